This design comes from an exercise in tuning for small area on the open sky130 flow, not from production work. RTL that was checked went through simulation tests only; none was proved equivalent to the original. Runs are listed by start time; runs that overlapped did not see each other's results, and the first one shown may already differ from the original design. Not every run is shown, and edits may drop behaviour that the tests do not exercise. The RTL of runs 1 to 4 was laid out without a check of its function. The clock cells of runs 7 to 15 come from the design's own scripts or RTL, not from TritonCTS. The clock port is modelled as an ideal driver, which makes a skipped or thinned clock tree look cheaper than it is; a real chip needs a root buffer or a tree. Power and IR drop assume default switching activity.

==> flow/design.v <==
module squareWave (clk, rst, out);
  parameter desiredFreq = 440;
  parameter clkFreq = 50000000;
  parameter clkDivider = clkFreq/desiredFreq/2;
  input clk, rst;
  output reg out;
  reg[31:0] counter;
  always @(posedge clk) begin
    if (rst) begin
      counter <= 0;
      out <= 0;
    end else if (counter == clkDivider-1) begin
      counter <= 0;
      out <= ~out;
    end else begin
      counter <= counter + 1;
    end
  end
endmodule
module edgeDetector(clk, rst, in, pos, neg);
input clk, rst, in;
output reg pos, neg;
reg buffer;
always @(posedge clk) begin
  if (rst) begin
    buffer <= 0;
    pos <= 0;
    neg <= 0;
  end else begin
  buffer <= in;
  if (!(in == buffer)) begin
    if (in) begin
      pos <= 1;
      neg <= 0;
    end else begin
      neg <= 1;
      pos <= 0;
    end
  end else begin
    pos <= 0;
    neg <= 0;
  end
  end
end
endmodule
module lfsr(clk, reset, en, q);
  input clk, reset, en;
  output reg[7:0] q; 
  always @(posedge clk) begin
    if (reset)
      q <= 8'd1;  
    else if (en)
      q <= {q[6:0], q[7] ^ q[5] ^ q[4] ^ q[3]};  
  end
endmodule
module songMemory(clk, Addr, DataOut);
  parameter song_len = 12;
  parameter encoding_len = 12;
  input clk;
  input[5:0] Addr;
  output[encoding_len-1:0] DataOut;
  reg [encoding_len-1:0] mem[song_len-1:0];
  initial begin 
    $readmemb("increasing.dat", mem);
  end
  assign DataOut = (Addr < song_len) ? mem[Addr] : {encoding_len{1'b0}};
endmodule
module keyboardBringup(clk, rst, sw, btn, gpioBank1, gpioBank2, gpioBank3);
  input clk, rst;
  input[7:0] sw;
  input[3:0] btn;
  output[3:0] gpioBank1, gpioBank2, gpioBank3;
  wire reset;
  assign reset = rst;
  wire outG;
  squareWave #(392) G4 (clk, rst, outG);
  assign gpioBank1[0] = outG & sw[7];
  wire outA;
  squareWave #(440) A4 (clk, rst, outA);
  assign gpioBank1[1] = outA & sw[6];
  wire outB;
  squareWave #(494) B4 (clk, rst, outB);
  assign gpioBank1[2] = outB & sw[5];
  wire outC;
  squareWave #(523) C5 (clk, rst, outC);
  assign gpioBank1[3] = outC & sw[4];
  wire outD;
  squareWave #(587) D5 (clk, rst, outD);
  assign gpioBank2[0] = outD & sw[3];
  wire outE;
  squareWave #(659) E5 (clk, rst, outE);
  assign gpioBank2[1] = outE & sw[2];
  wire outFs;
  squareWave #(740) Fs5 (clk, rst, outFs);
  assign gpioBank2[2] = outFs & sw[1];
  wire outGG;
  squareWave #(784) G5 (clk, rst, outGG);
  assign gpioBank2[3] = outGG & sw[0];
  wire nsqG, nposG, nnegG;
  wire[7:0] qG;
  lfsr noiseG (clk, reset, nposG, qG);
  squareWave #(440) nG4 (clk, rst, nsqG);
  edgeDetector ED_G (clk, rst, nsqG, nposG, nnegG);
  assign gpioBank3[0] = qG[0] & btn[3];
  wire nsqA, nposA, nnegA;
  wire[7:0] qA;
  lfsr noiseA (clk, reset, nposA, qA);
  squareWave #(659) nA4 (clk, rst, nsqA);
  edgeDetector ED_A (clk, rst, nsqA, nposA, nnegA);
  assign gpioBank3[1] = qA[0] & btn[2];
  wire nsqB, nposB, nnegB;
  wire[7:0] qB;
  lfsr noiseB (clk, reset, nposB, qB);
  squareWave #(880) nB4 (clk, rst, nsqB);
  edgeDetector ED_B (clk, rst, nsqB, nposB, nnegB);
  assign gpioBank3[2] = qB[0] & btn[1];
  wire nsqC, nposC, nnegC;
  wire[7:0] qC;
  lfsr noiseC (clk, reset, nposC, qC);
  squareWave #(659*2) nC4 (clk, rst, nsqC);
  edgeDetector ED_C (clk, rst, nsqC, nposC, nnegC);
  assign gpioBank3[3] = qC[0] & btn[0];
endmodule
module playFromFile(clk, rst, gpioBank1, gpioBank2, gpioBank3);
  parameter song_len = 12;
  parameter encoding_len = 12;
  parameter note_frequency = 400;
  input clk, rst;
  output[3:0] gpioBank1, gpioBank2, gpioBank3;
  reg[5:0] Addr;
  wire[encoding_len-1:0] notes;
  songMemory sMem (clk, Addr, notes);
  wire metronome, posMet, negMet;
  squareWave #(note_frequency) tempo (clk, rst, metronome);
  edgeDetector tempo_edge (clk, rst, metronome, posMet, negMet);
  keyboardBringup keyboard (clk, rst, notes[11:4], notes[3:0], gpioBank1, gpioBank2, gpioBank3);
  always @(posedge clk) begin
    if (rst) begin
      Addr <= 6'b0;
    end else begin
      Addr <= Addr + posMet;
      if (Addr == song_len) begin
        Addr <= 6'b0;
      end
    end
  end
endmodule
==> flow/increasing.dat <==
100000000000
010000000000
001000000000
000100000000
000010000000
000001000000
000000100000
000000010000
000000001000
000000000100
000000000010
000000000001
==> flow/run.sh <==
#!/bin/bash
# synth_recipe.tcl (not shown) runs the flow's synth.tcl, then flattens the netlist and writes it again
# the make line also repeats each setting of config.mk as NAME=value (left out here)
make -C /OpenROAD-flow-scripts/flow DESIGN_CONFIG=/design/flow/config.mk WORK_HOME=/design/flow/orfs CLKGATE_MAP_FILE= SYNTH_SCRIPT=/design/flow/synth_recipe.tcl finish
==> flow/config.mk <==
export PLATFORM = sky130hd
export DESIGN_NAME = playFromFile
export DESIGN_NICKNAME = playFromFile
export VERILOG_FILES = /design/flow/design.v
export SDC_FILE = /design/flow/constraint.sdc
export NUM_CORES = 4
export LEC_CHECK = 0
export CAP_MARGIN = 20
export CORE_MARGIN = 2
export CORE_UTILIZATION = 40
export SLEW_MARGIN = 20
==> flow/constraint.sdc <==
create_clock -name core_clock -period 20.0 [get_ports {clk}]
set_input_delay 4.0000 -clock core_clock [delete_from_list [all_inputs] [get_ports {clk}]]
set_output_delay 4.0000 -clock core_clock [all_outputs]
set_load 0.01 [all_outputs]
==> results.json, run 1 <==
{
  "clock-sinks": 489,
  "clockRootBuffer": "clkbuf_16",
  "dpl_cell_area_um2": 23700,
  "area_growth_pct": 11.3,
  "critical_path_class": "reg2out",
  "min_path_type": "reg2reg",
  "cts_tree": "done",
  "hold_violations": 0,
  "synthAdderAreaFrac_pct": 1.36,
  "pre_cts_ws_ns": 13.97,
  "period_share_pct": 33.3,
  "ys_seq_area_share_pct": 42.6,
  "regArea_um2": 9790,
  "io_pins": 14,
  "min_period_ns": 6.66,
  "dieArea_um2": 59400,
  "r2r_slack_ns": 17.41,
  "worstHoldPathCells": 1,
  "synth_cells": 2689,
  "internal_power_mw": 1.61,
  "dp_hpwl_um": 33100,
  "reg2reg_from": "keyboard.B4.counter[0]",
  "syn-mean-instance-area_um2": 8.54,
  "yosys.area_share.simple_pct": 31.3,
  "rsz0062_at_grt": "no",
  "min-delay-start": "keyboard.ED_G.buffer",
  "r2r.worst_path.cells": 5,
  "required_ns": 16.00,
  "row_count": 87,
  "layout_setup_ws_ns": 13.34,
  "slowest_delay_ns": 0.86,
  "grt_overflow_total": 0,
  "cts_resized": 0,
  "max-clock-path-buffers": 3,
  "path_clk_slew_ns": 0.06,
  "dieHeight_um": 244,
  "synth_area_leaders": "dfxtp_1, or4_1, a21oi_1",
  "grt_pass1_vias": 18397,
  "dieWidth_um": 244,
  "viasPerCell": 5.76,
  "timing.rr.end": "keyboard.B4.counter[28]",
  "fin_skew_ns": 0.0354,
  "yosysTopAreaCellShare_pct": 42.6,
  "leakagePower_nw": 7.72,
  "multiInputGateArea_um2": 12400,
  "power.density_nw_per_um2": 80.3,
  "drtIter0Drc": 1149,
  "clk_latency_ns": 0.61,
  "yosysMostFrequentCell": "dfxtp_1",
  "yosys_warnings": 15,
  "peakVddDrop_uv": 61.8,
  "fillers": 5452,
  "initial_utilization_pct": 40.6,
  "sw_frac_of_total_pct": 21.5,
  "clkPwrFrac_pct": 49.9,
  "hold_buffers": 0,
  "synth_mux_area_share_pct": 1.70,
  "status": "no timing/DRC/antenna violations",
  "path_cells": "a211oi_2, and3_1, clkdlybuf4s50_1",
  "synthFlopType": "dfxtp_1",
  "synth_compound_area_share_pct": 12.2,
  "grt_max_degree": 51,
  "drcViolationCount": 0,
  "start_kind": "flip-flop",
  "power_frac_seq_pct": 48.2,
  "syn_area_um2": 23000,
  "routedWlPerCell_um": 14.7,
  "synth_top_family_by_area": "simple AND/OR/NAND/NOR gates",
  "crit_family": "compound AO/OA/AOI/OAI gates",
  "async_flop_share_pct": 0,
  "antenna_left": 0,
  "crit_slowest_cell": "a211oi_2",
  "tns_ns": 0,
  "drtPass1Iterations": 5,
  "wl_um": 50200,
  "drv_cap": 0,
  "comb_power_share_pct": 1.8,
  "grt_usage_pct": 16.6,
  "crit_arrival_ns": 2.66,
  "port_buffers": 13,
  "place_congestion": 0.808,
  "synth-seq-cells": 489,
  "endpoint_kind": "primary output",
  "antenna_cells_inserted": 0,
  "synth_fp_nets": 2716,
  "synth_xor_area_share_pct": 7.13,
  "switching_power_uw": 440,
  "clock.fmax_ghz": 0.150,
  "htreeDepth": 2,
  "antenna_found_initial": 0,
  "setup_viol": 0,
  "synth.distinct_cells": 48,
  "synth_area_leader_cell": "dfxtp_1",
  "nets": 2653,
  "grt_pass1_wl_um": 86700,
  "tightestPinTransition_ns": 0.987,
  "slew_violations": 0,
  "synth-edff-count": 0,
  "fin_area_um2": 25600,
  "path_buf_inv": 1,
  "slew_headroom_pct": 34.1,
  "drive_gt1_share_pct": 5.25,
  "route.vias.total": 19740,
  "post-cts-setup-buffers": 0,
  "core_um2": 56600,
  "synth_common_cells": "dfxtp_1, nor2_1, a21oi_1",
  "hold_end": "keyboard.ED_G.pos",
  "crit_fanout": 12,
  "cts_buffers": 53
}
-- flip-flops by register name, summed over array words and instances (netlist names), 6 cells and up, named ones only --
name and flops:
keyboard.noiseG.q 8, keyboard.G5.counter 32, keyboard.E5.counter 32, keyboard.Fs5.counter 32, keyboard.B4.counter 32, keyboard.A4.counter 32, keyboard.nA4.counter 32, Addr 6
keyboard.nC4.counter 32, keyboard.nB4.counter 32, keyboard.C5.counter 32, keyboard.G4.counter 32, keyboard.noiseC.q 8, keyboard.noiseA.q 8, tempo.counter 32, keyboard.noiseB.q 8
keyboard.D5.counter 32, keyboard.nG4.counter 32
-- power by group through the flow --
stage	logic [mW]	clock network, mW	registers, mW
after detailed placement	0.0374	0	1.01
final	0.0374	1.02	0.989
after global routing	0.0423	1.09	0.990
after CTS	0.0377	1.06	0.989
after floorplan	0.0278	0	1.01
after global placement	0.0357	0	1.01
-- kinds of logic (layout without fill, tap and decap cells) --
| group | after synthesis | after routing |
|---|---|---|
| flops | 489 | 489 |
| simple gates | 1255 | 1255 |
| mux | 39 | 39 |
| buf+inv | 222 | 202 |
| xor+xnor | 187 | 187 |
| compound gates | 472 | 472 |
| fa+ha+maj | 25 | 25 |
-- worst max path at each step --
stage / from / slack [ns] / cells after the start / end
2_1_floorplan: Addr[3] / 14.92 / 3 / gpioBank1[0]
3_3_place_gp: Addr[3] / 14.02 / 3 / gpioBank2[2]
3_5_place_dp: Addr[3] / 13.97 / 3 / gpioBank2[3]
4_1_cts: Addr[3] / 13.29 / 3 / gpioBank2[2]
5_1_grt: Addr[3] / 13.18 / 3 / gpioBank2[3]
6_report: Addr[3] / 13.34 / 3 / gpioBank2[2]
-- cells in the final DEF, fill, tap and decap left out, types with 105 or more instances in the layout --
cell / n
a21oi_1: 209
dfxtp_1: 489
nand2_1: 136
nand3_1: 141
nand4_1: 149
nor2_1: 247
o31ai_1: 121
or3_1: 106
or4_1: 147
xnor2_1: 105
-- cell type report --
type / count / share of cell area (%)
clock buffer: 77 / 6.10
clock inverter: 21 / 1.13
inverter: 76 / 1.12
multi-input combinational: 1978 / 48.7
sequential: 489 / 38.3
tap: 756 / 3.70
timing repair buffer: 28 / 0.984
-- metal layers --
metal  track usage [%]  part of all wire [%]  vias up
li1                  -                     -     9934
met1              21.8                    48     9417
met2              28.0                    47      328
met3              2.81                   4.0       61
met4              4.34                   1.7        0
met5                 0                     0        -
-- stage by stage --
step	util (%)	hold WS (ns)	instances	total power, mW
after CTS	45.1	0.389	3424	2.08
final	45.1	0.384	3425	2.05
after global routing	45.1	0.397	3425	2.13
after global placement	41.8	0.371	3325	1.05
after floorplan	-	0.367	2689	1.04
after detailed placement	41.8	0.380	3326	1.05
==> run 2: changes to the inputs <==
==> flow/design.v (replaced) <==
module playFromFile(clk, rst, gpioBank1, gpioBank2, gpioBank3);
  input clk, rst;
  output[3:0] gpioBank1, gpioBank2, gpioBank3;
  reg [15:0] c_g4;
  wire end_g4 = c_g4[0] & c_g4[1] & c_g4[2] & c_g4[3] & c_g4[4] & ~c_g4[5] & c_g4[6] & c_g4[7] & ~c_g4[9] & ~c_g4[10] & ~c_g4[11] & c_g4[12] & ~c_g4[13] & c_g4[14] & ~c_g4[15];
  always @(posedge clk)
    if (rst | end_g4) c_g4 <= 16'd0;
    else c_g4 <= {~c_g4[14:0], c_g4[8] ^ c_g4[14] ^ c_g4[15]};
  reg [14:0] c_a;
  wire end_a = c_a[1] & ~c_a[2] & ~c_a[3] & c_a[4] & c_a[5] & ~c_a[6] & ~c_a[7] & c_a[8] & ~c_a[9] & c_a[10] & c_a[11] & ~c_a[13] & ~c_a[14];
  wire one_a = c_a[1] & c_a[2] & c_a[3] & c_a[4] & c_a[5] & c_a[6] & c_a[7] & c_a[9] & c_a[10] & c_a[11] & c_a[12] & c_a[13] & c_a[14];
  always @(posedge clk)
    if (rst | end_a) c_a <= 15'd0;
    else c_a <= {~c_a[13:0], c_a[6] ^ c_a[14]};
  reg [15:0] c_b4;
  wire end_b4 = c_b4[1] & ~c_b4[2] & c_b4[3] & c_b4[4] & c_b4[5] & ~c_b4[7] & c_b4[8] & c_b4[9] & ~c_b4[10] & c_b4[11] & ~c_b4[12] & ~c_b4[13] & c_b4[14] & ~c_b4[15];
  always @(posedge clk)
    if (rst | end_b4) c_b4 <= 16'd0;
    else c_b4 <= {~c_b4[14:0], c_b4[6] ^ c_b4[15]};
  reg [15:0] c_c5;
  wire end_c5 = ~c_c5[0] & c_c5[1] & ~c_c5[3] & ~c_c5[4] & ~c_c5[5] & c_c5[6] & c_c5[7] & c_c5[8] & ~c_c5[9] & ~c_c5[10] & ~c_c5[11] & ~c_c5[13] & c_c5[14] & ~c_c5[15];
  always @(posedge clk)
    if (rst | end_c5) c_c5 <= 16'd0;
    else c_c5 <= {~c_c5[14:0], ~(c_c5[2] ^ c_c5[15])};
  reg [15:0] c_d5;
  wire end_d5 = c_d5[0] & ~c_d5[1] & c_d5[3] & ~c_d5[5] & ~c_d5[6] & c_d5[7] & ~c_d5[8] & c_d5[9] & ~c_d5[10] & c_d5[11] & ~c_d5[12] & c_d5[13] & c_d5[14] & ~c_d5[15];
  always @(posedge clk)
    if (rst | end_d5) c_d5 <= 16'd0;
    else c_d5 <= {~c_d5[14:0], c_d5[2] ^ c_d5[15]};
  reg [14:0] c_e;
  wire end_e = ~c_e[0] & c_e[4] & c_e[5] & c_e[6] & c_e[7] & c_e[8] & ~c_e[9] & ~c_e[10] & c_e[11] & c_e[12] & c_e[13] & ~c_e[14];
  wire one_e = c_e[1] & c_e[3] & c_e[4] & c_e[5] & c_e[6] & c_e[7] & c_e[8] & c_e[9] & c_e[10] & c_e[11] & c_e[12] & c_e[13] & c_e[14];
  always @(posedge clk)
    if (rst | end_e) c_e <= 15'd0;
    else c_e <= {~c_e[13:0], c_e[0] ^ c_e[14]};
  reg [15:0] c_fs5;
  wire end_fs5 = c_fs5[0] & c_fs5[2] & c_fs5[3] & c_fs5[5] & ~c_fs5[7] & ~c_fs5[8] & ~c_fs5[9] & c_fs5[10] & ~c_fs5[11] & ~c_fs5[12] & c_fs5[13] & c_fs5[14] & c_fs5[15];
  always @(posedge clk)
    if (rst | end_fs5) c_fs5 <= 16'd0;
    else c_fs5 <= {~c_fs5[14:0], c_fs5[2] ^ c_fs5[15]};
  reg [14:0] c_g5;
  wire end_g5 = ~c_g5[0] & c_g5[1] & c_g5[3] & c_g5[4] & ~c_g5[5] & c_g5[6] & ~c_g5[7] & ~c_g5[8] & ~c_g5[9] & ~c_g5[10] & ~c_g5[11] & c_g5[12] & ~c_g5[13] & c_g5[14];
  always @(posedge clk)
    if (rst | end_g5) c_g5 <= 15'd0;
    else c_g5 <= {~c_g5[13:0], c_g5[3] ^ c_g5[14]};
  reg [15:0] c_t;
  wire end_t = ~c_t[0] & ~c_t[1] & ~c_t[2] & ~c_t[3] & c_t[4] & ~c_t[5] & c_t[6] & ~c_t[7] & ~c_t[8] & c_t[9] & ~c_t[10] & ~c_t[11] & c_t[12] & c_t[13] & ~c_t[14];
  wire one_t = c_t[1] & c_t[2] & c_t[3] & c_t[4] & c_t[5] & c_t[6] & c_t[7] & c_t[8] & c_t[9] & c_t[10] & c_t[11] & c_t[12] & c_t[13] & c_t[14] & c_t[15];
  always @(posedge clk)
    if (rst | end_t) c_t <= 16'd0;
    else c_t <= {~c_t[14:0], c_t[6] ^ c_t[15]};
  reg w_g4;
  always @(posedge clk) if (rst) w_g4 <= 1'b0; else if (end_g4) w_g4 <= ~w_g4;
  reg w_b4;
  always @(posedge clk) if (rst) w_b4 <= 1'b0; else if (end_b4) w_b4 <= ~w_b4;
  reg w_c5;
  always @(posedge clk) if (rst) w_c5 <= 1'b0; else if (end_c5) w_c5 <= ~w_c5;
  reg w_d5;
  always @(posedge clk) if (rst) w_d5 <= 1'b0; else if (end_d5) w_d5 <= ~w_d5;
  reg w_fs5;
  always @(posedge clk) if (rst) w_fs5 <= 1'b0; else if (end_fs5) w_fs5 <= ~w_fs5;
  reg w_g5;
  always @(posedge clk) if (rst) w_g5 <= 1'b0; else if (end_g5) w_g5 <= ~w_g5;
  reg w_n880;
  always @(posedge clk) if (rst) w_n880 <= 1'b0; else if (end_a) w_n880 <= ~w_n880;
  reg w_n1318;
  always @(posedge clk) if (rst) w_n1318 <= 1'b0; else if (end_e) w_n1318 <= ~w_n1318;
  reg w_met;
  always @(posedge clk) if (rst) w_met <= 1'b0; else if (end_t) w_met <= ~w_met;
  reg w_a4, w_e5;    
  always @(posedge clk) if (rst) w_a4 <= 1'b0; else if (end_a & w_n880) w_a4 <= ~w_a4;
  always @(posedge clk) if (rst) w_e5 <= 1'b0; else if (end_e & w_n1318) w_e5 <= ~w_e5;
  wire st_n440 = one_a & ~w_n880 & w_a4;
  wire st_n880 = one_a & w_n880;
  wire st_n659 = one_e & ~w_n1318 & w_e5;
  wire st_n1318 = one_e & w_n1318;
  reg [7:0] q_n440;
  always @(posedge clk) if (rst) q_n440 <= 8'd1; else if (st_n440) q_n440 <= {q_n440[6:0], q_n440[7] ^ q_n440[5] ^ q_n440[4] ^ q_n440[3]};
  reg [7:0] q_n880;
  always @(posedge clk) if (rst) q_n880 <= 8'd1; else if (st_n880) q_n880 <= {q_n880[6:0], q_n880[7] ^ q_n880[5] ^ q_n880[4] ^ q_n880[3]};
  reg [7:0] q_n659;
  always @(posedge clk) if (rst) q_n659 <= 8'd1; else if (st_n659) q_n659 <= {q_n659[6:0], q_n659[7] ^ q_n659[5] ^ q_n659[4] ^ q_n659[3]};
  reg [7:0] q_n1318;
  always @(posedge clk) if (rst) q_n1318 <= 8'd1; else if (st_n1318) q_n1318 <= {q_n1318[6:0], q_n1318[7] ^ q_n1318[5] ^ q_n1318[4] ^ q_n1318[3]};
  reg [3:0] Addr;
  wire posMet = one_t & w_met;
  always @(posedge clk)
    if (rst | (Addr == 4'd12)) Addr <= 4'd0;
    else if (posMet) Addr <= Addr + 4'd1;
  assign gpioBank1[0] = w_g4 & (Addr == 4'd0);
  assign gpioBank1[1] = w_a4 & (Addr == 4'd1);
  assign gpioBank1[2] = w_b4 & (Addr == 4'd2);
  assign gpioBank1[3] = w_c5 & (Addr == 4'd3);
  assign gpioBank2[0] = w_d5 & (Addr == 4'd4);
  assign gpioBank2[1] = w_e5 & (Addr == 4'd5);
  assign gpioBank2[2] = w_fs5 & (Addr == 4'd6);
  assign gpioBank2[3] = w_g5 & (Addr == 4'd7);
  assign gpioBank3[0] = q_n440[0] & (Addr == 4'd8);
  assign gpioBank3[1] = q_n659[0] & (Addr == 4'd9);
  assign gpioBank3[2] = q_n880[0] & (Addr == 4'd10);
  assign gpioBank3[3] = q_n1318[0] & (Addr == 4'd11);
endmodule
removed: flow/increasing.dat
==> run 2 against run 1 <==
Compared with the run above: combinational power shrank 43%; synthesized area shrank 74%; flip-flop and latch count shrank 301; non-clock buffer count shrank 13; critical path type unchanged.
==> results.json, run 2 <==
{
  "status": "no timing/DRC/antenna violations",
  "worstHoldPathCells": 1,
  "synth_area_leaders": "dfxtp_1, nor2_1, mux2i_1",
  "layout_commonest_cell": "dfxtp_1",
  "grt_pass1_wl_um": 16700,
  "drv_cap": 0,
  "cts_resized": 0,
  "path_clk_slew_ns": 0.07,
  "period_share_pct": 30.0,
  "synth_top_family_by_area": "simple AND/OR/NAND/NOR gates",
  "yosysMostFrequentCell": "dfxtp_1",
  "wl_um": 9480,
  "drtIter0Drc": 192,
  "min_path_type": "reg2reg",
  "max-clock-path-buffers": 2,
  "synthAdderAreaFrac_pct": 0.847,
  "syn-mean-instance-area_um2": 10.4,
  "row_count": 44,
  "drtPass1Iterations": 4,
  "fin_area_um2": 6770,
  "syn_area_um2": 5910,
  "synthFlopType": "dfxtp_1",
  "antenna_found_initial": 0,
  "crit_fanout": 7,
  "routedWlPerCell_um": 12.2,
  "dp.cells": 747,
  "yosys_warnings": 1,
  "synth-edff-count": 0,
  "route.vias.total": 3718,
  "initial_utilization_pct": 40.8,
  "clock-sinks": 188,
  "required_ns": 16.00,
  "drive_gt1_share_pct": 7.06,
  "synth_mux_area_share_pct": 4.74,
  "peakVddDrop_uv": 65.5,
  "drcViolationCount": 0,
  "leakagePower_nw": 2.91,
  "endpoint_kind": "primary output",
  "area_growth_pct": 14.5,
  "slew_violations": 0,
  "slew_headroom_pct": 51.4,
  "rsz0062_at_grt": "no",
  "most-common-layout-cells": "dfxtp_1, nor2_1, mux2i_1",
  "r2r.worst_path.cells": 4,
  "min_period_ns": 6.00,
  "post-cts-setup-buffers": 0,
  "dp_hpwl_um": 6350,
  "clock.fmax_ghz": 0.167,
  "synth_common_cells": "dfxtp_1, nor2_1, mux2i_1",
  "antenna_cells_inserted": 0,
  "synth_area_leader_cell": "dfxtp_1",
  "start_kind": "flip-flop",
  "yosys.area_share.simple_pct": 22.8,
  "synth_xor_area_share_pct": 4.59,
  "io_pins": 14,
  "grt_usage_pct": 13.1,
  "fillers": 1336,
  "cts_buffers": 17,
  "synth_compound_area_share_pct": 1.71,
  "synth_cells": 568,
  "clk_latency_ns": 0.43,
  "core_um2": 14500,
  "viasPerCell": 4.77,
  "stdcell_count": 779,
  "hold_buffers": 0,
  "nets": 588,
  "antenna_left": 0,
  "synth-seq-cells": 188,
  "htreeDepth": 4,
  "critical_path_class": "reg2out",
  "final_util_pct": 46.8,
  "dpl_cell_area_um2": 6200,
  "synth.distinct_cells": 39,
  "dieWidth_um": 126,
  "dieArea_um2": 15800,
  "setup_viol": 0,
  "tightestPinTransition_ns": 0.727,
  "port_buffers": 13,
  "clockRootBuffer": "clkbuf_16",
  "grt_pass1_vias": 3650,
  "power.density_nw_per_um2": 110,
  "fin_skew_ns": 0.00677,
  "hold_violations": 0,
  "async_flop_share_pct": 0,
  "synth_fp_nets": 574,
  "grt_max_degree": 58,
  "dieHeight_um": 126,
  "cts_tree": "done",
  "tns_ns": 0,
  "place_congestion": 0.741,
  "crit_arrival_ns": 2.00,
  "ys_seq_area_share_pct": 63.7,
  "grt_overflow_total": 0,
  "yosysTopAreaCellShare_pct": 63.7
}
[run 2: layout make-up]
| cell class | count | area, um^2 | share of cell area (%) |
|---|---|---|---|
| clock inverter | 13 | 115 | 1.70 |
| inverter | 4 | 15.0 | 0.222 |
| timing repair buffer | 15 | 140 | 2.07 |
| tap | 184 | 230 | 3.40 |
| sequential | 188 | 3760 | 55.6 |
| multi-input combinational | 356 | 2050 | 30.3 |
| clock buffer | 19 | 453 | 6.69 |
[run 2: routing by layer]
layer  track usage, %  wire length (um)  up-vias
li1                 -                 -     1910
met1             16.6              4740     1756
met2             20.0              4210       35
met3             4.66               308       17
met4             6.14               216        0
met5                0                 0        -
[run 2: power breakdown]
part | internal (mW) | switching, mW | total, mW
registers | 0.396 | 0.0118 | 0.408
clock network | 0.179 | 0.140 | 0.318
logic | 0.00945 | 0.0120 | 0.0214
[run 2: worst max-delay path: stages (launching register included)]
cell	delay [ns]
dfxtp_1	0.42
nor2b_1	0.36
and3_1	0.25
clkdlybuf4s50_1	0.55
[run 2: cell families (layout without fill, tap and decap cells)]
| logic type | Yosys count | after routing |
|---|---|---|
| simple gates | 277 | 277 |
| flops | 188 | 188 |
| compound gates | 16 | 16 |
| buf+inv | 24 | 51 |
| xor+xnor | 31 | 31 |
| fa+ha+maj | 4 | 4 |
| mux | 28 | 28 |
[run 2: per-stage QoR]
step                      hold slack, ns  power [mW]  worst slack (ns)
after floorplan                    0.368       0.431             15.03
after global placement             0.370       0.436             14.25
after detailed placement           0.374       0.438             14.21
after CTS                          0.383       0.756             13.99
after global routing               0.395       0.777             13.94
final                              0.382       0.747             14.00
[run 2: worst paths after layout]
check	from	slack, ns	endpoint
worst min-delay path	c_fs5[6]	0.38	c_fs5[7]
worst min register to register	c_fs5[6]	0.38	c_fs5[7]
worst max register to register	c_d5[8]	18.22	c_d5[0]
worst max-delay path	Addr[2]	14.00	gpioBank2[0]
==> run 3: changes to the inputs <==
--- a/flow/config.mk
+++ b/flow/config.mk
@@ -8,4 +8,6 @@
 export CAP_MARGIN = 20
 export CORE_MARGIN = 2
 export CORE_UTILIZATION = 40
+export CTS_BUF_LIST = sky130_fd_sc_hd__clkbuf_8
+export CTS_CLUSTER_SIZE = 20
 export SLEW_MARGIN = 20
==> run 3 against run 2 <==
Compared with the run above: still clean; combinational power about the same; core utilization fell by 1.3 points; clock skew rose by 0.0029 ns; register-to-register slack barely moved; critical path type unchanged; largest cell class unchanged; largest power group unchanged.
==> results.json, run 3 <==
{
  "internal_power_uw": 511,
  "grt_usage_pct": 12.9,
  "clock.fmax_ghz": 0.166,
  "tightestPinTransition_ns": 0.728,
  "max-clock-path-buffers": 2,
  "pre_cts_ws_ns": 14.21,
  "worstHoldPathCells": 1,
  "initial_utilization_pct": 40.8,
  "layout_commonest_cell": "dfxtp_1",
  "clkPwrFrac_pct": 35.2,
  "synth_cells": 568,
  "fin_skew_ns": 0.00969,
  "grt_overflow_total": 0,
  "antenna_cells_inserted": 0,
  "route.vias.total": 3707,
  "hold_buffers": 0,
  "yosys_warnings": 1,
  "yosysTopAreaCellShare_pct": 63.7,
  "port_buffers": 13,
  "slew_headroom_pct": 51.4,
  "dieWidth_um": 126,
  "most-common-layout-cells": "dfxtp_1, nor2_1, mux2i_1",
  "viasPerCell": 4.76,
  "grt_pass1_vias": 3651,
  "wl_um": 9300,
  "comb_power_share_pct": 3.2,
  "hold_violations": 0,
  "status": "no timing/DRC/antenna violations",
  "critical_path_class": "reg2out",
  "cts_resized": 0,
  "crit_fanout": 7,
  "io_pins": 14,
  "antenna_found_initial": 0,
  "sw_frac_of_total_pct": 22.8,
  "timing.rr.end": "c_d5[0]",
  "synth_area_leader_cell": "dfxtp_1",
  "drtPass1Iterations": 4,
  "grt_max_degree": 58,
  "row_count": 44,
  "power.density_nw_per_um2": 101,
  "dieArea_um2": 15800,
  "r2r_slack_ns": 18.22,
  "period_share_pct": 30.2,
  "power_frac_seq_pct": 61.6,
  "antenna_left": 0,
  "synthFlopType": "dfxtp_1",
  "cts_buffers": 17,
  "slew_violations": 0,
  "layout_setup_ws_ns": 13.97,
  "drv_cap": 0,
  "rsz0062_at_grt": "no",
  "routedWlPerCell_um": 11.9,
  "drive_gt1_share_pct": 7.06,
  "nets": 588,
  "ys_seq_area_share_pct": 63.7,
  "tns_ns": 0,
  "drtIter0Drc": 142,
  "drcViolationCount": 0,
  "synth_area_leaders": "dfxtp_1, nor2_1, mux2i_1",
  "peakVddDrop_uv": 38.7,
  "synth-edff-count": 0,
  "start_kind": "flip-flop",
  "required_ns": 16.00,
  "r2r.worst_path.cells": 4,
  "path_clk_slew_ns": 0.09,
  "hold_ws_ns": 0.385,
  "place_congestion": 0.741,
  "fin_area_um2": 6580,
  "dp_hpwl_um": 6350,
  "leakagePower_nw": 2.82,
  "synth-seq-cells": 188,
  "synth_fp_nets": 574,
  "final_util_pct": 45.4,
  "min-delay-start": "c_fs5[6]",
  "cts_tree": "done",
  "dpl_cell_area_um2": 6200,
  "yosysMostFrequentCell": "dfxtp_1",
  "core_um2": 14500,
  "clk_latency_ns": 0.44,
  "area_growth_pct": 11.3,
  "crit_arrival_ns": 2.03,
  "synth_common_cells": "dfxtp_1, nor2_1, mux2i_1",
  "min_period_ns": 6.03,
  "htreeDepth": 4,
  "endpoint_kind": "primary output",
  "syn-mean-instance-area_um2": 10.4,
  "fillers": 1365,
  "grt_pass1_wl_um": 16500,
  "clockRootBuffer": "clkbuf_8",
  "hold_end": "c_fs5[7]",
  "setup_viol": 0,
  "dieHeight_um": 126,
  "syn_area_um2": 5910,
  "clock-sinks": 188,
  "post-cts-setup-buffers": 0,
  "min_path_type": "reg2reg",
  "synth.distinct_cells": 39,
  "switching_power_uw": 151,
  "reg2reg_from": "c_d5[8]",
  "async_flop_share_pct": 0
}
run 3: cell counts after synthesis:
Identical to the previous run, type by type.
run 3: metal layers:
layer / global-route usage, % / vias to the layer above / part of all wire (%)
met3: 3.89 / 17 / 2.7
met1: 15.9 / 1749 / 50
met2: 20.4 / 33 / 45
met5: 0 / - / 0
met4: 6.73 / 0 / 2.2
li1: - / 1908 / -
run 3: worst max path at each step:
stage / startpoint / to / cells past startpoint
after floorplan: rst / q_n1318[7] / 4
after global placement: rst / c_g4[0] / 5
after detailed placement: rst / c_g4[3] / 5
after CTS: Addr[2] / gpioBank2[1] / 3
after global routing: Addr[2] / gpioBank2[1] / 3
final: Addr[2] / gpioBank2[1] / 3
run 3: cell type report:
type,count,area (um^2),share of cell area [%]
Clock buffer,19,262,3.97
Clock inverter,13,115,1.75
Inverter,4,15.0,0.228
Multi-Input combinational cell,356,2050,31.2
Sequential cell,188,3760,57.2
Tap cell,184,230,3.50
Timing Repair Buffer,15,140,2.13
run 3: worst max-delay path, cell delays in order (launching register included):
cell,delay (ns)
dfxtp_1,0.43
nor2b_1,0.36
and3_1,0.25
clkdlybuf4s50_1,0.55
run 3: logic make-up (layout without fill, tap and decap cells):
| group | Yosys count | count (layout) | share of synthesized area [%] |
|---|---|---|---|
| AOI/OAI and AO/OA | 16 | 16 | 1.71 |
| xor gates and xnor gates | 31 | 31 | 4.59 |
| muxes | 28 | 28 | 4.74 |
| DFF | 188 | 188 | 63.7 |
| adders and majority gates | 4 | 4 | 0.847 |
| buffers and inverters | 24 | 51 | 1.61 |
| and+or+nand+nor | 277 | 277 | 22.8 |
run 3: power by group through the flow:
stage          Clock, mW  Combinational, mW  Sequential, mW
4_1_cts            0.242             0.0219           0.408
3_5_place_dp           0             0.0218           0.416
5_1_grt            0.257             0.0250           0.410
6_report           0.233             0.0213           0.407
2_1_floorplan          0             0.0184           0.413
3_3_place_gp           0             0.0207           0.416
run 3: metrics by stage:
step | std cells | power (mW)
floorplan | 568 | 0.431
global placement | 747 | 0.436
detailed placement | 747 | 0.438
CTS | 779 | 0.672
global route | 779 | 0.692
finish | 779 | 0.662
==> run 4: changes to the inputs <==
==> flow/flow/run.sh (new file) <==
#!/bin/bash
# Standard ORFS layout (standard.sh, standard synthesis unchanged) with two changes:
# clock tree synthesis without dummy loads, and buf_1 cells as the port buffers.
set -o pipefail
cp standard.sh standard_sh.log
export CTS_ARGS="-sink_clustering_enable -repair_clock_nets -dont_use_dummy_load"
export BUFFER_PORTS_ARGS="-buffer_cell sky130_fd_sc_hd__buf_1"
bash standard.sh > standard_run.log 2>&1
==> flow/standard.sh (new file) <==
#!/bin/bash
# synth_recipe.tcl (not shown) runs the flow's synth.tcl, then flattens the netlist and writes it again
# the make line also repeats each setting of config.mk as NAME=value (left out here)
make -C /OpenROAD-flow-scripts/flow DESIGN_CONFIG=/design/flow/config.mk WORK_HOME=/design/flow/orfs CLKGATE_MAP_FILE= SYNTH_SCRIPT=/design/flow/synth_recipe.tcl "${@:-finish}"
--- a/flow/config.mk
+++ b/flow/config.mk
@@ -9,5 +9,4 @@
 export CORE_MARGIN = 2
 export CORE_UTILIZATION = 40
 export CTS_BUF_LIST = sky130_fd_sc_hd__clkbuf_8
-export CTS_CLUSTER_SIZE = 20
 export SLEW_MARGIN = 20
removed: flow/run.sh
==> run 4 against run 3 <==
Compared with the run above: first-iteration DRC count increased by 22%; register-to-register slack worse by 0.04 ns; clock skew rose by 0.0049 ns; die area stayed put; wire length is 0.69% higher; count of clock-buffer cells in the layout down 2; setup slack better by 0.50 ns; largest cell class unchanged; highest routed layer unchanged.
==> results.json, run 4 <==
{
  "status": "no timing/DRC/antenna violations",
  "hold_violations": 0,
  "synth_area_leaders": "dfxtp_1, nor2_1, mux2i_1",
  "period_share_pct": 27.6,
  "htreeDepth": 4,
  "cts_tree": "done",
  "max-clock-path-buffers": 2,
  "fin_skew_ns": 0.0146,
  "grt_usage_pct": 13.1,
  "drv_cap": 0,
  "layout_commonest_cell": "dfxtp_1",
  "r2r.worst_path.cells": 4,
  "slew_violations": 0,
  "row_count": 44,
  "peakVddDrop_uv": 61.5,
  "ys_seq_area_share_pct": 63.7,
  "critical_path_class": "reg2out",
  "dieArea_um2": 15800,
  "layout_setup_ws_ns": 14.47,
  "nets": 587,
  "r2r_slack_ns": 18.18,
  "clk_latency_ns": 0.43,
  "start_kind": "flip-flop",
  "async_flop_share_pct": 0,
  "min_period_ns": 5.53,
  "synth_common_cells": "dfxtp_1, nor2_1, mux2i_1",
  "worstHoldPathCells": 1,
  "area_growth_pct": 10.7,
  "antenna_cells_inserted": 0,
  "synthFlopType": "dfxtp_1",
  "yosys_warnings": 1,
  "place_congestion": 0.753,
  "tightestPinTransition_ns": 0.743,
  "wl_um": 9360,
  "yosysTopAreaCellShare_pct": 63.7,
  "viasPerCell": 4.82,
  "synth.distinct_cells": 39,
  "most-common-layout-cells": "dfxtp_1, nor2_1, mux2i_1",
  "tns_ns": 0,
  "final_util_pct": 45.2,
  "dp_hpwl_um": 6370,
  "pre_cts_ws_ns": 14.11,
  "syn-mean-instance-area_um2": 10.4,
  "grt_overflow_total": 0,
  "clock.fmax_ghz": 0.181,
  "drive_gt1_share_pct": 4.49,
  "antenna_found_initial": 0,
  "drtIter0Drc": 173,
  "synth_cells": 568,
  "rsz0062_at_grt": "no",
  "synth_area_leader_cell": "dfxtp_1",
  "synth_fp_nets": 574,
  "crit_arrival_ns": 1.53,
  "crit_fanout": 5,
  "power.density_nw_per_um2": 106,
  "endpoint_kind": "primary output",
  "drtPass1Iterations": 4,
  "initial_utilization_pct": 40.8,
  "grt_max_degree": 78,
  "post-cts-setup-buffers": 0,
  "switching_power_uw": 142,
  "stdcell_count": 763,
  "route.vias.total": 3674,
  "yosysMostFrequentCell": "dfxtp_1",
  "min_path_type": "reg2reg",
  "grt_pass1_wl_um": 16800,
  "synth-edff-count": 0,
  "hold_buffers": 0,
  "routedWlPerCell_um": 12.3,
  "cts_buffers": 17,
  "synth-seq-cells": 188,
  "fin_area_um2": 6550,
  "comb_power_share_pct": 3.0,
  "slew_headroom_pct": 50.5,
  "dieWidth_um": 126,
  "dp.cells": 746,
  "port_buffers": 13,
  "core_um2": 14500,
  "sw_frac_of_total_pct": 20.4,
  "cts_resized": 0,
  "antenna_left": 0,
  "internal_power_uw": 553,
  "dpl_cell_area_um2": 6120,
  "required_ns": 16.00,
  "clkPwrFrac_pct": 38.3,
  "leakagePower_nw": 2.81,
  "clock-sinks": 188,
  "clockRootBuffer": "clkbuf_16",
  "grt_pass1_vias": 3746,
  "power_frac_seq_pct": 58.7,
  "drcViolationCount": 0,
  "path_clk_slew_ns": 0.06,
  "setup_viol": 0,
  "syn_area_um2": 5910,
  "dieHeight_um": 126,
  "io_pins": 14
}
run 4: cell counts after synthesis:
Identical to the previous run, type by type.
run 4: critical path: stages (launching register included):
cell and delay [ns]:
dfxtp_1 0.40, inv_1 0.11, ha_1 0.26, and3_1 0.20, buf_1 0.13
run 4: layer usage:
layer / share of wire, % / wire [um] / track usage [%] / vias to the layer above
met5: 0 / 0 / 0 / -
met2: 46 / 4320 / 21.3 / 44
met1: 48 / 4470 / 15.7 / 1716
met3: 3.5 / 332 / 4.32 / 17
li1: - / - / - / 1897
met4: 2.6 / 239 / 6.54 / 0
run 4: stage by stage:
stage	power (mW)	hold WS (ns)
floorplan	0.431	0.368
global route	0.725	0.389
CTS	0.705	0.381
detailed placement	0.438	0.373
global placement	0.437	0.370
finish	0.695	0.377
run 4: worst paths after layout:
check        startpoint      endpoint
max reg2reg     c_d5[8]       c_d5[0]
max             Addr[0]  gpioBank1[0]
min             c_d5[4]       c_d5[5]
min reg2reg     c_d5[4]       c_d5[5]
run 4: logic make-up after synthesis:
family	share of synthesized area, %
AO/OA/AOI/OAI	1.71
AND/OR/NAND/NOR	22.8
multiplexers	4.74
adder cells (fa/ha/maj)	0.847
XOR/XNOR	4.59
buffers and inverters	1.61
flip-flops	63.7
run 4: final cells by class:
class	count	area (um^2)
inverters	4	15.0
multi-input cells	356	2050
clock buffers	17	425
flip-flops and latches	188	3760
repair buffers	14	57.6
well taps	184	230
fillers	1354	7930
run 4: power by group through the flow:
stage	registers, mW	logic [mW]	clock network (mW)
detailed placement	0.416	0.0217	0
CTS	0.408	0.0218	0.274
floorplan	0.413	0.0184	0
global placement	0.416	0.0206	0
global route	0.411	0.0247	0.289
finish	0.408	0.0212	0.266
==> run 5: changes to the inputs <==
--- a/flow/design.v
+++ b/flow/design.v
@@ -7,11 +7,12 @@
     if (rst | end_g4) c_g4 <= 16'd0;
     else c_g4 <= {~c_g4[14:0], c_g4[8] ^ c_g4[14] ^ c_g4[15]};
   reg [14:0] c_a;
-  wire end_a = c_a[1] & ~c_a[2] & ~c_a[3] & c_a[4] & c_a[5] & ~c_a[6] & ~c_a[7] & c_a[8] & ~c_a[9] & c_a[10] & c_a[11] & ~c_a[13] & ~c_a[14];
-  wire one_a = c_a[1] & c_a[2] & c_a[3] & c_a[4] & c_a[5] & c_a[6] & c_a[7] & c_a[9] & c_a[10] & c_a[11] & c_a[12] & c_a[13] & c_a[14];
+  wire end_a = c_a[0] & ~c_a[1] & ~c_a[2] & c_a[3] & ~c_a[5] & ~c_a[6] & c_a[7] & ~c_a[8] & c_a[9] & c_a[10] & c_a[11] & ~c_a[12] & ~c_a[13] & c_a[14];
+  wire win_a = ~c_a[1] & c_a[2] & ~c_a[3] & c_a[4] & ~c_a[5] & c_a[6] & ~c_a[7] & c_a[8] & ~c_a[9] & c_a[10] & ~c_a[11] & c_a[12] & ~c_a[13];    
+  wire one_a = win_a & ~c_a[0];
   always @(posedge clk)
-    if (rst | end_a) c_a <= 15'd0;
-    else c_a <= {~c_a[13:0], c_a[6] ^ c_a[14]};
+    if (rst | end_a) c_a <= 15'd21845;
+    else c_a <= {~c_a[13:0], c_a[0] ^ c_a[14]};
   reg [15:0] c_b4;
   wire end_b4 = c_b4[1] & ~c_b4[2] & c_b4[3] & c_b4[4] & c_b4[5] & ~c_b4[7] & c_b4[8] & c_b4[9] & ~c_b4[10] & c_b4[11] & ~c_b4[12] & ~c_b4[13] & c_b4[14] & ~c_b4[15];
   always @(posedge clk)
@@ -28,10 +29,11 @@
     if (rst | end_d5) c_d5 <= 16'd0;
     else c_d5 <= {~c_d5[14:0], c_d5[2] ^ c_d5[15]};
   reg [14:0] c_e;
-  wire end_e = ~c_e[0] & c_e[4] & c_e[5] & c_e[6] & c_e[7] & c_e[8] & ~c_e[9] & ~c_e[10] & c_e[11] & c_e[12] & c_e[13] & ~c_e[14];
-  wire one_e = c_e[1] & c_e[3] & c_e[4] & c_e[5] & c_e[6] & c_e[7] & c_e[8] & c_e[9] & c_e[10] & c_e[11] & c_e[12] & c_e[13] & c_e[14];
+  wire end_e = c_e[0] & ~c_e[2] & ~c_e[3] & c_e[4] & ~c_e[5] & c_e[6] & ~c_e[8] & ~c_e[9] & ~c_e[10] & c_e[12] & c_e[13] & c_e[14];
+  wire win_e = ~c_e[1] & c_e[2] & ~c_e[3] & c_e[4] & ~c_e[5] & c_e[6] & ~c_e[7] & c_e[8] & ~c_e[9] & c_e[10] & ~c_e[11] & c_e[12] & ~c_e[13];    
+  wire one_e = win_e & ~c_e[0];
   always @(posedge clk)
-    if (rst | end_e) c_e <= 15'd0;
+    if (rst | end_e) c_e <= 15'd21845;
     else c_e <= {~c_e[13:0], c_e[0] ^ c_e[14]};
   reg [15:0] c_fs5;
   wire end_fs5 = c_fs5[0] & c_fs5[2] & c_fs5[3] & c_fs5[5] & ~c_fs5[7] & ~c_fs5[8] & ~c_fs5[9] & c_fs5[10] & ~c_fs5[11] & ~c_fs5[12] & c_fs5[13] & c_fs5[14] & c_fs5[15];
@@ -44,11 +46,12 @@
     if (rst | end_g5) c_g5 <= 15'd0;
     else c_g5 <= {~c_g5[13:0], c_g5[3] ^ c_g5[14]};
   reg [15:0] c_t;
-  wire end_t = ~c_t[0] & ~c_t[1] & ~c_t[2] & ~c_t[3] & c_t[4] & ~c_t[5] & c_t[6] & ~c_t[7] & ~c_t[8] & c_t[9] & ~c_t[10] & ~c_t[11] & c_t[12] & c_t[13] & ~c_t[14];
-  wire one_t = c_t[1] & c_t[2] & c_t[3] & c_t[4] & c_t[5] & c_t[6] & c_t[7] & c_t[8] & c_t[9] & c_t[10] & c_t[11] & c_t[12] & c_t[13] & c_t[14] & c_t[15];
+  wire end_t = c_t[0] & c_t[2] & ~c_t[3] & c_t[4] & c_t[5] & ~c_t[6] & ~c_t[7] & c_t[8] & c_t[9] & ~c_t[10] & c_t[11] & c_t[12] & ~c_t[13] & c_t[14] & ~c_t[15];
+  wire win_t = c_t[1] & ~c_t[2] & c_t[3] & ~c_t[4] & c_t[5] & ~c_t[6] & c_t[7] & ~c_t[8] & c_t[9] & ~c_t[10] & c_t[11] & ~c_t[12] & c_t[13] & ~c_t[14] & c_t[15];    
+  wire one_t = win_t & c_t[0];
   always @(posedge clk)
-    if (rst | end_t) c_t <= 16'd0;
-    else c_t <= {~c_t[14:0], c_t[6] ^ c_t[15]};
+    if (rst | end_t) c_t <= 16'd43690;
+    else c_t <= {~c_t[14:0], c_t[8] ^ c_t[15]};
   reg w_g4;
   always @(posedge clk) if (rst) w_g4 <= 1'b0; else if (end_g4) w_g4 <= ~w_g4;
   reg w_b4;
@@ -71,17 +74,23 @@
   always @(posedge clk) if (rst) w_a4 <= 1'b0; else if (end_a & w_n880) w_a4 <= ~w_a4;
   always @(posedge clk) if (rst) w_e5 <= 1'b0; else if (end_e & w_n1318) w_e5 <= ~w_e5;
   wire st_n440 = one_a & ~w_n880 & w_a4;
-  wire st_n880 = one_a & w_n880;
   wire st_n659 = one_e & ~w_n1318 & w_e5;
-  wire st_n1318 = one_e & w_n1318;
   reg [7:0] q_n440;
   always @(posedge clk) if (rst) q_n440 <= 8'd1; else if (st_n440) q_n440 <= {q_n440[6:0], q_n440[7] ^ q_n440[5] ^ q_n440[4] ^ q_n440[3]};
-  reg [7:0] q_n880;
-  always @(posedge clk) if (rst) q_n880 <= 8'd1; else if (st_n880) q_n880 <= {q_n880[6:0], q_n880[7] ^ q_n880[5] ^ q_n880[4] ^ q_n880[3]};
   reg [7:0] q_n659;
   always @(posedge clk) if (rst) q_n659 <= 8'd1; else if (st_n659) q_n659 <= {q_n659[6:0], q_n659[7] ^ q_n659[5] ^ q_n659[4] ^ q_n659[3]};
-  reg [7:0] q_n1318;
-  always @(posedge clk) if (rst) q_n1318 <= 8'd1; else if (st_n1318) q_n1318 <= {q_n1318[6:0], q_n1318[7] ^ q_n1318[5] ^ q_n1318[4] ^ q_n1318[3]};
+  reg q0_n880;
+  always @* case ({w_a4, w_n880, win_a})
+    3'b000, 3'b001, 3'b011, 3'b110: q0_n880 = q_n440[0] ^ q_n440[2] ^ q_n440[3] ^ q_n440[4];
+    3'b010, 3'b101: q0_n880 = q_n440[2];
+    default: q0_n880 = q_n440[3];
+  endcase
+  reg q0_n1318;
+  always @* case ({w_e5, w_n1318, win_e})
+    3'b000, 3'b001, 3'b011, 3'b110: q0_n1318 = q_n659[0] ^ q_n659[2] ^ q_n659[3] ^ q_n659[4];
+    3'b010, 3'b101: q0_n1318 = q_n659[2];
+    default: q0_n1318 = q_n659[3];
+  endcase
   reg [3:0] Addr;
   wire posMet = one_t & w_met;
   always @(posedge clk)
@@ -97,6 +106,6 @@
   assign gpioBank2[3] = w_g5 & (Addr == 4'd7);
   assign gpioBank3[0] = q_n440[0] & (Addr == 4'd8);
   assign gpioBank3[1] = q_n659[0] & (Addr == 4'd9);
-  assign gpioBank3[2] = q_n880[0] & (Addr == 4'd10);
-  assign gpioBank3[3] = q_n1318[0] & (Addr == 4'd11);
+  assign gpioBank3[2] = q0_n880 & (Addr == 4'd10);
+  assign gpioBank3[3] = q0_n1318 & (Addr == 4'd11);
 endmodule
==> flow/flow/run.sh (replaced) <==
#!/bin/bash
# Standard ORFS layout (standard.sh, standard synthesis unchanged) with two changes:
# clock tree synthesis without dummy loads, and buf_1 cells as the port buffers.
set -o pipefail
export CTS_ARGS="-sink_clustering_enable -repair_clock_nets -dont_use_dummy_load -buf_list sky130_fd_sc_hd__clkbuf_8 -sink_clustering_size 25 -sink_clustering_max_diameter 120"
export BUFFER_PORTS_ARGS="-buffer_cell sky130_fd_sc_hd__buf_1"
bash standard.sh > standard_run.log 2>&1
--- a/flow/config.mk
+++ b/flow/config.mk
@@ -8,5 +8,4 @@
 export CAP_MARGIN = 20
 export CORE_MARGIN = 2
 export CORE_UTILIZATION = 40
-export CTS_BUF_LIST = sky130_fd_sc_hd__clkbuf_8
 export SLEW_MARGIN = 20
==> run 5 against run 4 <==
Compared with the run above: synthesized area down 7.6%; power shrank 20%; global-route usage down 0.22 points; die area is 7.3% lower; hold slack lost 0.0060 ns; sequential power shrank about 10%; clock power shrank 35%; combinational power decreased by 9.9%.
==> results.json, run 5 <==
{
  "path_clk_slew_ns": 0.07,
  "slew_violations": 0,
  "synth.distinct_cells": 41,
  "endpoint_kind": "primary output",
  "synth_common_cells": "dfxtp_1, nor2_1, nand2_1",
  "antenna_left": 0,
  "dp.cells": 706,
  "crit_fanout": 5,
  "wl_um": 8660,
  "setup_viol": 0,
  "area_growth_pct": 7.67,
  "critical_path_class": "reg2out",
  "layout_setup_ws_ns": 13.49,
  "viasPerCell": 4.78,
  "routedWlPerCell_um": 12.0,
  "syn_area_um2": 5460,
  "dp_hpwl_um": 5960,
  "path_cells": "or4b_1, or4_1, xor2_1, a32oi_1, a21oi_1, buf_1",
  "crit_slowest_cell": "or4_1",
  "clk_latency_ns": 0.43,
  "power.total_uw": 558,
  "layout_commonest_cell": "dfxtp_1",
  "start_kind": "flip-flop",
  "multiInputGateArea_um2": 1920,
  "min_period_ns": 6.51,
  "row_count": 42,
  "path_buf_inv": 1,
  "pre_cts_ws_ns": 13.92,
  "status": "no timing/DRC/antenna violations",
  "core_um2": 13300,
  "clock-sinks": 172,
  "max-clock-path-buffers": 2,
  "clock.fmax_ghz": 0.154,
  "grt_pass1_vias": 3398,
  "yosys_warnings": 1,
  "drtIter0Drc": 191,
  "synth_cells": 537,
  "grt_overflow_total": 0,
  "io_pins": 14,
  "synth-edff-count": 0,
  "most-common-layout-cells": "dfxtp_1, nor2_1, nand2_1",
  "htreeDepth": 4,
  "rsz0062_at_grt": "no",
  "ys_seq_area_share_pct": 63.0,
  "yosysTopAreaCellShare_pct": 63.0,
  "required_ns": 16.00,
  "synth-seq-cells": 172,
  "drcViolationCount": 0,
  "slew_headroom_pct": 46.2,
  "cts_tree": "done",
  "dieArea_um2": 14600,
  "final_util_pct": 44.3,
  "tns_ns": 0,
  "drive_gt1_share_pct": 5.30,
  "syn-mean-instance-area_um2": 10.2,
  "cts_buffers": 17,
  "tightestPinTransition_ns": 0.807,
  "dieWidth_um": 121,
  "regArea_um2": 3440,
  "reg2reg_from": "c_e[11]",
  "port_buffers": 13,
  "min-delay-start": "c_c5[12]",
  "period_share_pct": 32.6,
  "hold_violations": 0,
  "hold_buffers": 0,
  "post-cts-setup-buffers": 0,
  "r2r.worst_path.cells": 4,
  "dpl_cell_area_um2": 5650,
  "fin_area_um2": 5880,
  "drtPass1Iterations": 4,
  "grt_max_degree": 82,
  "clockRootBuffer": "clkbuf_8",
  "leakagePower_nw": 2.44,
  "nets": 555,
  "synth_area_leader_cell": "dfxtp_1",
  "async_flop_share_pct": 0,
  "min_path_type": "reg2reg",
  "cts_resized": 0,
  "fin_skew_ns": 0.0289,
  "fillers": 1282,
  "synthFlopType": "dfxtp_1",
  "peakVddDrop_uv": 38.7,
  "timing.rr.end": "q_n659[0]",
  "drv_cap": 0,
  "crit_family": "simple AND/OR/NAND/NOR gates",
  "worstHoldPathCells": 1,
  "synth_area_leaders": "dfxtp_1, nor2_1, xnor2_1",
  "grt_pass1_wl_um": 15100,
  "slowest_delay_ns": 0.60,
  "hold_end": "c_c5[13]",
  "crit_arrival_ns": 2.51,
  "power.density_nw_per_um2": 94.8,
  "stdcell_count": 723,
  "dieHeight_um": 121,
  "r2r_slack_ns": 17.49,
  "yosysMostFrequentCell": "dfxtp_1",
  "initial_utilization_pct": 41.1,
  "route.vias.total": 3454,
  "hold_ws_ns": 0.371,
  "antenna_cells_inserted": 0,
  "antenna_found_initial": 0,
  "place_congestion": 0.733,
  "synth_fp_nets": 543,
  "grt_usage_pct": 12.9
}
==> run 5: changes by cell type after synthesis, sizes merged, moves of 4 or more <==
cell / delta
nor2: -33
nor4: -5
xor2: +8
nand4: -7
dfxtp: -16
and3: -4
nand2b: +7
nor3: +8
nand2: +26
and4: -5
mux2i: -12
buf: +4
==> run 5: where the power goes <==
group          internal (mW)  switching, mW
Combinational        0.00808         0.0110
Clock                 0.0752         0.0972
Sequential             0.358        0.00810
Total                  0.442          0.116
==> run 5: layer usage <==
layer	global-route usage [%]	vias to the layer above	routed length, um
met1	16.2	1636	4290
met4	5.01	0	74
met2	20.8	44	4010
met3	4.09	8	287
met5	0	-	0
li1	-	1766	-
==> run 5: area by class of cell <==
class,count,share of cell area [%]
sequential,172,58.5
multi-input combinational,342,32.6
clock buffer,17,3.98
tap,176,3.74
timing repair buffer,14,0.978
inverter,2,0.128
==> run 5: worst max-delay path by stage <==
stage / from / endpoint / slack (ns) / cells past startpoint
finish: c_a[5] / gpioBank3[2] / 13.49 / 6
global route: c_a[1] / gpioBank3[2] / 13.33 / 6
CTS: c_a[5] / gpioBank3[2] / 13.45 / 6
detailed placement: c_a[5] / gpioBank3[2] / 13.92 / 6
global placement: c_a[5] / gpioBank3[2] / 13.99 / 6
floorplan: c_a[5] / gpioBank3[2] / 14.13 / 6
==> run 5: cells by family (layout without fill, tap and decap cells) <==
logic type | count (synthesis) | count (layout) | synth area share, %
AO/OA/AOI/OAI | 13 | 13 | 1.56
XOR/XNOR | 36 | 36 | 5.77
adder cells (fa/ha/maj) | 4 | 4 | 0.916
buffers and inverters | 23 | 33 | 1.83
flip-flops | 172 | 172 | 63.0
multiplexers | 16 | 16 | 2.93
AND/OR/NAND/NOR | 273 | 273 | 24.0
==> run 6: changes to the inputs <==
==> flow/flow/run.sh (replaced) <==
#!/bin/bash
# Standard ORFS layout (standard.sh, standard synthesis unchanged) with two changes:
# clock tree synthesis without dummy loads, and buf_1 cells as the port buffers.
set -o pipefail
export CTS_ARGS="-sink_clustering_enable -repair_clock_nets -dont_use_dummy_load -buf_list sky130_fd_sc_hd__clkbuf_8"
export BUFFER_PORTS_ARGS="-buffer_cell sky130_fd_sc_hd__buf_1"
bash standard.sh > standard_run.log 2>&1
==> run 6 against run 5 <==
Compared with the run above: still clean on timing, DRC and antenna; count of clock-buffer cells in the layout is the same; die area is the same; combinational power is essentially flat; hold slack is the same; non-clock buffer count is the same; synthesized area is the same; setup slack is the same; cell count is the same; critical endpoint unchanged; highest routed layer unchanged.
==> results.json, run 6 <==
{
  "syn_area_um2": 5460,
  "clockRootBuffer": "clkbuf_8",
  "setup_viol": 0,
  "antenna_cells_inserted": 0,
  "power.density_nw_per_um2": 94.8,
  "max-clock-path-buffers": 2,
  "min_period_ns": 6.51,
  "async_flop_share_pct": 0,
  "place_congestion": 0.733,
  "slew_headroom_pct": 46.2,
  "synth-seq-cells": 172,
  "path_clk_slew_ns": 0.07,
  "route.vias.total": 3454,
  "reg2reg_from": "c_e[11]",
  "peakVddDrop_uv": 38.7,
  "synth_area_leader_cell": "dfxtp_1",
  "synth-edff-count": 0,
  "clock.fmax_ghz": 0.154,
  "synth_cells": 537,
  "viasPerCell": 4.78,
  "r2r.worst_path.cells": 4,
  "drv_cap": 0,
  "initial_utilization_pct": 41.1,
  "syn-mean-instance-area_um2": 10.2,
  "r2r_slack_ns": 17.49,
  "post-cts-setup-buffers": 0,
  "period_share_pct": 32.6,
  "htreeDepth": 4,
  "cts_resized": 0,
  "routedWlPerCell_um": 12.0,
  "grt_max_degree": 82,
  "area_growth_pct": 7.67,
  "endpoint_kind": "primary output",
  "io_pins": 14,
  "dieArea_um2": 14600,
  "fin_area_um2": 5880,
  "tightestPinTransition_ns": 0.807,
  "dieWidth_um": 121,
  "hold_ws_ns": 0.371,
  "synth.distinct_cells": 41,
  "slew_violations": 0,
  "leakagePower_nw": 2.44,
  "dieHeight_um": 121,
  "nets": 555,
  "synth_common_cells": "dfxtp_1, nor2_1, nand2_1",
  "grt_usage_pct": 12.9,
  "clock-sinks": 172,
  "dp_hpwl_um": 5960,
  "wl_um": 8660,
  "worstHoldPathCells": 1,
  "synth_area_leaders": "dfxtp_1, nor2_1, xnor2_1",
  "antenna_found_initial": 0,
  "grt_pass1_wl_um": 15100,
  "most-common-layout-cells": "dfxtp_1, nor2_1, nand2_1",
  "drcViolationCount": 0,
  "drtIter0Drc": 191,
  "critPathCapture": "gpioBank3[2]",
  "start_kind": "flip-flop",
  "yosysTopAreaCellShare_pct": 63.0,
  "clk_latency_ns": 0.43,
  "layout_setup_ws_ns": 13.49,
  "drive_gt1_share_pct": 5.30,
  "cts_tree": "done",
  "rsz0062_at_grt": "no",
  "hold_buffers": 0,
  "status": "no timing/DRC/antenna violations",
  "dpl_cell_area_um2": 5650,
  "crit_fanout": 5,
  "yosysMostFrequentCell": "dfxtp_1",
  "hold_violations": 0,
  "drtPass1Iterations": 4,
  "synth_fp_nets": 543,
  "timing.rr.end": "q_n659[0]",
  "yosys_warnings": 1,
  "grt_overflow_total": 0,
  "row_count": 42,
  "fin_skew_ns": 0.0289,
  "grt_pass1_vias": 3398,
  "min_path_type": "reg2reg",
  "required_ns": 16.00,
  "pre_cts_ws_ns": 13.92,
  "startpoint": "c_a[5]",
  "crit_arrival_ns": 2.51,
  "synthFlopType": "dfxtp_1",
  "core_um2": 13300,
  "cts_buffers": 17,
  "min-delay-start": "c_c5[12]",
  "ys_seq_area_share_pct": 63.0,
  "antenna_left": 0,
  "critical_path_class": "reg2out",
  "tns_ns": 0,
  "layout_commonest_cell": "dfxtp_1",
  "port_buffers": 13
}
## run 6: cell counts in the layout (fill, tap and decap cells not counted)
No cell type changed its count.
## run 6: metal layers
layer	track usage, %	wire [um]	vias to the layer above
met5	0	0	-
met4	5.01	74	0
met3	4.09	287	8
met2	20.8	4010	44
met1	16.2	4290	1636
li1	-	-	1766
## run 6: worst min-delay path by stage
stage | endpoint
CTS | c_c5[13]
global route | c_c5[13]
floorplan | c_e[8]
detailed placement | c_e[10]
finish | c_c5[13]
global placement | c_e[10]
## run 6: cells by family (layout without fill, tap and decap cells)
kind of cell	Yosys count	count (layout)	share of synthesized area [%]
AND/OR/NAND/NOR	273	273	24.0
flip-flops	172	172	63.0
adder cells (fa/ha/maj)	4	4	0.916
buffers and inverters	23	33	1.83
multiplexers	16	16	2.93
XOR/XNOR	36	36	5.77
AO/OA/AOI/OAI	13	13	1.56
## run 6: critical path, stage by stage (launching register included)
cell	delay (ns)
dfxtp_1	0.30
or4b_1	0.53
or4_1	0.60
xor2_1	0.20
a32oi_1	0.12
a21oi_1	0.18
buf_1	0.17
## run 6: report_power, final
group / switching (mW) / total, mW / internal (mW) / leakage, nW
clock network: 0.0972 / 0.172 / 0.0752 / 0.122
logic: 0.0110 / 0.0191 / 0.00808 / 0.897
registers: 0.00810 / 0.366 / 0.358 / 1.42
total: 0.116 / 0.558 / 0.442 / 2.44
## run 6: layout make-up
class                   instances  area [um^2]
well taps                     176          220
clock buffers                  17          234
flip-flops and latches        172         3440
repair buffers                 14         57.6
inverters                       2         7.51
multi-input cells             342         1920
fillers                      1282         7410
## run 6: per-stage QoR
stage                     utilization, %  power [mW]  cells
final                               44.3       0.558    723
after global placement              42.5       0.392    706
after floorplan                        -       0.388    537
after detailed placement            42.5       0.394    706
after CTS                           44.3       0.566    723
after global routing                44.3       0.586    723
==> run 7: changes to the inputs <==
--- a/flow/design.v
+++ b/flow/design.v
@@ -93,19 +93,35 @@
   endcase
   reg [3:0] Addr;
   wire posMet = one_t & w_met;
+  reg fb;
+  always @* case (Addr)
+    4'd0: fb = 1'b1;
+    4'd1: fb = 1'b0;
+    4'd2: fb = 1'b1;
+    4'd5: fb = 1'b1;
+    4'd11: fb = 1'b0;
+    4'd6: fb = 1'b1;
+    4'd13: fb = 1'b0;
+    4'd10: fb = 1'b0;
+    4'd4: fb = 1'b1;
+    4'd9: fb = 1'b1;
+    4'd3: fb = 1'b1;
+    4'd7: fb = 1'b0;
+    default: fb = 1'bx;
+  endcase
   always @(posedge clk)
-    if (rst | (Addr == 4'd12)) Addr <= 4'd0;
-    else if (posMet) Addr <= Addr + 4'd1;
+    if (rst | (Addr == 4'd14)) Addr <= 4'd0;
+    else if (posMet) Addr <= {Addr[2:0], fb};
   assign gpioBank1[0] = w_g4 & (Addr == 4'd0);
   assign gpioBank1[1] = w_a4 & (Addr == 4'd1);
   assign gpioBank1[2] = w_b4 & (Addr == 4'd2);
-  assign gpioBank1[3] = w_c5 & (Addr == 4'd3);
-  assign gpioBank2[0] = w_d5 & (Addr == 4'd4);
-  assign gpioBank2[1] = w_e5 & (Addr == 4'd5);
-  assign gpioBank2[2] = w_fs5 & (Addr == 4'd6);
-  assign gpioBank2[3] = w_g5 & (Addr == 4'd7);
-  assign gpioBank3[0] = q_n440[0] & (Addr == 4'd8);
+  assign gpioBank1[3] = w_c5 & (Addr == 4'd5);
+  assign gpioBank2[0] = w_d5 & (Addr == 4'd11);
+  assign gpioBank2[1] = w_e5 & (Addr == 4'd6);
+  assign gpioBank2[2] = w_fs5 & (Addr == 4'd13);
+  assign gpioBank2[3] = w_g5 & (Addr == 4'd10);
+  assign gpioBank3[0] = q_n440[0] & (Addr == 4'd4);
   assign gpioBank3[1] = q_n659[0] & (Addr == 4'd9);
-  assign gpioBank3[2] = q0_n880 & (Addr == 4'd10);
-  assign gpioBank3[3] = q0_n1318 & (Addr == 4'd11);
+  assign gpioBank3[2] = q0_n880 & (Addr == 4'd3);
+  assign gpioBank3[3] = q0_n1318 & (Addr == 4'd7);
 endmodule
==> flow/flow/run.sh (replaced) <==
#!/bin/bash
# Standard ORFS layout (standard.sh, standard synthesis unchanged) with two changes:
# a two-level clock tree built by flow/mycts.tcl in place of TritonCTS, and buf_1 cells
# as the port buffers.
set -o pipefail
export PRE_CTS_TCL=$PWD/flow/cts_hook.tcl
export MYCTS_NET=clk MYCTS_MAX=29 MYCTS_LEAF=sky130_fd_sc_hd__clkbuf_8 MYCTS_ROOT=sky130_fd_sc_hd__clkbuf_8
export BUFFER_PORTS_ARGS="-buffer_cell sky130_fd_sc_hd__buf_1"
bash standard.sh > standard_run.log 2>&1
==> flow/flow/cts_hook.tcl (new file) <==
# Sourced by ORFS cts.tcl before clock tree synthesis (PRE_CTS_TCL): replace TritonCTS's
# H-tree with the two-level tree of mycts.tcl; the rest of cts.tcl (placement legalisation,
# timing repair) runs unchanged.
source [file join [file dirname [info script]] mycts.tcl]
rename clock_tree_synthesis orig_clock_tree_synthesis
proc clock_tree_synthesis {args} {
  mycts
  set_propagated_clock [all_clocks]
}
==> flow/flow/mycts.tcl (new file) <==
# Clock tree built by hand: the register clock pins are split by recursive median
# bisection into clusters of at most $::env(MYCTS_MAX) sinks; each cluster gets one leaf
# buffer at its centroid, and one root buffer at the centroid of the leaves drives them.
proc mycts_split {items maxn} {
  if {[llength $items] <= $maxn} { return [list $items] }
  set xs {}; set ys {}
  foreach it $items { lappend xs [lindex $it 1]; lappend ys [lindex $it 2] }
  set dx [expr {[tcl::mathfunc::max {*}$xs] - [tcl::mathfunc::min {*}$xs]}]
  set dy [expr {[tcl::mathfunc::max {*}$ys] - [tcl::mathfunc::min {*}$ys]}]
  set k [expr {$dx >= $dy ? 1 : 2}]
  set s [lsort -real -index $k $items]
  set h [expr {[llength $s] / 2}]
  return [concat [mycts_split [lrange $s 0 [expr {$h-1}]] $maxn] [mycts_split [lrange $s $h end] $maxn]]
}
proc mycts {} {
  set db [ord::get_db]
  set block [ord::get_db_block]
  set clk [$block findNet $::env(MYCTS_NET)]
  set leafm [$db findMaster $::env(MYCTS_LEAF)]
  set rootm [$db findMaster $::env(MYCTS_ROOT)]
  set items {}
  foreach it [$clk getITerms] {
    set inst [$it getInst]
    set bb [$inst getBBox]
    lappend items [list $it [expr {([$bb xMin]+[$bb xMax])/2}] [expr {([$bb yMin]+[$bb yMax])/2}]]
  }
  set clusters [mycts_split $items $::env(MYCTS_MAX)]
  set rootnet [odb::dbNet_create $block "clknet_root"]
  $rootnet setSigType CLOCK
  set root [odb::dbInst_create $block $rootm "clkbuf_root"]
  set i 0; set sx 0; set sy 0
  foreach c $clusters {
    set net [odb::dbNet_create $block "clknet_leaf_$i"]
    $net setSigType CLOCK
    set buf [odb::dbInst_create $block $leafm "clkbuf_leaf_$i"]
    set x 0; set y 0
    foreach it $c {
      set x [expr {$x + [lindex $it 1]}]; set y [expr {$y + [lindex $it 2]}]
      set iterm [lindex $it 0]
      $iterm disconnect
      $iterm connect $net
    }
    set x [expr {int($x / [llength $c])}]; set y [expr {int($y / [llength $c])}]
    $buf setLocation $x $y
    $buf setPlacementStatus PLACED
    [$buf findITerm A] connect $rootnet
    [$buf findITerm X] connect $net
    set sx [expr {$sx + $x}]; set sy [expr {$sy + $y}]
    puts "mycts: leaf $i [llength $c] sinks at $x $y"
    incr i
  }
  $root setLocation [expr {int($sx / $i)}] [expr {int($sy / $i)}]
  $root setPlacementStatus PLACED
  [$root findITerm A] connect $clk
  [$root findITerm X] connect $rootnet
}
--- a/flow/config.mk
+++ b/flow/config.mk
@@ -7,5 +7,5 @@
 export LEC_CHECK = 0
 export CAP_MARGIN = 20
 export CORE_MARGIN = 2
-export CORE_UTILIZATION = 40
+export CORE_UTILIZATION = 60
 export SLEW_MARGIN = 20
==> run 7 against run 6 <==
Compared with the run above: largest power group unchanged; maximum frequency grew 0.28%; flip-flop and latch count is the same; global-route usage grew 3.9 points; synthesized area shrank 0.23%; register-to-register slack is essentially flat; synthesized cell count shrank 0.37%; wire length shrank 2.7%; hold slack gained 0.018 ns; setup slack gained 0.018 ns.
==> results.json, run 7 <==
{
  "hold_buffers": 0,
  "peakVddDrop_uv": 59.0,
  "min_period_ns": 6.50,
  "endpoint_kind": "primary output",
  "fin_skew_ns": 0.0124,
  "io_pins": 14,
  "synth_fp_nets": 537,
  "clk_latency_ns": 0.39,
  "cts_resized": 0,
  "critical_path_class": "reg2out",
  "period_share_pct": 32.5,
  "synthFlopType": "dfxtp_1",
  "async_flop_share_pct": 0,
  "yosysTopAreaCellShare_pct": 63.2,
  "clock.fmax_ghz": 0.154,
  "routedWlPerCell_um": 13.1,
  "required_ns": 16.00,
  "synth_common_cells": "dfxtp_1, nor2_1, nand2_1",
  "grt_usage_pct": 16.8,
  "dieWidth_um": 99.3,
  "grt_pass1_wl_um": 14300,
  "hold_ws_ns": 0.389,
  "synth-seq-cells": 172,
  "r2r_slack_ns": 17.48,
  "nets": 540,
  "drcViolationCount": 0,
  "syn-mean-instance-area_um2": 10.2,
  "most-common-layout-cells": "dfxtp_1, nor2_1, nand2_1",
  "grt_pass1_vias": 3233,
  "wl_um": 8430,
  "slew_headroom_pct": 56.9,
  "drv_cap": 0,
  "path_cells": "or4b_1, or4_1, xor2_1, a32oi_1, a21oi_1, buf_1",
  "final_util_pct": 64.8,
  "area_growth_pct": 4.11,
  "viasPerCell": 5.23,
  "dieHeight_um": 99.3,
  "route.vias.total": 3367,
  "crit_fanout": 5,
  "path_clk_slew_ns": 0.13,
  "place_congestion": 0.794,
  "ys_seq_area_share_pct": 63.2,
  "status": "no timing/DRC/antenna violations",
  "slew_violations": 0,
  "post-cts-setup-buffers": 0,
  "yosys_warnings": 1,
  "rsz0062_at_grt": "no",
  "tightestPinTransition_ns": 0.644,
  "core_um2": 8760,
  "row_count": 34,
  "fillers": 754,
  "layout_commonest_cell": "dfxtp_1",
  "antenna_left": 0,
  "yosysMostFrequentCell": "dfxtp_1",
  "port_buffers": 13,
  "synth_area_leader_cell": "dfxtp_1",
  "slowest_delay_ns": 0.60,
  "antenna_found_initial": 0,
  "antenna_cells_inserted": 0,
  "dieArea_um2": 9860,
  "grt_overflow_total": 0,
  "drtPass1Iterations": 4,
  "syn_area_um2": 5450,
  "leakagePower_nw": 2.34,
  "setup_viol": 0,
  "hold_violations": 0,
  "drtIter0Drc": 105,
  "synth.distinct_cells": 46,
  "grt_max_degree": 45,
  "drive_gt1_share_pct": 4.66,
  "path_buf_inv": 1,
  "dp_hpwl_um": 5840,
  "crit_family": "simple AND/OR/NAND/NOR gates",
  "synth-edff-count": 0,
  "tns_ns": 0,
  "initial_utilization_pct": 62.2,
  "synth_cells": 535,
  "synth_area_leaders": "dfxtp_1, nor2_1, xnor2_1",
  "power.density_nw_per_um2": 91.3,
  "start_kind": "flip-flop",
  "crit_slowest_cell": "or4_1",
  "crit_arrival_ns": 2.50,
  "min_path_type": "reg2reg"
}
[run 7: cell types whose count changed in the layout (fill, tap and decap cells not counted), moves of 2 or more]
cell | before | now
nor3_1 | 8 | 6
and4_1 | 0 | 2
nor2_1 | 152 | 156
xor2_1 | 14 | 11
and3_1 | 13 | 10
clkbuf_8 | 17 | 9
nand2_1 | 32 | 26
mux2i_1 | 16 | 18
ha_1 | 4 | 0
[run 7: area by class of cell]
cell class | instances | area (um^2) | share of cell area, %
timing repair buffer | 15 | 65.1 | 1.15
sequential | 172 | 3440 | 60.7
buffer | 9 | 124 | 2.18
multi-input combinational | 339 | 1900 | 33.6
inverter | 1 | 3.75 | 0.0661
tap | 108 | 135 | 2.38
[run 7: logic make-up after synthesis]
group	synth area share, %
AOI/OAI and AO/OA	2.00
muxes	3.51
buffers and inverters	1.90
and+or+nand+nor	24.1
DFF	63.2
xor gates and xnor gates	5.30
[run 7: power by group]
group	total [mW]	switching (mW)	internal, mW
combinational	0.0190	0.0109	0.00814
sequential	0.367	0.00823	0.358
clock	0.132	0.0911	0.0413
[run 7: path summary, 6_finish.rpt]
path,depth (start not counted),end,from
setup reg to reg,4,q_n440[0],c_a[5]
hold reg to reg,1,c_a[4],c_a[3]
setup / recovery,6,gpioBank3[2],c_a[5]
hold / removal,1,c_a[4],c_a[3]
[run 7: routing by layer]
metal | wire length [um] | GRT usage (%) | share of wire (%)
met1 | 4280 | 23.8 | 51
met2 | 3810 | 29.0 | 45
met3 | 188 | 1.34 | 2.2
met4 | 141 | 2.74 | 1.7
met5 | 0 | 0 | 0
[run 7: stage by stage]
stage / std cells / area, um^2 / setup WS [ns] / power, mW
3_3_place_gp: 635 / 5550 / 14.00 / 0.392
3_5_place_dp: 635 / 5550 / 13.95 / 0.394
5_1_grt: 644 / 5680 / 13.38 / 0.538
4_1_cts: 644 / 5680 / 13.48 / 0.523
6_report: 644 / 5680 / 13.50 / 0.518
2_1_floorplan: 535 / 5450 / 14.13 / 0.388
==> run 8: changes to the inputs <==
--- a/flow/flow/run.sh
+++ b/flow/flow/run.sh
@@ -4,6 +4,6 @@
 # as the port buffers.
 set -o pipefail
 export PRE_CTS_TCL=$PWD/flow/cts_hook.tcl
-export MYCTS_NET=clk MYCTS_MAX=29 MYCTS_LEAF=sky130_fd_sc_hd__clkbuf_8 MYCTS_ROOT=sky130_fd_sc_hd__clkbuf_8
+export MYCTS_NET=clk MYCTS_MAX=15 MYCTS_LEAF=sky130_fd_sc_hd__clkbuf_8 MYCTS_ROOT=sky130_fd_sc_hd__clkbuf_8
 export BUFFER_PORTS_ARGS="-buffer_cell sky130_fd_sc_hd__buf_1"
 bash standard.sh > standard_run.log 2>&1
--- a/flow/flow/mycts.tcl
+++ b/flow/flow/mycts.tcl
@@ -1,16 +1,17 @@
-# Clock tree built by hand: the register clock pins are split by recursive median
-# bisection into clusters of at most $::env(MYCTS_MAX) sinks; each cluster gets one leaf
+# Clock tree built by hand: the register clock pins are split by recursive
+# bisection into ceil(sinks / $::env(MYCTS_MAX)) clusters of near-equal size; each cluster gets one leaf
 # buffer at its centroid, and one root buffer at the centroid of the leaves drives them.
-proc mycts_split {items maxn} {
-  if {[llength $items] <= $maxn} { return [list $items] }
+proc mycts_split {items k} {
+  if {$k <= 1} { return [list $items] }
   set xs {}; set ys {}
   foreach it $items { lappend xs [lindex $it 1]; lappend ys [lindex $it 2] }
   set dx [expr {[tcl::mathfunc::max {*}$xs] - [tcl::mathfunc::min {*}$xs]}]
   set dy [expr {[tcl::mathfunc::max {*}$ys] - [tcl::mathfunc::min {*}$ys]}]
-  set k [expr {$dx >= $dy ? 1 : 2}]
-  set s [lsort -real -index $k $items]
-  set h [expr {[llength $s] / 2}]
-  return [concat [mycts_split [lrange $s 0 [expr {$h-1}]] $maxn] [mycts_split [lrange $s $h end] $maxn]]
+  set ix [expr {$dx >= $dy ? 1 : 2}]
+  set s [lsort -real -index $ix $items]
+  set k1 [expr {$k / 2}]
+  set h [expr {([llength $s] * $k1 + $k / 2) / $k}]
+  return [concat [mycts_split [lrange $s 0 [expr {$h-1}]] $k1] [mycts_split [lrange $s $h end] [expr {$k - $k1}]]]
 }
 proc mycts {} {
   set db [ord::get_db]
@@ -24,7 +25,7 @@
     set bb [$inst getBBox]
     lappend items [list $it [expr {([$bb xMin]+[$bb xMax])/2}] [expr {([$bb yMin]+[$bb yMax])/2}]]
   }
-  set clusters [mycts_split $items $::env(MYCTS_MAX)]
+  set clusters [mycts_split $items [expr {int(ceil([llength $items] / double($::env(MYCTS_MAX))))}]]
   set rootnet [odb::dbNet_create $block "clknet_root"]
   $rootnet setSigType CLOCK
   set root [odb::dbInst_create $block $rootm "clkbuf_root"]
==> run 8 against run 7 <==
Compared with the run above: highest routed layer unchanged; register-to-register slack is essentially flat; largest cell class unchanged; clock power up 15%; via count increased by 0.86%; wire length hardly changed; critical path depth unchanged; cell area up 0.97%; critical path type unchanged; cell count grew 0.62%; power increased by 3.8%.
==> results.json, run 8 <==
{
  "routedWlPerCell_um": 13.0,
  "row_count": 34,
  "drtIter0Drc": 116,
  "drive_gt1_share_pct": 5.37,
  "peakVddDrop_uv": 79.5,
  "post-cts-setup-buffers": 0,
  "grt_max_degree": 45,
  "rsz0062_at_grt": "no",
  "grt_usage_pct": 17.1,
  "reg2reg_from": "c_a[5]",
  "drtPass1Iterations": 4,
  "power_frac_seq_pct": 68.1,
  "syn_area_um2": 5450,
  "grt_overflow_total": 0,
  "syn-mean-instance-area_um2": 10.2,
  "antenna_cells_inserted": 0,
  "hold_violations": 0,
  "slew_violations": 0,
  "r2r_slack_ns": 17.48,
  "crit_slowest_cell": "or4_1",
  "crit_arrival_ns": 2.50,
  "synth_compound_area_share_pct": 2.00,
  "power.density_nw_per_um2": 93.8,
  "dieWidth_um": 99.3,
  "comb_power_share_pct": 3.5,
  "min_period_ns": 6.50,
  "tightestPinTransition_ns": 0.647,
  "port_buffers": 13,
  "dieHeight_um": 99.3,
  "synth_mux_area_share_pct": 3.51,
  "min_path_type": "reg2reg",
  "initial_utilization_pct": 62.2,
  "synth.distinct_cells": 46,
  "sw_frac_of_total_pct": 21.1,
  "internal_power_uw": 424,
  "antenna_found_initial": 0,
  "synth_area_leader_cell": "dfxtp_1",
  "timing.rr.end": "q_n440[0]",
  "switching_power_uw": 113,
  "fillers": 750,
  "path_cells": "or4b_1, or4_1, xor2_1, a32oi_1, a21oi_1, buf_1",
  "synth-seq-cells": 172,
  "fin_skew_ns": 0.0124,
  "clkPwrFrac_pct": 28.4,
  "hold_buffers": 0,
  "critical_path_class": "reg2out",
  "min-delay-start": "c_e[5]",
  "r2r.worst_path.cells": 4,
  "dp_hpwl_um": 5840,
  "tns_ns": 0,
  "synth-edff-count": 0,
  "drv_cap": 0,
  "cts_resized": 0,
  "leakagePower_nw": 2.37,
  "synth_area_leaders": "dfxtp_1, nor2_1, xnor2_1",
  "clk_latency_ns": 0.41,
  "core_um2": 8760,
  "yosys_warnings": 1,
  "hold_end": "c_e[6]",
  "worstHoldPathCells": 1,
  "slowest_delay_ns": 0.60,
  "yosys.area_share.simple_pct": 24.1,
  "path_clk_slew_ns": 0.09,
  "area_growth_pct": 5.12,
  "most-common-layout-cells": "dfxtp_1, nor2_1, nand2_1",
  "path_buf_inv": 1,
  "synth_top_family_by_area": "simple AND/OR/NAND/NOR gates",
  "route.vias.total": 3396,
  "io_pins": 14,
  "synth_common_cells": "dfxtp_1, nor2_1, nand2_1",
  "status": "no timing/DRC/antenna violations",
  "antenna_left": 0,
  "crit_fanout": 5,
  "synth_fp_nets": 537,
  "viasPerCell": 5.24,
  "slew_headroom_pct": 56.6,
  "grt_pass1_wl_um": 14500,
  "yosysMostFrequentCell": "dfxtp_1",
  "required_ns": 16.00,
  "hold_ws_ns": 0.380,
  "endpoint_kind": "primary output",
  "yosysTopAreaCellShare_pct": 63.2,
  "start_kind": "flip-flop",
  "period_share_pct": 32.5,
  "clock.fmax_ghz": 0.154,
  "grt_pass1_vias": 3239,
  "ys_seq_area_share_pct": 63.2,
  "nets": 544,
  "crit_family": "simple AND/OR/NAND/NOR gates",
  "async_flop_share_pct": 0,
  "dieArea_um2": 9860,
  "wl_um": 8430,
  "synth_cells": 535,
  "setup_viol": 0,
  "synthFlopType": "dfxtp_1",
  "synth_xor_area_share_pct": 5.30,
  "place_congestion": 0.794,
  "synthAdderAreaFrac_pct": 0,
  "drcViolationCount": 0,
  "layout_commonest_cell": "dfxtp_1"
}
[run 8: cell counts after synthesis]
No cell type changed its count.
[run 8: final cells by class]
type                    count  area, um^2  share of cell area [%]
well taps                 108         135                    2.36
multi-input cells         339        1900                    33.2
plain buffers              13         179                    3.12
inverters                   1        3.75                  0.0655
flip-flops and latches    172        3440                    60.1
repair buffers             15        65.1                    1.14
[run 8: per-layer routing]
metal  wire length, um  global-route usage, %  vias to the layer above  share of wire (%)
li1                  -                      -                     1753                  -
met1              4200                   24.7                     1604                 50
met2              3870                   28.8                       26                 46
met3               211                   1.62                       13                2.5
met4               150                   2.85                        0                1.8
met5                 0                      0                        -                  0
[run 8: stage by stage]
step | instances | power [mW] | util [%] | setup WS, ns | instance area [um^2]
3_5_place_dp | 635 | 0.394 | 63.3 | 13.95 | 5550
5_1_grt | 648 | 0.561 | 65.4 | 13.37 | 5730
2_1_floorplan | 535 | 0.388 | - | 14.13 | 5450
3_3_place_gp | 635 | 0.392 | 63.3 | 14.00 | 5550
6_report | 648 | 0.538 | 65.4 | 13.50 | 5730
4_1_cts | 648 | 0.545 | 65.4 | 13.47 | 5730
[run 8: cell families (layout without fill, tap and decap cells)]
logic type             after synthesis  after routing
AO/OA/AOI/OAI                       16             16
XOR/XNOR                            33             33
buffers and inverters               24             29
flip-flops                         172            172
multiplexers                        19             19
AND/OR/NAND/NOR                    271            271
[run 8: power by group through the flow]
stage	clock (mW)	combinational [mW]	sequential, mW
3_3_place_gp	0	0.0184	0.374
5_1_grt	0.170	0.0221	0.368
6_report	0.152	0.0190	0.366
3_5_place_dp	0	0.0192	0.374
2_1_floorplan	0	0.0162	0.372
4_1_cts	0.159	0.0194	0.366
[run 8: worst register-to-register path, cell delays in order, from the launching register on]
cell,delay (ns)
dfxtp_1,0.32
or4b_1,0.54
or4_1,0.60
or3_1,0.60
a211o_1,0.35
[run 8: how the worst max path moves through the flow]
stage | startpoint | endpoint | slack (ns) | cells after the start
finish | c_a[5] | gpioBank3[2] | 13.50 | 6
global route | c_a[5] | gpioBank3[2] | 13.37 | 6
global placement | c_a[5] | gpioBank3[2] | 14.00 | 6
floorplan | c_a[5] | gpioBank3[2] | 14.13 | 6
CTS | c_a[5] | gpioBank3[2] | 13.47 | 6
detailed placement | c_a[5] | gpioBank3[2] | 13.95 | 6
==> run 9: changes to the inputs <==
==> flow/flow/run.sh (replaced) <==
#!/bin/bash
# Standard ORFS layout (standard.sh) with three changes:
#  - after the standard synthesis, its combinational logic is re-mapped for area by
#    flow/remap.tcl (registers untouched);
#  - a two-level clock tree built by flow/mycts.tcl in place of TritonCTS;
#  - buf_1 cells as the port buffers.
set -o pipefail
export PRE_CTS_TCL=$PWD/flow/cts_hook.tcl
export MYCTS_NET=clk MYCTS_MAX=15 MYCTS_LEAF=sky130_fd_sc_hd__clkbuf_8 MYCTS_ROOT=sky130_fd_sc_hd__clkbuf_8
export BUFFER_PORTS_ARGS="-buffer_cell sky130_fd_sc_hd__buf_1"
bash standard.sh synth > standard_synth.log 2>&1 || exit 1
R=$PWD/orfs/results/$FLOW_PLATFORM/playFromFile/base
cp $R/1_2_yosys.v $PWD/standard_1_2_yosys.v
export REMAP_IN=$PWD/standard_1_2_yosys.v REMAP_OUT=$R/1_2_yosys.v
export REMAP_LIB=$FLOW_HOME/platforms/$FLOW_PLATFORM/lib/sky130_fd_sc_hd__tt_025C_1v80.lib
export REMAP_SCRIPT=$PWD/flow/remap_abc.script
export REMAP_DONT_USE="$(sed -n '/DONT_USE_CELLS *+=/,/^$/p' $FLOW_HOME/platforms/$FLOW_PLATFORM/config.mk | grep -oE 'sky130_fd_sc_hd__[a-z0-9_]+' | tr '\n' ' ')"
YOSYS=$(command -v yosys || echo $FLOW_HOME/../tools/install/yosys/bin/yosys)
$YOSYS -c flow/remap.tcl > remap_yosys.log 2>&1 || exit 1
rm -f $R/1_synth.odb $R/1_synth.sdc
bash standard.sh > standard_run.log 2>&1
==> flow/flow/remap.tcl (new file) <==
# Re-map the combinational logic of the standard synthesis netlist for area, keeping every
# register cell (instance name, cell type, connections) as the standard synthesis left it.
# Run by flow/run.sh as: yosys -c flow/remap.tcl (env: REMAP_IN, REMAP_OUT, REMAP_LIB,
# REMAP_DONT_USE, REMAP_SCRIPT).
yosys read_liberty -ignore_miss_func $::env(REMAP_LIB)
# sequential cells stay black boxes, so flatten below only dissolves the logic cells
yosys blackbox sky130_fd_sc_hd__df* sky130_fd_sc_hd__edf* sky130_fd_sc_hd__sdf* sky130_fd_sc_hd__sedf* sky130_fd_sc_hd__dl* sky130_fd_sc_hd__sdl*
yosys read_verilog $::env(REMAP_IN)
yosys hierarchy -top $::env(FLOW_TOP)
yosys stat -liberty $::env(REMAP_LIB)
yosys flatten
yosys rename -hide w:*.*
yosys rename -hide c:*.*
yosys opt -purge
set du {}
foreach c $::env(REMAP_DONT_USE) { lappend du -dont_use $c }
yosys abc -liberty $::env(REMAP_LIB) {*}$du -script $::env(REMAP_SCRIPT)
yosys opt_clean -purge
yosys stat -liberty $::env(REMAP_LIB)
yosys read_liberty -lib -overwrite $::env(REMAP_LIB)
yosys check -assert -mapped
yosys write_verilog -noattr -nohex -nodec $::env(REMAP_OUT)
==> flow/flow/remap_abc.script (new file) <==
strash
dch -f
amap
topo
==> run 9 against run 8 <==
Compared with the run above: still clean on timing, DRC and antenna; cell area shrank 1.0%; flip-flop and latch count is the same; synthesized cell count grew 3.0%; critical path type unchanged; highest routed layer unchanged.
==> results.json, run 9 <==
{
  "required_ns": 16.00,
  "synth_fp_nets": 553,
  "hold_violations": 0,
  "drive_gt1_share_pct": 2.60,
  "switching_power_uw": 116,
  "area_growth_pct": 7.01,
  "min_period_ns": 6.91,
  "slew_headroom_pct": 32.8,
  "grt_pass1_vias": 3469,
  "drtIter0Drc": 160,
  "peakVddDrop_uv": 60.7,
  "slew_violations": 0,
  "crit_slowest_cell": "nor4b_1",
  "grt_pass1_wl_um": 15900,
  "syn_area_um2": 5300,
  "path_clk_slew_ns": 0.09,
  "yosys_warnings": 1,
  "hold_buffers": 0,
  "final_util_pct": 65.7,
  "period_share_pct": 34.6,
  "grt_max_degree": 66,
  "wl_um": 9160,
  "antenna_left": 0,
  "cts_resized": 0,
  "dieHeight_um": 98.0,
  "hold_ws_ns": 0.385,
  "clock.fmax_ghz": 0.145,
  "most-common-layout-cells": "dfxtp_1, nor2_1, nand2_1",
  "sw_frac_of_total_pct": 21.6,
  "io_pins": 14,
  "crit_fanout": 3,
  "post-cts-setup-buffers": 0,
  "initial_utilization_pct": 61.4,
  "comb_power_share_pct": 3.3,
  "crit_family": "simple AND/OR/NAND/NOR gates",
  "leakagePower_nw": 2.12,
  "power.density_nw_per_um2": 95.0,
  "pre_cts_ws_ns": 13.59,
  "dieArea_um2": 9600,
  "rsz0062_at_grt": "no",
  "antenna_found_initial": 0,
  "endpoint_kind": "primary output",
  "row_count": 34,
  "layout_commonest_cell": "dfxtp_1",
  "grt_overflow_total": 0,
  "antenna_cells_inserted": 0,
  "critical_path_class": "reg2out",
  "layout_setup_ws_ns": 13.09,
  "syn-mean-instance-area_um2": 9.62,
  "clk_latency_ns": 0.42,
  "path_buf_inv": 2,
  "dieWidth_um": 98.0,
  "drtPass1Iterations": 4,
  "grt_usage_pct": 19.1,
  "core_um2": 8640,
  "viasPerCell": 5.42,
  "nets": 582,
  "dp_hpwl_um": 6260,
  "status": "no timing/DRC/antenna violations",
  "route.vias.total": 3721,
  "routedWlPerCell_um": 13.4,
  "internal_power_uw": 423,
  "min_path_type": "reg2reg",
  "start_kind": "flip-flop",
  "setup_viol": 0,
  "crit_arrival_ns": 2.91,
  "place_congestion": 0.834,
  "power_frac_seq_pct": 67.8,
  "synth_cells": 551,
  "drv_cap": 0,
  "clkPwrFrac_pct": 28.8,
  "path_cells": "nor4b_1, nand3_1, nor4b_1, clkinv_1, a21oi_1, o21a_1, nor2_1, nor3_1, a21oi_1, nor3_1, buf_1",
  "tightestPinTransition_ns": 1.01,
  "tns_ns": 0,
  "fin_skew_ns": 0.0111,
  "port_buffers": 13,
  "fillers": 724,
  "drcViolationCount": 0,
  "slowest_delay_ns": 0.46
}
==> run 9: power groups by stage <==
stage	registers, mW	clock network (mW)	logic, mW
global route	0.368	0.173	0.0212
global placement	0.373	0	0.0176
floorplan	0.371	0	0.0127
finish	0.366	0.155	0.0180
detailed placement	0.374	0	0.0183
CTS	0.366	0.159	0.0184
==> run 9: metal layers <==
layer / track usage (%) / wire length [um] / share of wire [%]
met1: 28.1 / 4530 / 49
met2: 30.2 / 4080 / 44
met3: 3.15 / 391 / 4.3
met4: 3.74 / 166 / 1.8
met5: 0 / 0 / 0
==> run 9: path summary, 6_finish.rpt <==
path	startpoint	slack, ns	to	cells past startpoint
max	c_e[3]	13.09	gpioBank3[3]	11
min	c_g5[2]	0.39	c_g5[3]	1
max reg2reg	c_a[1]	16.96	q_n440[6]	8
min reg2reg	c_g5[2]	0.39	c_g5[3]	1
==> run 9: layout make-up <==
| class | instances | area, um^2 | share of cell area (%) |
|---|---|---|---|
| inverter | 31 | 116 | 2.05 |
| tap | 108 | 135 | 2.38 |
| multi-input combinational | 348 | 1740 | 30.7 |
| buffer | 13 | 179 | 3.15 |
| timing repair buffer | 14 | 57.6 | 1.01 |
| sequential | 172 | 3440 | 60.7 |
==> run 9: worst reg2reg max path, delay by kind of cell, from the launching register on <==
| family | cells | cell delay, ns |
|---|---|---|
| AO/OA/AOI/OAI | 1 | 0.23 |
| buffers and inverters | 1 | 0.48 |
| flip-flops | 1 | 0.32 |
| AND/OR/NAND/NOR | 6 | 1.88 |
==> run 9: stage by stage <==
step	std cells	area (um^2)	power (mW)
CTS	686	5670	0.544
floorplan	551	5300	0.384
finish	686	5670	0.539
global route	686	5670	0.562
detailed placement	673	5490	0.392
global placement	673	5490	0.391
==> run 10: changes to the inputs <==
==> flow/flow/remap_abc.script (replaced) <==
&get -n
&st
&deepsyn -T 30
&dch -f
&nf -R 1000
&dch -f
&nf -R 1000
&put
topo
==> run 10 against run 9 <==
Compared with the run above: first-iteration DRC count decreased by 16%; synthesized cell count down 8.9%; maximum frequency grew 13%; setup slack gained 0.77 ns; highest routed layer unchanged.
==> results.json, run 10 <==
{
  "slew_violations": 0,
  "dieWidth_um": 96.9,
  "crit_arrival_ns": 2.14,
  "required_ns": 16.00,
  "crit_fanout": 2,
  "topRoutingLayerUsed": "met4",
  "synth_cells": 502,
  "multiInputGateArea_um2": 1720,
  "peakVddDrop_uv": 59.3,
  "min_period_ns": 6.14,
  "initial_utilization_pct": 62.4,
  "io_pins": 14,
  "tns_ns": 0,
  "syn-mean-instance-area_um2": 10.3,
  "port_buffers": 13,
  "grt_pass1_wl_um": 15200,
  "most-common-layout-cells": "dfxtp_1, nor2_1, nand2_1",
  "status": "no timing/DRC/antenna violations",
  "yosys_warnings": 1,
  "drtPass1Iterations": 4,
  "grt_usage_pct": 18.5,
  "rsz0062_at_grt": "no",
  "hold_violations": 0,
  "grt_max_degree": 67,
  "row_count": 33,
  "start_kind": "flip-flop",
  "hold_buffers": 0,
  "antenna_left": 0,
  "dpl_cell_area_um2": 5370,
  "drv_cap": 0,
  "endpoint_kind": "primary output",
  "drtIter0Drc": 135,
  "routedWlPerCell_um": 13.9,
  "grt_pass1_vias": 3382,
  "antenna_cells_inserted": 0,
  "drcViolationCount": 0,
  "path_clk_slew_ns": 0.09,
  "drive_gt1_share_pct": 2.84,
  "min_path_type": "reg2reg",
  "slew_headroom_pct": 36.8,
  "clock.fmax_ghz": 0.163,
  "tightestPinTransition_ns": 0.938,
  "post-cts-setup-buffers": 0,
  "fin_area_um2": 5550,
  "r2r_slack_ns": 17.94,
  "viasPerCell": 5.44,
  "met3RoutedLength_um": 328,
  "leakagePower_nw": 2.22,
  "m1WireLength_um": 4330,
  "dp_hpwl_um": 6040,
  "syn_area_um2": 5180,
  "synth_fp_nets": 504,
  "core_um2": 8300,
  "route.vias.total": 3448,
  "dieArea_um2": 9390,
  "antenna_found_initial": 0,
  "clk_latency_ns": 0.42,
  "setup_viol": 0,
  "fillers": 698,
  "critical_path_class": "reg2out",
  "cts_resized": 0,
  "fin_skew_ns": 0.0108,
  "dieHeight_um": 96.9,
  "nets": 533,
  "wl_met2_um": 3950,
  "area_growth_pct": 7.10,
  "place_congestion": 0.829,
  "power.density_nw_per_um2": 96.9,
  "wl_um": 8830,
  "period_share_pct": 30.7,
  "regArea_um2": 3440,
  "grt_overflow_total": 0,
  "layout_commonest_cell": "dfxtp_1"
}
-- run 10: routing by layer --
metal / track usage [%] / vias to the layer above
met5: 0 / -
met4: 4.77 / 0
met3: 2.82 / 20
met2: 31.3 / 46
met1: 25.0 / 1630
li1: - / 1752
-- run 10: layout make-up --
cell class	instances	area share, %
multi-input cells	325	30.9
inverters	5	0.338
plain buffers	13	3.23
repair buffers	14	1.04
flip-flops and latches	172	62.1
well taps	105	2.37
-- run 10: per-stage QoR --
step | worst slack [ns] | hold WS [ns] | utilization [%] | total power, mW | std cells
after global routing | 13.64 | 0.396 | 66.8 | 0.560 | 634
after floorplan | 14.35 | 0.353 | - | 0.385 | 502
after global placement | 14.01 | 0.365 | 64.7 | 0.392 | 621
after detailed placement | 13.98 | 0.368 | 64.7 | 0.393 | 621
after CTS | 13.81 | 0.387 | 66.8 | 0.543 | 634
final | 13.86 | 0.388 | 66.8 | 0.537 | 634
-- run 10: path summary, 6_finish.rpt --
check	cells past startpoint	start	to
worst min register to register	1	c_t[10]	c_t[11]
worst min-delay path	1	c_t[10]	c_t[11]
worst max register to register	6	c_a[13]	q_n440[7]
worst max-delay path	9	c_e[9]	gpioBank3[3]
-- run 10: power breakdown --
group          internal, mW  switching (mW)  total, mW
Combinational       0.00712          0.0108     0.0180
Clock                0.0581          0.0950      0.153
Sequential            0.358         0.00844      0.366
Total                 0.423           0.114      0.537
-- run 10: critical path, cell delays in order (launching register included) --
cell and delay [ns]:
dfxtp_1 0.32, nand4b_1 0.16, nor3_1 0.20, nand2_1 0.11, nand2_1 0.11, nor2_1 0.05, nor2_1 0.15, nor3_1 0.08
a2111oi_0 0.35, buf_1 0.19
==> run 11: changes to the inputs <==
==> flow/flow/run.sh (replaced) <==
#!/bin/bash
# Standard ORFS layout (standard.sh) with three changes:
#  - after the standard synthesis, its combinational logic is re-mapped for area by
#    flow/remap.tcl (registers untouched); four ABC runs with different seeds, the
#    smallest netlist is kept;
#  - a two-level clock tree built by flow/mycts.tcl in place of TritonCTS;
#  - buf_1 cells as the port buffers.
set -o pipefail
export PRE_CTS_TCL=$PWD/flow/cts_hook.tcl
export MYCTS_NET=clk MYCTS_MAX=16 MYCTS_LEAF=sky130_fd_sc_hd__clkbuf_8 MYCTS_ROOT=sky130_fd_sc_hd__clkbuf_2
export BUFFER_PORTS_ARGS="-buffer_cell sky130_fd_sc_hd__buf_1"
bash standard.sh synth > standard_synth.log 2>&1 || exit 1
R=$PWD/orfs/results/$FLOW_PLATFORM/playFromFile/base
cp $R/1_2_yosys.v $PWD/standard_1_2_yosys.v
export REMAP_IN=$PWD/standard_1_2_yosys.v
export REMAP_LIB=$FLOW_HOME/platforms/$FLOW_PLATFORM/lib/sky130_fd_sc_hd__tt_025C_1v80.lib
export REMAP_DONT_USE="$(sed -n '/DONT_USE_CELLS *+=/,/^$/p' $FLOW_HOME/platforms/$FLOW_PLATFORM/config.mk | grep -oE 'sky130_fd_sc_hd__[a-z0-9_]+' | tr '\n' ' ')"
YOSYS=$(command -v yosys || echo $FLOW_HOME/../tools/install/yosys/bin/yosys)
for s in 1 2 3 4; do
  sed "s/&deepsyn -T 30/&deepsyn -T 30 -S $s/" flow/remap_abc.script > remap_abc_$s.script
  REMAP_SCRIPT=$PWD/remap_abc_$s.script REMAP_OUT=$PWD/remap_$s.v $YOSYS -c flow/remap.tcl > remap_yosys_$s.log 2>&1 &
done
wait
best=""; besta=""
for s in 1 2 3 4; do
  a=$(grep "Chip area for module" remap_yosys_$s.log | tail -1 | awk '{print $NF}')
  [ -s remap_$s.v ] && grep -q "Found and reported 0 problems" remap_yosys_$s.log || continue
  if [ -z "$besta" ] || awk "BEGIN{exit !($a < $besta)}"; then best=$s; besta=$a; fi
done
echo "remap areas: $(grep -h 'Chip area for module' remap_yosys_*.log | awk '{print $NF}' | tr '\n' ' ') kept $best ($besta)" > remap_choice.log
[ -n "$best" ] || exit 1
cp remap_$best.v $R/1_2_yosys.v
rm -f $R/1_synth.odb $R/1_synth.sdc
bash standard.sh > standard_run.log 2>&1
==> run 11 against run 10 <==
Compared with the run above: synthesized area hardly changed; combinational power about the same; via count shrank 0.46%; maximum frequency fell by 9.4%; sequential share of layout area up 0.18 points; cell area is 0.29% lower; wire length shrank 4.6%; power decreased by 2.0%; register-to-register slack got worse by 0.56 ns; core utilization fell by 0.20 points; global-route usage fell by 0.74 points; largest power group unchanged.
==> results.json, run 11 <==
{
  "status": "no timing/DRC/antenna violations",
  "met3RoutedLength_um": 349,
  "drtPass1Iterations": 7,
  "topRoutingLayerUsed": "met4",
  "antenna_cells_inserted": 0,
  "most-common-layout-cells": "dfxtp_1, nor2_1, nand2_1",
  "slew_headroom_pct": 36.3,
  "crit_arrival_ns": 2.77,
  "antenna_found_initial": 0,
  "path_cells": "nor4b_1, nand4_1, nor4b_1, nand2_1, or2_0, nand3_1, o211ai_1, a21oi_1, buf_1",
  "yosys_warnings": 1,
  "peakVddDrop_uv": 57.0,
  "dieHeight_um": 96.9,
  "leakagePower_nw": 2.18,
  "worst_path_most_repeated_cell": "nor4b_1",
  "drtIter0Drc": 78,
  "core_um2": 8300,
  "wl_met2_um": 3590,
  "grt_pass1_wl_um": 14700,
  "grt_pass1_vias": 3248,
  "slew_violations": 0,
  "multiInputGateArea_um2": 1730,
  "path_buf_inv": 1,
  "nets": 531,
  "endpoint_kind": "primary output",
  "port_buffers": 13,
  "synth_cells": 501,
  "path_clk_slew_ns": 0.10,
  "grt_overflow_total": 0,
  "drv_cap": 0,
  "wl_um": 8420,
  "clk_latency_ns": 0.66,
  "crit_fanout": 2,
  "min_path_type": "reg2reg",
  "crit_family": "simple AND/OR/NAND/NOR gates",
  "rsz0062_at_grt": "no",
  "clock.fmax_ghz": 0.148,
  "post-cts-setup-buffers": 0,
  "hold_buffers": 0,
  "syn-mean-instance-area_um2": 10.3,
  "drcViolationCount": 0,
  "drive_gt1_share_pct": 2.85,
  "min_period_ns": 6.77,
  "dpl_cell_area_um2": 5370,
  "grt_max_degree": 69,
  "hold_violations": 0,
  "dieArea_um2": 9390,
  "dp_hpwl_um": 5740,
  "crit_slowest_cell": "nor4b_1",
  "route.vias.total": 3432,
  "hold_ws_ns": 0.386,
  "period_share_pct": 33.9,
  "cts_resized": 0,
  "regArea_um2": 3440,
  "routedWlPerCell_um": 13.3,
  "row_count": 33,
  "tightestPinTransition_ns": 0.949,
  "initial_utilization_pct": 62.4,
  "area_growth_pct": 6.76,
  "io_pins": 14,
  "slowest_delay_ns": 0.39,
  "setup_viol": 0,
  "critical_path_class": "reg2out",
  "viasPerCell": 5.43,
  "m1WireLength_um": 4320,
  "syn_area_um2": 5180,
  "fin_area_um2": 5530,
  "grt_usage_pct": 17.8,
  "tns_ns": 0,
  "fillers": 693,
  "synth_fp_nets": 503,
  "place_congestion": 0.842,
  "dieWidth_um": 96.9,
  "required_ns": 16.00,
  "layout_commonest_cell": "dfxtp_1",
  "power.density_nw_per_um2": 95.2,
  "fin_skew_ns": 0.0113,
  "antenna_left": 0,
  "start_kind": "flip-flop"
}
[run 11: changes by cell type in the layout (fill, tap and decap cells not counted), moves of 2 or more]
cell / previous run / this run
nand2_1: 42 / 38
a21oi_1: 12 / 14
a22oi_1: 0 / 2
a32o_1: 2 / 0
clkbuf_8: 13 / 11
nand4b_1: 11 / 9
o211ai_1: 0 / 2
xnor2_1: 12 / 14
xor2_1: 8 / 6
[run 11: layout make-up]
class / count / area share, %
Multi-Input combinational cell: 325 / 31.2
Inverter: 4 / 0.271
Sequential cell: 172 / 62.3
Timing Repair Buffer: 14 / 1.04
Tap cell: 105 / 2.38
Buffer: 12 / 2.83
[run 11: report_power, final]
part           switching (mW)  internal (mW)  total (mW)
combinational          0.0107        0.00722      0.0179
sequential            0.00857          0.358       0.367
clock                  0.0925         0.0497       0.142
total                   0.112          0.415       0.527
[run 11: stage by stage]
| step | util (%) | total power [mW] | instances | setup slack, ns |
|---|---|---|---|---|
| 5_1_grt | 66.6 | 0.550 | 632 | 12.88 |
| 3_5_place_dp | 64.7 | 0.393 | 620 | 13.94 |
| 4_1_cts | 66.6 | 0.533 | 632 | 13.18 |
| 6_report | 66.6 | 0.527 | 632 | 13.23 |
| 3_3_place_gp | 64.7 | 0.392 | 620 | 13.99 |
| 2_1_floorplan | - | 0.385 | 501 | 14.18 |
[run 11: path summary, 6_finish.rpt]
check                from           end  slack, ns  cells past startpoint
setup reg to reg  c_a[13]     q_n440[2]      17.38                      8
setup / recovery  c_a[13]  gpioBank3[2]      13.23                      9
hold / removal     c_e[9]       c_e[10]       0.39                      1
hold reg to reg    c_e[9]       c_e[10]       0.39                      1
[run 11: per-layer routing]
metal | GRT usage (%) | vias to the layer above
li1 | - | 1755
met1 | 26.6 | 1607
met2 | 27.9 | 51
met3 | 2.60 | 19
met4 | 3.14 | 0
met5 | 0 | -
==> run 12: changes to the inputs <==
==> flow/flow/run.sh (replaced) <==
#!/bin/bash
# Standard ORFS layout (standard.sh) with three changes:
#  - after the standard synthesis, its combinational logic is re-mapped for area by
#    flow/remap.tcl (registers untouched);
#  - a two-level clock tree built by flow/mycts.tcl in place of TritonCTS;
#  - buf_1 cells as the port buffers.
set -o pipefail
export PRE_CTS_TCL=$PWD/flow/cts_hook.tcl
export MYCTS_NET=clk MYCTS_MAX=16 MYCTS_LEAF=sky130_fd_sc_hd__clkbuf_8 MYCTS_ROOT=sky130_fd_sc_hd__clkbuf_2
export BUFFER_PORTS_ARGS="-buffer_cell sky130_fd_sc_hd__buf_1"
bash standard.sh synth > standard_synth.log 2>&1 || exit 1
R=$PWD/orfs/results/$FLOW_PLATFORM/playFromFile/base
cp $R/1_2_yosys.v $PWD/standard_1_2_yosys.v
export REMAP_IN=$PWD/standard_1_2_yosys.v REMAP_OUT=$R/1_2_yosys.v
export REMAP_LIB=$FLOW_HOME/platforms/$FLOW_PLATFORM/lib/sky130_fd_sc_hd__tt_025C_1v80.lib
export REMAP_SCRIPT=$PWD/flow/remap_abc.script
export REMAP_DONT_USE="$(sed -n '/DONT_USE_CELLS *+=/,/^$/p' $FLOW_HOME/platforms/$FLOW_PLATFORM/config.mk | grep -oE 'sky130_fd_sc_hd__[a-z0-9_]+' | tr '\n' ' ')"
YOSYS=$(command -v yosys || echo $FLOW_HOME/../tools/install/yosys/bin/yosys)
$YOSYS -c flow/remap.tcl > remap_yosys.log 2>&1 || exit 1
rm -f $R/1_synth.odb $R/1_synth.sdc
bash standard.sh > standard_run.log 2>&1
--- a/flow/config.mk
+++ b/flow/config.mk
@@ -7,5 +7,5 @@
 export LEC_CHECK = 0
 export CAP_MARGIN = 20
 export CORE_MARGIN = 2
-export CORE_UTILIZATION = 60
+export CORE_UTILIZATION = 80
 export SLEW_MARGIN = 20
==> run 12 against run 11 <==
Compared with the run above: hold slack got worse by 0.0036 ns; critical path depth did not move; combinational power barely moved; critical path type unchanged; still clean on timing, DRC and antenna; synthesized cell count rose by 0.20%; cell count fell by 4.3%; clock skew rose by 0.0033 ns; via count rose by 1.7%.
==> results.json, run 12 <==
{
  "met3RoutedLength_um": 286,
  "path_clk_slew_ns": 0.10,
  "synth_cells": 502,
  "endpoint_kind": "primary output",
  "comb_power_share_pct": 3.4,
  "status": "no timing/DRC/antenna violations",
  "place_congestion": 0.858,
  "period_share_pct": 32.3,
  "m1WireLength_um": 4200,
  "initial_utilization_pct": 82.0,
  "hold_buffers": 0,
  "area_growth_pct": 5.99,
  "crit_arrival_ns": 2.45,
  "fillers": 321,
  "clock.fmax_ghz": 0.155,
  "grt_pass1_vias": 3442,
  "dieArea_um2": 7130,
  "internal_power_uw": 415,
  "power_frac_seq_pct": 69.5,
  "fin_skew_ns": 0.0146,
  "grt_usage_pct": 25.5,
  "drive_gt1_share_pct": 2.65,
  "core_um2": 6310,
  "peakVddDrop_uv": 90.8,
  "clk_latency_ns": 0.65,
  "antenna_found_initial": 0,
  "switching_power_uw": 114,
  "drtIter0Drc": 139,
  "dieWidth_um": 84.5,
  "antenna_cells_inserted": 0,
  "yosys_warnings": 1,
  "leakagePower_nw": 2.21,
  "grt_pass1_wl_um": 15400,
  "io_pins": 14,
  "start_kind": "flip-flop",
  "row_count": 29,
  "route.vias.total": 3489,
  "grt_overflow_total": 0,
  "syn-mean-instance-area_um2": 10.3,
  "routedWlPerCell_um": 15.1,
  "multiInputGateArea_um2": 1720,
  "nets": 532,
  "sw_frac_of_total_pct": 21.5,
  "tns_ns": 0,
  "grt_max_degree": 67,
  "clkPwrFrac_pct": 27.0,
  "dieHeight_um": 84.5,
  "regArea_um2": 3440,
  "layout_commonest_cell": "dfxtp_1",
  "synth_fp_nets": 504,
  "min_period_ns": 6.45,
  "viasPerCell": 5.77,
  "antenna_left": 0,
  "post-cts-setup-buffers": 0,
  "drtPass1Iterations": 4,
  "power.density_nw_per_um2": 96.3,
  "slew_violations": 0,
  "cts_resized": 0,
  "rsz0062_at_grt": "no",
  "dp.cells": 593,
  "topRoutingLayerUsed": "met4",
  "drcViolationCount": 0,
  "crit_fanout": 2,
  "stdcell_count": 605,
  "drv_cap": 0,
  "required_ns": 16.00,
  "hold_violations": 0,
  "setup_viol": 0,
  "dp_hpwl_um": 6430,
  "most-common-layout-cells": "dfxtp_1, nor2_1, nand2_1",
  "critical_path_class": "reg2out",
  "slew_headroom_pct": 37.8,
  "syn_area_um2": 5180,
  "min_path_type": "reg2reg",
  "tightestPinTransition_ns": 0.924,
  "wl_um": 9160,
  "pre_cts_ws_ns": 14.10,
  "wl_met2_um": 4520,
  "layout_setup_ws_ns": 13.55,
  "port_buffers": 13
}
==> run 12: cell count changes in the layout (fill, tap and decap cells not counted), moves of 2 or more <==
cell and delta:
a21oi_1 -2, nand4b_1 +2, xor2_1 +2, a32o_1 +2, o211ai_1 -2, xnor2_1 -2, a22oi_1 -2, nand2_1 +4
==> run 12: power by group through the flow <==
stage	Sequential [mW]	Clock, mW	Combinational [mW]
after global routing	0.369	0.155	0.0205
after global placement	0.374	0	0.0169
after floorplan	0.372	0	0.0130
after CTS	0.368	0.143	0.0182
after detailed placement	0.375	0	0.0181
final	0.368	0.143	0.0181
==> run 12: path summary, 6_finish.rpt <==
path	cells past startpoint	slack [ns]	end	from
worst max-delay path	9	13.55	gpioBank3[3]	c_e[9]
worst min-delay path	1	0.38	c_t[11]	c_t[10]
worst max register to register	6	17.81	Addr[1]	c_t[5]
worst min register to register	1	0.38	c_t[11]	c_t[10]
==> run 12: cell type report <==
type                            instances  area share, %
Buffer                                 12           2.85
Inverter                                5          0.342
Multi-Input combinational cell        325           31.3
Sequential cell                       172           62.7
Tap cell                               77           1.76
Timing Repair Buffer                   14           1.05
==> run 12: layer usage <==
metal,track usage (%),up-vias
met2,45.5,57
met5,0,-
met1,34.9,1663
met4,3.90,0
met3,2.46,17
li1,-,1752
==> run 12: critical path, stage by stage (launching register included) <==
cell and delay, ns:
dfxtp_1 0.32, nand4b_1 0.16, nor3_1 0.24, nand2_1 0.13
nand2_1 0.12, nor2_1 0.05, nor2_1 0.15, nor3_1 0.07
a2111oi_0 0.36, buf_1 0.21
==> run 12: metrics by stage <==
| step | total power, mW | instance area [um^2] | util (%) | hold slack (ns) |
|---|---|---|---|---|
| floorplan | 0.385 | 5180 | - | 0.353 |
| global placement | 0.391 | 5330 | 84.5 | 0.363 |
| detailed placement | 0.393 | 5330 | 84.5 | 0.367 |
| CTS | 0.529 | 5490 | 86.9 | 0.381 |
| global route | 0.545 | 5490 | 86.9 | 0.397 |
| finish | 0.529 | 5490 | 86.9 | 0.382 |
==> run 13: changes to the inputs <==
--- a/flow/config.mk
+++ b/flow/config.mk
@@ -7,5 +7,5 @@
 export LEC_CHECK = 0
 export CAP_MARGIN = 20
 export CORE_MARGIN = 2
-export CORE_UTILIZATION = 80
+export CORE_UTILIZATION = 60
 export SLEW_MARGIN = 20
==> run 13 against run 12 <==
Compared with the run above: still clean on timing, DRC and antenna; sequential share of layout area decreased by 0.40 points; clock skew decreased by 0.0029 ns; cell count increased by 4.6%; synthesized area unchanged; critical path type unchanged; first-iteration DRC count decreased by 7.9%; wire length decreased by 4.7%; synthesized cell count unchanged; die area increased by 32%; clock power about the same; largest power group unchanged.
==> results.json, run 13 <==
{
  "synth_cells": 502,
  "path_clk_slew_ns": 0.10,
  "hold_buffers": 0,
  "clk_latency_ns": 0.68,
  "dieWidth_um": 96.9,
  "peakVddDrop_uv": 60.3,
  "core_um2": 8300,
  "dp.cells": 621,
  "start_kind": "flip-flop",
  "fin_skew_ns": 0.0118,
  "initial_utilization_pct": 62.4,
  "viasPerCell": 5.41,
  "crit_fanout": 3,
  "hold_violations": 0,
  "hold_ws_ns": 0.388,
  "row_count": 33,
  "io_pins": 14,
  "min_period_ns": 6.40,
  "nets": 532,
  "tns_ns": 0,
  "rsz0062_at_grt": "no",
  "post-cts-setup-buffers": 0,
  "drcViolationCount": 0,
  "syn_area_um2": 5180,
  "drv_cap": 0,
  "port_buffers": 13,
  "slew_headroom_pct": 37.5,
  "cts_resized": 0,
  "required_ns": 16.00,
  "antenna_cells_inserted": 0,
  "status": "no timing/DRC/antenna violations",
  "antenna_left": 0,
  "drtIter0Drc": 128,
  "path_cells": "nor4b_1, nand4_1, nor2_1, a211o_1, nand4_1, a21oi_1, buf_1",
  "dieHeight_um": 96.9,
  "r2r_slack_ns": 17.96,
  "tightestPinTransition_ns": 0.928,
  "wl_um": 8730,
  "endpoint_kind": "primary output",
  "crit_slowest_cell": "nor4b_1",
  "power.density_nw_per_um2": 95.8,
  "grt_pass1_wl_um": 15200,
  "drtPass1Iterations": 4,
  "worst_path_most_repeated_cell": "nand4_1",
  "worstHoldPathCells": 1,
  "route.vias.total": 3423,
  "r2r.worst_path.cells": 6,
  "place_congestion": 0.829,
  "slowest_delay_ns": 0.40,
  "grt_overflow_total": 0,
  "critical_path_class": "reg2out",
  "grt_usage_pct": 18.5,
  "min_path_type": "reg2reg",
  "routedWlPerCell_um": 13.8,
  "area_growth_pct": 6.67,
  "synth_fp_nets": 504,
  "layout_commonest_cell": "dfxtp_1",
  "syn-mean-instance-area_um2": 10.3,
  "period_share_pct": 32.0,
  "leakagePower_nw": 2.21,
  "stdcell_count": 633,
  "grt_pass1_vias": 3377,
  "grt_max_degree": 67,
  "drive_gt1_share_pct": 2.65,
  "crit_arrival_ns": 2.40,
  "dp_hpwl_um": 6040,
  "clock.fmax_ghz": 0.156,
  "antenna_found_initial": 0,
  "most-common-layout-cells": "dfxtp_1, nor2_1, nand2_1",
  "setup_viol": 0,
  "slew_violations": 0,
  "yosys_warnings": 1,
  "dieArea_um2": 9390
}
-- run 13: cell counts in the layout (fill, tap and decap cells not counted) --
Identical to the previous run, type by type.
-- run 13: cell type report --
cell class | instances | area [um^2]
buffer | 12 | 156
fill | 693 | 2780
inverter | 5 | 18.8
multi-input combinational | 325 | 1720
sequential | 172 | 3440
tap | 105 | 131
timing repair buffer | 14 | 57.6
-- run 13: worst paths after layout --
kind	start	endpoint
setup / recovery	c_a[13]	gpioBank3[2]
hold / removal	c_e[9]	c_e[10]
setup reg to reg	c_a[13]	q_n440[6]
hold reg to reg	c_e[9]	c_e[10]
-- run 13: per-stage QoR --
stage	instance area, um^2	utilization (%)	setup WS (ns)	total power [mW]
final	5520	66.6	13.60	0.529
after global routing	5520	66.6	13.36	0.552
after CTS	5520	66.6	13.52	0.534
after detailed placement	5370	64.7	13.98	0.393
after global placement	5370	64.7	14.01	0.392
after floorplan	5180	-	14.35	0.385
-- run 13: routing by layer --
layer  vias to the layer above  wire, um  GRT usage [%]
li1                       1749         -              -
met1                      1603      4230           25.5
met2                        51      3850           31.2
met3                        20       379           2.24
met4                         0       264           4.66
met5                         -         0              0
-- run 13: report_power, final --
group	internal, mW	switching [mW]	total [mW]
clock network	0.0498	0.0947	0.144
registers	0.358	0.00845	0.367
logic	0.00712	0.0109	0.0180
-- run 13: critical path: cells and delay by family (launching register included) --
kind / cells / cell delay [ns]
simple gates: 4 / 0.89
compound gates: 2 / 0.34
buf+inv: 1 / 0.17
flops: 1 / 0.33
==> run 14: changes to the inputs <==
--- a/flow/design.v
+++ b/flow/design.v
@@ -76,20 +76,20 @@
   wire st_n440 = one_a & ~w_n880 & w_a4;
   wire st_n659 = one_e & ~w_n1318 & w_e5;
   reg [7:0] q_n440;
-  always @(posedge clk) if (rst) q_n440 <= 8'd1; else if (st_n440) q_n440 <= {q_n440[6:0], q_n440[7] ^ q_n440[5] ^ q_n440[4] ^ q_n440[3]};
+  always @(posedge clk) if (rst) q_n440 <= 8'd17; else if (st_n440) q_n440 <= {q_n440[6:0], q_n440[7] ^ q_n440[5] ^ q_n440[4] ^ q_n440[3]};
   reg [7:0] q_n659;
-  always @(posedge clk) if (rst) q_n659 <= 8'd1; else if (st_n659) q_n659 <= {q_n659[6:0], q_n659[7] ^ q_n659[5] ^ q_n659[4] ^ q_n659[3]};
+  always @(posedge clk) if (rst) q_n659 <= 8'd17; else if (st_n659) q_n659 <= {q_n659[6:0], q_n659[7] ^ q_n659[5] ^ q_n659[4] ^ q_n659[3]};
   reg q0_n880;
   always @* case ({w_a4, w_n880, win_a})
-    3'b000, 3'b001, 3'b011, 3'b110: q0_n880 = q_n440[0] ^ q_n440[2] ^ q_n440[3] ^ q_n440[4];
-    3'b010, 3'b101: q0_n880 = q_n440[2];
-    default: q0_n880 = q_n440[3];
+    3'b000, 3'b001, 3'b011, 3'b110: q0_n880 = q_n440[0] ^ q_n440[5] ^ q_n440[7];
+    3'b010, 3'b101: q0_n880 = q_n440[6];
+    default: q0_n880 = q_n440[7];
   endcase
   reg q0_n1318;
   always @* case ({w_e5, w_n1318, win_e})
-    3'b000, 3'b001, 3'b011, 3'b110: q0_n1318 = q_n659[0] ^ q_n659[2] ^ q_n659[3] ^ q_n659[4];
-    3'b010, 3'b101: q0_n1318 = q_n659[2];
-    default: q0_n1318 = q_n659[3];
+    3'b000, 3'b001, 3'b011, 3'b110: q0_n1318 = q_n659[0] ^ q_n659[5] ^ q_n659[7];
+    3'b010, 3'b101: q0_n1318 = q_n659[6];
+    default: q0_n1318 = q_n659[7];
   endcase
   reg [3:0] Addr;
   wire posMet = one_t & w_met;
@@ -120,8 +120,8 @@
   assign gpioBank2[1] = w_e5 & (Addr == 4'd6);
   assign gpioBank2[2] = w_fs5 & (Addr == 4'd13);
   assign gpioBank2[3] = w_g5 & (Addr == 4'd10);
-  assign gpioBank3[0] = q_n440[0] & (Addr == 4'd4);
-  assign gpioBank3[1] = q_n659[0] & (Addr == 4'd9);
+  assign gpioBank3[0] = q_n440[4] & (Addr == 4'd4);
+  assign gpioBank3[1] = q_n659[4] & (Addr == 4'd9);
   assign gpioBank3[2] = q0_n880 & (Addr == 4'd3);
   assign gpioBank3[3] = q0_n1318 & (Addr == 4'd7);
 endmodule
==> run 14 against run 13 <==
Compared with the run above: still clean on timing, DRC and antenna; synthesized cell count down 0.40%; first-iteration DRC count shrank 26%; critical path depth rose by 1; core utilization grew 0.18 points; global-route usage shrank 0.64 points; power increased by 0.16%; wire length down 0.69%; sequential share of layout area fell by 0.17 points; critical endpoint unchanged; largest cell class unchanged.
==> results.json, run 14 <==
{
  "wl_um": 8670,
  "drtIter0Drc": 95,
  "synth_fp_nets": 502,
  "period_share_pct": 33.7,
  "setup_viol": 0,
  "min_period_ns": 6.73,
  "grt_pass1_vias": 3173,
  "rsz0062_at_grt": "no",
  "place_congestion": 0.830,
  "antenna_left": 0,
  "row_count": 33,
  "leakagePower_nw": 2.23,
  "area_growth_pct": 6.96,
  "endpoint_kind": "primary output",
  "r2r.worst_path.cells": 7,
  "synth_cells": 500,
  "hold_buffers": 0,
  "cts_resized": 0,
  "path_cells": "or4b_1, nor4_1, nand2b_1, nand2_1, mux2i_1, xor2_1, a21oi_1, buf_1",
  "slew_headroom_pct": 49.3,
  "dieWidth_um": 96.9,
  "tightestPinTransition_ns": 0.753,
  "start_kind": "flip-flop",
  "io_pins": 14,
  "slowest_delay_ns": 0.55,
  "syn-mean-instance-area_um2": 10.4,
  "route.vias.total": 3388,
  "clk_latency_ns": 0.70,
  "r2r_slack_ns": 17.90,
  "slew_violations": 0,
  "timing.rr.end": "q_n440[2]",
  "min_path_type": "reg2reg",
  "required_ns": 16.00,
  "fin_skew_ns": 0.0123,
  "min-delay-start": "c_c5[12]",
  "crit_family": "simple AND/OR/NAND/NOR gates",
  "dieArea_um2": 9390,
  "syn_area_um2": 5180,
  "most-common-layout-cells": "dfxtp_1, nor2_1, nand2_1",
  "clock.fmax_ghz": 0.148,
  "crit_arrival_ns": 2.73,
  "drcViolationCount": 0,
  "layout_commonest_cell": "dfxtp_1",
  "path_buf_inv": 1,
  "grt_max_degree": 40,
  "grt_pass1_wl_um": 14600,
  "nets": 532,
  "drive_gt1_share_pct": 3.03,
  "viasPerCell": 5.35,
  "hold_violations": 0,
  "status": "no timing/DRC/antenna violations",
  "path_clk_slew_ns": 0.10,
  "power.density_nw_per_um2": 95.7,
  "crit_slowest_cell": "or4b_1",
  "drv_cap": 0,
  "post-cts-setup-buffers": 0,
  "reg2reg_from": "c_a[1]",
  "tns_ns": 0,
  "hold_ws_ns": 0.384,
  "peakVddDrop_uv": 59.7,
  "drtPass1Iterations": 4,
  "dieHeight_um": 96.9,
  "antenna_cells_inserted": 0,
  "grt_usage_pct": 17.9,
  "port_buffers": 13,
  "yosys_warnings": 1,
  "routedWlPerCell_um": 13.7,
  "core_um2": 8300,
  "crit_fanout": 2,
  "dp_hpwl_um": 5880,
  "initial_utilization_pct": 62.4,
  "grt_overflow_total": 0,
  "critical_path_class": "reg2out",
  "antenna_found_initial": 0,
  "hold_end": "c_c5[13]",
  "worstHoldPathCells": 1
}
## run 14: routing by layer
layer / GRT usage [%] / part of all wire, % / up-vias
met5: 0 / 0 / -
met2: 29.2 / 44 / 35
met1: 25.8 / 51 / 1597
met4: 3.25 / 1.9 / 0
met3: 2.46 / 3.6 / 16
li1: - / - / 1740
## run 14: report_power, final
part	internal [mW]	switching [mW]	total (mW)
Sequential	0.358	0.00849	0.367
Clock	0.0498	0.0958	0.146
Combinational	0.00708	0.0106	0.0177
Total	0.415	0.115	0.530
## run 14: per-stage QoR
step                      utilization (%)  cells  setup WS (ns)  cell area [um^2]  power (mW)
after floorplan                         -    500          14.20              5180       0.385
after global placement               64.9    621          14.01              5380       0.391
after detailed placement             64.9    621          14.00              5380       0.392
after CTS                            66.7    633          13.19              5540       0.535
after global routing                 66.7    633          13.05              5540       0.552
final                                66.7    633          13.27              5540       0.530
## run 14: how the worst max path moves through the flow
stage	start	slack (ns)	endpoint	cells past startpoint
after global routing	c_a[13]	13.05	gpioBank3[2]	8
after floorplan	c_a[1]	14.20	gpioBank3[2]	7
after detailed placement	c_a[1]	14.00	gpioBank3[2]	8
final	c_a[1]	13.27	gpioBank3[2]	8
after global placement	c_a[1]	14.01	gpioBank3[2]	8
after CTS	c_a[1]	13.19	gpioBank3[2]	8
## run 14: cell type report
type	count	area, um^2
plain buffers	12	156
well taps	105	131
multi-input cells	322	1710
flip-flops and latches	172	3440
fillers	703	2760
inverters	6	22.5
repair buffers	16	72.6
## run 14: worst reg2reg max path: cells and delay by family, from the launching register on
kind	cells	cell delay (ns)
flip-flops	1	0.32
AO/OA/AOI/OAI	1	0.21
buffers and inverters	1	0.22
AND/OR/NAND/NOR	5	1.24
==> run 15: changes to the inputs <==
--- a/flow/design.v
+++ b/flow/design.v
@@ -98,30 +98,30 @@
     4'd0: fb = 1'b1;
     4'd1: fb = 1'b0;
     4'd2: fb = 1'b1;
-    4'd5: fb = 1'b1;
-    4'd11: fb = 1'b0;
-    4'd6: fb = 1'b1;
-    4'd13: fb = 1'b0;
+    4'd5: fb = 1'b0;
     4'd10: fb = 1'b0;
     4'd4: fb = 1'b1;
     4'd9: fb = 1'b1;
-    4'd3: fb = 1'b1;
-    4'd7: fb = 1'b0;
+    4'd3: fb = 1'b0;
+    4'd6: fb = 1'b1;
+    4'd13: fb = 1'b1;
+    4'd11: fb = 1'b1;
+    4'd7: fb = 1'b1;
     default: fb = 1'bx;
   endcase
   always @(posedge clk)
-    if (rst | (Addr == 4'd14)) Addr <= 4'd0;
+    if (rst | (Addr == 4'd15)) Addr <= 4'd0;
     else if (posMet) Addr <= {Addr[2:0], fb};
   assign gpioBank1[0] = w_g4 & (Addr == 4'd0);
   assign gpioBank1[1] = w_a4 & (Addr == 4'd1);
   assign gpioBank1[2] = w_b4 & (Addr == 4'd2);
   assign gpioBank1[3] = w_c5 & (Addr == 4'd5);
-  assign gpioBank2[0] = w_d5 & (Addr == 4'd11);
-  assign gpioBank2[1] = w_e5 & (Addr == 4'd6);
-  assign gpioBank2[2] = w_fs5 & (Addr == 4'd13);
-  assign gpioBank2[3] = w_g5 & (Addr == 4'd10);
-  assign gpioBank3[0] = q_n440[4] & (Addr == 4'd4);
-  assign gpioBank3[1] = q_n659[4] & (Addr == 4'd9);
-  assign gpioBank3[2] = q0_n880 & (Addr == 4'd3);
+  assign gpioBank2[0] = w_d5 & (Addr == 4'd10);
+  assign gpioBank2[1] = w_e5 & (Addr == 4'd4);
+  assign gpioBank2[2] = w_fs5 & (Addr == 4'd9);
+  assign gpioBank2[3] = w_g5 & (Addr == 4'd3);
+  assign gpioBank3[0] = q_n440[4] & (Addr == 4'd6);
+  assign gpioBank3[1] = q_n659[4] & (Addr == 4'd13);
+  assign gpioBank3[2] = q0_n880 & (Addr == 4'd11);
   assign gpioBank3[3] = q0_n1318 & (Addr == 4'd7);
 endmodule
==> flow/flow/run.sh (replaced) <==
#!/bin/bash
# Standard ORFS layout (standard.sh) with three changes:
#  - after the standard synthesis, its combinational logic is re-mapped for area by
#    flow/remap.tcl (registers untouched); four ABC runs with different seeds, the
#    smallest netlist is kept;
#  - a two-level clock tree built by flow/mycts.tcl in place of TritonCTS;
#  - buf_1 cells as the port buffers.
set -o pipefail
export PRE_CTS_TCL=$PWD/flow/cts_hook.tcl
export MYCTS_NET=clk MYCTS_MAX=16 MYCTS_LEAF=sky130_fd_sc_hd__clkbuf_8 MYCTS_ROOT=sky130_fd_sc_hd__clkbuf_2
export BUFFER_PORTS_ARGS="-buffer_cell sky130_fd_sc_hd__buf_1"
bash standard.sh synth > standard_synth.log 2>&1 || exit 1
R=$PWD/orfs/results/$FLOW_PLATFORM/playFromFile/base
cp $R/1_2_yosys.v $PWD/standard_1_2_yosys.v
export REMAP_IN=$PWD/standard_1_2_yosys.v
export REMAP_LIB=$FLOW_HOME/platforms/$FLOW_PLATFORM/lib/sky130_fd_sc_hd__tt_025C_1v80.lib
export REMAP_DONT_USE="$(sed -n '/DONT_USE_CELLS *+=/,/^$/p' $FLOW_HOME/platforms/$FLOW_PLATFORM/config.mk | grep -oE 'sky130_fd_sc_hd__[a-z0-9_]+' | tr '\n' ' ')"
YOSYS=$(command -v yosys || echo $FLOW_HOME/../tools/install/yosys/bin/yosys)
for s in 1 2 3 4; do
  sed "s/&deepsyn -T 30/&deepsyn -T 45 -S $s/" flow/remap_abc.script > remap_abc_$s.script
  REMAP_SCRIPT=$PWD/remap_abc_$s.script REMAP_OUT=$PWD/remap_$s.v $YOSYS -c flow/remap.tcl > remap_yosys_$s.log 2>&1 &
done
wait
best=""; besta=""
for s in 1 2 3 4; do
  a=$(grep "Chip area for module" remap_yosys_$s.log | tail -1 | awk '{print $NF}')
  [ -s remap_$s.v ] && grep -q "Found and reported 0 problems" remap_yosys_$s.log || continue
  if [ -z "$besta" ] || awk "BEGIN{exit !($a < $besta)}"; then best=$s; besta=$a; fi
done
echo "remap areas: $(grep -h 'Chip area for module' remap_yosys_*.log | awk '{print $NF}' | tr '\n' ' ') kept $best ($besta)" > remap_choice.log
[ -n "$best" ] || exit 1
cp remap_$best.v $R/1_2_yosys.v
rm -f $R/1_synth.odb $R/1_synth.sdc
bash standard.sh > standard_run.log 2>&1
==> run 15 against run 14 <==
Compared with the run above: clock skew is 0.0033 ns lower; power down 0.69%; still clean on timing, DRC and antenna; global-route usage decreased by 0.074 points; largest cell class unchanged; register-to-register slack worse by 1.0 ns; combinational power about the same; critical endpoint is now gpioBank3[3]; critical path depth did not move; die area rose by 0.13%; via count about the same; cell count rose by 0.79%.
==> results.json, run 15 <==
{
  "worst_path_most_repeated_cell": "or4_1",
  "dieArea_um2": 9400,
  "antenna_left": 0,
  "antenna_found_initial": 0,
  "start_kind": "flip-flop",
  "path_clk_slew_ns": 0.10,
  "nets": 537,
  "most-common-layout-cells": "dfxtp_1, nor2_1, nand2_1",
  "hold_buffers": 0,
  "final_util_pct": 66.8,
  "post-cts-setup-buffers": 0,
  "dieHeight_um": 97.0,
  "comb_power_share_pct": 3.4,
  "period_share_pct": 34.6,
  "slowest_delay_ns": 0.42,
  "antenna_cells_inserted": 0,
  "syn-mean-instance-area_um2": 10.2,
  "status": "no timing/DRC/antenna violations",
  "area_growth_pct": 6.92,
  "initial_utilization_pct": 62.5,
  "power.total_uw": 526,
  "crit_fanout": 3,
  "min_path_type": "reg2reg",
  "layout_commonest_cell": "dfxtp_1",
  "drive_gt1_share_pct": 3.00,
  "power.density_nw_per_um2": 94.9,
  "worstHoldPathCells": 1,
  "multiInputGateArea_um2": 1730,
  "crit_arrival_ns": 2.92,
  "hold_ws_ns": 0.381,
  "grt_overflow_total": 0,
  "fillers": 688,
  "power_frac_seq_pct": 69.6,
  "peakVddDrop_uv": 56.9,
  "dpl_cell_area_um2": 5380,
  "clkPwrFrac_pct": 27.0,
  "fin_skew_ns": 0.00897,
  "drtIter0Drc": 97,
  "grt_pass1_vias": 3262,
  "row_count": 33,
  "critical_path_class": "reg2out",
  "grt_max_degree": 64,
  "route.vias.total": 3391,
  "tightestPinTransition_ns": 1.03,
  "place_congestion": 0.840,
  "required_ns": 16.00,
  "setup_viol": 0,
  "core_um2": 8300,
  "internal_power_uw": 415,
  "drtPass1Iterations": 4,
  "hold_violations": 0,
  "rsz0062_at_grt": "no",
  "endpoint_kind": "primary output",
  "leakagePower_nw": 2.19,
  "clock.fmax_ghz": 0.144,
  "port_buffers": 13,
  "cts_resized": 0,
  "drv_cap": 0,
  "regArea_um2": 3440,
  "routedWlPerCell_um": 13.3,
  "fin_area_um2": 5550,
  "io_pins": 14,
  "min_period_ns": 6.92,
  "r2r.worst_path.cells": 7,
  "synth_cells": 506,
  "slew_headroom_pct": 30.9,
  "grt_usage_pct": 17.8,
  "viasPerCell": 5.32,
  "slew_violations": 0,
  "wl_um": 8490,
  "tns_ns": 0,
  "switching_power_uw": 111,
  "dp_hpwl_um": 5850,
  "yosys_warnings": 1,
  "dieWidth_um": 97.0,
  "grt_pass1_wl_um": 14600,
  "crit_slowest_cell": "or4_1",
  "syn_area_um2": 5190,
  "synth_fp_nets": 508,
  "sw_frac_of_total_pct": 21.2,
  "drcViolationCount": 0,
  "path_cells": "nand4b_1, or4_1, or4_1, or3b_1, o21ai_0, a22oi_1, a21oi_1, buf_1",
  "clk_latency_ns": 0.66
}
==> run 15: layer usage <==
layer | GRT usage, % | part of all wire, % | up-vias
met5 | 0 | 0 | -
met4 | 3.03 | 1.1 | 0
met3 | 2.53 | 3.7 | 9
met2 | 29.6 | 44 | 30
met1 | 25.3 | 51 | 1587
li1 | - | - | 1765
==> run 15: area by class of cell <==
class,count,share of cell area [%]
multi-input cells,328,31.1
inverters,6,0.406
flip-flops and latches,172,62.1
plain buffers,12,2.82
repair buffers,15,1.17
well taps,105,2.37
==> run 15: power by group through the flow <==
stage,Combinational (mW),Sequential (mW),Clock (mW)
4_1_cts,0.0180,0.367,0.148
6_report,0.0177,0.366,0.142
3_5_place_dp,0.0181,0.374,0
2_1_floorplan,0.0128,0.372,0
3_3_place_gp,0.0172,0.374,0
5_1_grt,0.0205,0.368,0.160
==> run 15: path summary, 6_finish.rpt <==
check	end	start	slack (ns)
hold reg to reg	c_d5[5]	c_d5[4]	0.38
setup / recovery	gpioBank3[3]	c_e[10]	13.08
setup reg to reg	q_n659[1]	c_e[10]	16.86
hold / removal	c_d5[5]	c_d5[4]	0.38
==> run 15: critical path, delay by kind of cell (launching register included) <==
kind | cells | cell delay [ns]
AND/OR/NAND/NOR | 4 | 1.33
buffers and inverters | 1 | 0.17
flip-flops | 1 | 0.37
AO/OA/AOI/OAI | 3 | 0.38
==> run 15: stage by stage <==
step                      std cells  setup slack, ns
after global placement          626            13.83
after floorplan                 506            13.97
after CTS                       638            13.02
after detailed placement        626            13.79
after global routing            638            12.87
final                           638            13.08

afterwards: timing with drivers on the ports:
Ports are ideal in the flow. The routed layouts listed here were re-timed in OpenROAD.
Step 1 assumes that a clkbuf_16 drives the clock port and a buf_2 every other input.
Step 2 times the ports against the registers' clock, not the clock port: input delays grow and output delays shrink by t, the midpoint of the rising clock arrivals with the driver on.
Slacks: no drivers / after step 1 / after step 2; pairs: no drivers / after step 1.
run	shift t [ns]	setup slack, ns	hold WS [ns]	slew at the worst register clock pin (ns)
run 1	0.651	13.342 / 13.284 / 13.935	0.384 / 0.384 / 0.384	0.06 / 0.06
run 2	0.464	13.998 / 13.955 / 14.229	0.382 / 0.382 / 0.382	0.07 / 0.07
run 3	0.480	13.968 / 13.930 / 14.245	0.385 / 0.385 / 0.385	0.09 / 0.09
run 4	0.461	14.471 / 14.431 / 14.167	0.377 / 0.377 / 0.377	0.07 / 0.07
run 5	0.446	13.486 / 13.453 / 13.899	0.371 / 0.371 / 0.371	0.09 / 0.09
run 6	0.446	13.486 / 13.453 / 13.899	0.371 / 0.371 / 0.371	0.09 / 0.09
run 7	0.416	13.504 / 13.475 / 13.891	0.389 / 0.389 / 0.389	0.13 / 0.13
run 8	0.435	13.500 / 13.471 / 13.906	0.380 / 0.380 / 0.380	0.09 / 0.09
run 9	0.442	13.087 / 13.058 / 13.500	0.385 / 0.385 / 0.385	0.10 / 0.10
run 10	0.447	13.861 / 13.830 / 13.983	0.388 / 0.388 / 0.388	0.09 / 0.09
run 11	0.683	13.226 / 13.200 / 13.884	0.386 / 0.386 / 0.386	0.10 / 0.10
run 12	0.673	13.549 / 13.521 / 14.077	0.382 / 0.382 / 0.382	0.10 / 0.10
run 13	0.702	13.602 / 13.576 / 13.996	0.388 / 0.388 / 0.388	0.10 / 0.10
run 14	0.724	13.266 / 13.240 / 13.965	0.384 / 0.384 / 0.384	0.10 / 0.10
run 15	0.684	13.078 / 13.047 / 13.732	0.381 / 0.381 / 0.381	0.10 / 0.10
After both steps every run listed still meets setup and hold. The setup slack of run 4, which loses most, moves by -0.040 ns with the drivers and by -0.304 ns with both steps.
